Context: an optimization exercise on an open-source flow, tuned for small area. The choices shown serve that exercise and are no tape-out recipe.
At most, simulation tests tie the RTL to the original design; equivalence was not proved.
Runs are listed by start time; runs that overlapped did not see each other's results, and the first one shown may already differ from the original design.
Not every run is shown, and edits may drop behaviour that the tests do not exercise.
Function not checked in runs 2 and 7: the RTL went through the layout flow alone.
In runs 2 to 6, 8 and 9 the design's own scripts or RTL, not TritonCTS, make the clock network.
No driver is modelled on the clock port, so clock power and skew are understated where the tree is cut down; a real chip needs a root buffer or a tree.
No activity file was given, so power comes from the tool's default toggle rates.

$ cat design/flow/design.v
`timescale 1ns / 1ps
module main(
    input clk,
    input rst,
    input [1:0] state_input,
    input secset,
    input minset,
    input hourset,
    input [5:0] timenum,
    output [7:0] seg,
    output [7:0] an
    );
localparam [16:0] D1_RST  = 17'b01100000010110101;
localparam [16:0] D1_TICK = 17'b10110011100011101;
localparam [16:0] D1_MASK = 17'b10111111111110111;
reg [16:0] d1;
wire tick_s = (d1 & D1_MASK) == (D1_TICK & D1_MASK);
always @(posedge clk)
    if (rst) d1 <= D1_RST;
    else     d1 <= {d1[15:0], d1[16] ^ d1[13] ^ tick_s};
localparam [6:0] D2_RST  = 7'b0110100;
localparam [6:0] D2_TICK = 7'b0010100;
localparam [6:0] D2_MASK = 7'b0111111;
reg [6:0] d2;
wire step = (d2 & D2_MASK) == (D2_TICK & D2_MASK);
always @(posedge clk)
    if (rst) d2 <= D2_RST;
    else     d2 <= {d2[5:0], d2[6] ^ d2[5] ^ step};
wire run  = state_input == 2'b00;
wire setm = state_input[0] ^ state_input[1];
wire ldm  = state_input == 2'b11;
reg [5:0] sec, sec_reg;
reg sec60sig;
always @(posedge clk)
    if (rst) begin
        sec <= 0; sec_reg <= 0; sec60sig <= 0;
    end else if (tick_s) begin
        if (run) begin
            sec <= (sec == 59) ? 6'd0 : sec + 6'd1;
            sec60sig <= (sec == 59);
        end
    end else begin
        if (setm && secset) sec_reg <= timenum;
        else if (ldm && secset) sec <= sec_reg;
    end
reg s_now, s_before;
always @(posedge clk) begin
    s_now <= sec60sig;
    s_before <= s_now;
end
wire tick_m = s_now & ~s_before;
reg [5:0] min, min_reg;
reg min60sig;
always @(posedge clk)
    if (rst) begin
        min <= 0; min_reg <= 0; min60sig <= 0;
    end else if (tick_m) begin
        if (run) begin
            min <= (min == 59) ? 6'd0 : min + 6'd1;
            min60sig <= (min == 59);
        end
    end else begin
        if (setm && minset) min_reg <= timenum;
        else if (ldm && minset) min <= min_reg;
    end
reg m_now, m_before;
always @(posedge clk) begin
    m_now <= min60sig;
    m_before <= m_now;
end
wire tick_h = m_now & ~m_before;
reg [5:0] hour, hour_reg;
always @(posedge clk)
    if (rst) begin
        hour <= 0; hour_reg <= 0;
    end else if (tick_h) begin
        if (run)
            hour <= (hour == 23) ? 6'd0 : hour + 6'd1;
    end else begin
        if (setm && hourset) hour_reg <= timenum;
        else if (ldm && hourset) hour <= hour_reg;
    end
reg [2:0] sc;
reg [3:0] Q;
wire [2:0] k = (sc == 3'd6) ? 3'd0 : sc;       
wire [5:0] v = (k[2:1] == 2'd0) ? sec : (k[2:1] == 2'd1) ? min : hour;
wire [2:0] H = (v > 49) ? 3'd5 : (v > 39) ? 3'd4 : (v > 29) ? 3'd3 :
               (v > 19) ? 3'd2 : (v > 9) ? 3'd1 : 3'd0;
wire [5:0] Lw = v - H * 4'd10;
wire [3:0] dig = k[0] ? {1'b0, H} : Lw[3:0];
always @(posedge clk, posedge rst)
    if (rst) begin
        sc <= 3'd0;
        Q <= 4'hF;
    end else if (step) begin
        sc <= k + 3'd1;
        Q <= dig;
    end
assign an[7:6] = 2'b11;
genvar i;
generate for (i = 0; i < 6; i = i + 1) begin : g_an
    assign an[i] = sc != (i + 1);
end endgenerate
reg [6:0] sg;
always @* begin
    case (Q)
        4'd0: sg = 7'h40;
        4'd1: sg = 7'h79;
        4'd2: sg = 7'h24;
        4'd3: sg = 7'h30;
        4'd4: sg = 7'h19;
        4'd5: sg = 7'h12;
        4'd6: sg = 7'h02;
        4'd7: sg = 7'h78;
        4'd8: sg = 7'h00;
        4'd9: sg = 7'h10;
        default: sg = 7'h7F;
    endcase
end
assign seg = {1'b1, sg};
endmodule
$ cat design/flow/run.sh
#!/bin/bash
# synth_recipe.tcl (not shown) runs the flow's synth.tcl, then flattens the netlist and writes it again
# the make line also repeats each setting of config.mk as NAME=value (left out here)
make -C /OpenROAD-flow-scripts/flow DESIGN_CONFIG=/design/flow/config.mk WORK_HOME=/design/flow/orfs CLKGATE_MAP_FILE= SYNTH_SCRIPT=/design/flow/synth_recipe.tcl finish
$ cat design/flow/config.mk
export PLATFORM = sky130hd
export DESIGN_NAME = main
export DESIGN_NICKNAME = main
export VERILOG_FILES = /design/flow/design.v
export SDC_FILE = /design/flow/constraint.sdc
export NUM_CORES = 4
export LEC_CHECK = 0
export CAP_MARGIN = 20
export CORE_MARGIN = 2
export CORE_UTILIZATION = 40
export SLEW_MARGIN = 20
$ cat design/flow/constraint.sdc
create_clock -name core_clock -period 10.0 [get_ports {clk}]
set_input_delay 2.0000 -clock core_clock [delete_from_list [all_inputs] [get_ports {clk}]]
set_output_delay 2.0000 -clock core_clock [all_outputs]
set_load 0.01 [all_outputs]
==> results of run 1 <==
-- area by class of cell --
type,count,area share
clock inverters,7,0.0184
flip-flops and latches,73,0.368
inverters,12,0.0110
clock buffers,9,0.0303
multi-input cells,308,0.480
well taps,108,0.0331
repair buffers,25,0.0600
-- logic make-up after synthesis --
logic type,share of synthesized area
AO/OA/AOI/OAI,0.143
multiplexers,0.0913
flip-flops,0.412
AND/OR/NAND/NOR,0.237
buffers and inverters,0.0522
other,0.00103
XOR/XNOR,0.0168
adder cells (fa/ha/maj),0.0467
-- layer usage --
layer	GRT usage	vias to the layer above
met5	0	-
met4	0.0485	0
met3	0.0344	6
met2	0.261	38
met1	0.222	1340
li1	-	1455
-- final timing paths --
check                      cells past startpoint                 to                  start
max                                            6             seg[3]       Q[1]$_DFFE_PP1N_
min                                            0      s_now$_DFF_P_  sec60sig$_SDFFE_PP0P_
max in group asynchronous                      2   Q[0]$_DFFE_PP1N_                    rst
min in group asynchronous                      2  sc[2]$_DFFE_PP0N_                    rst
min reg2reg                                    0      s_now$_DFF_P_  sec60sig$_SDFFE_PP0P_
max reg2reg                                   12   Q[3]$_DFFE_PP1N_      sc[1]$_DFFE_PP0N_
-- cells in the final DEF, fill, tap and decap left out, drive strengths merged, types with 3 or more instances in the layout --
cell type	count
nand3	12
conb	3
dfrtp	3
o21ai	16
a21oi	31
a31oi	3
xnor2	4
dfstp	4
ha	12
nor2b	24
nand3b	3
or2	14
dfxtp	66
o31ai	3
or3	3
nor3	3
nand2	27
mux2i	31
inv	14
and3	5
clkdlybuf4s50	24
o211ai	5
a22oi	5
a211oi	7
nor2	57
nand2b	9
clkinv	4
clkbuf	9
a21o	3
xor2	3
-- where the power goes --
group	switching, mW	total [mW]	internal [mW]
Clock	0.115	0.233	0.117
Sequential	0.0363	0.352	0.316
Combinational	0.110	0.224	0.114
-- stage by stage --
step	area [um^2]	setup WS (ns)	std cells	power, mW	util
2_1_floorplan	3650	6.67	420	0.514	-
3_3_place_gp	3890	5.93	526	0.581	0.443
3_5_place_dp	3890	5.78	526	0.584	0.443
4_1_cts	4090	5.79	542	0.818	0.466
5_1_grt	4090	5.73	542	0.863	0.466
6_report	4090	5.82	542	0.809	0.466
-- cells in the mapped netlist, drive strengths merged (7+ instances only) --
cell type	number	area share
or2	14	0.024
nand2b	9	0.018
a211oi	7	0.014
clkbuf	19	0.020
mux2i	31	0.085
dfxtp	66	0.36
o21ai	16	0.022
inv	11	0.011
ha	12	0.041
buf	7	0.018
nand2	27	0.028
nand3	12	0.016
nor2	57	0.059
nor2b	24	0.041
a21oi	31	0.045
==> flow_summary.json, run 1 <==
{
  "ys_seq_area_frac": 0.412,
  "cts_hold_buf": 0,
  "clock_latency_ns": 0.35,
  "clock_sinks": 73,
  "ir_drop_mv": 0.107,
  "top_layer": "met4",
  "cts_resized": 0,
  "crit_arrival_ns": 2.18,
  "portBuffers": 25,
  "max_slew_margin": 0.306,
  "outcome": "complete, no violations",
  "drive_above_1_share": 0.0991,
  "htree_num_levels": 3,
  "met1_length_um": 3660,
  "min_path_type": "reg -> reg",
  "async_flop_share": 0.0959,
  "clock_path_buffers": 2,
  "cts_made_buffers": 9,
  "cts-root-buf": "clkbuf_8",
  "met3_length_um": 314,
  "total_leakage_power_nw": 1.64,
  "regMostFlops": "d1",
  "fp.dieW_um": 99.4,
  "crit_fanout": 6,
  "setup_violations": 0,
  "worst_pin_slew_ns": 1.04,
  "grt_setup_unrepaired": "no",
  "max_stage_delay_ns": 0.59,
  "crit_chain": "inv_1 > ha_1 > or2_2 > a21oi_1 > nor2_1 > clkdlybuf4s50_1",
  "grt_start_max_net_pins": 62,
  "final_hold_viol_count": 0,
  "cap_violations": 0,
  "whs_ns": 0.353,
  "core_area_um2": 8760,
  "cp_num_buf_inv": 2,
  "critPathCaptureType": "primary output",
  "required_ns": 8.00,
  "yosysWarnings": 1,
  "crit_family": "flip-flops",
  "die_area_um2": 9890,
  "crit_type": "reg -> out",
  "syn_to_final_growth_pct": 12.1,
  "r2r_setup_slack_ns": 6.38,
  "via_count": 2839,
  "cts.clk_slew.worst_paths_ns": 0.09,
  "grt_pass1_vias": 2743,
  "place_congestion": 0.887,
  "initial_core_util": 0.416,
  "n_antenna_cell": 0,
  "nNetsFinal": 455,
  "dp_hpwl_um": 5360,
  "fill_cells": 864,
  "ios": 29,
  "powerDensity_nw_per_um2": 198,
  "cts_tree": "done",
  "syn_area_per_cell_um2": 8.72,
  "largest_register_ffs": 17,
  "synth-edff-count": 0,
  "drt_pre_antenna_iters": 4,
  "period_share": 0.418,
  "synth.distinct_cells": 57,
  "clock-skew-final_ns": 0.0106,
  "via_per_inst": 5.24,
  "postCtsSetupBuffers": 0,
  "crit_path_start_kind": "flop",
  "slowest_stage": "dfstp_2",
  "ant_nets": 0,
  "drv_slew": 0,
  "drc": 0,
  "wl_per_cell_um": 13.9,
  "grt-ovfl-total": 0,
  "synthCells": 418,
  "wl_met2_um": 3520,
  "die_h_um": 99.4,
  "track_usage": 0.163,
  "drtIter0Drc": 133,
  "routed_wl_um": 7560,
  "rows": 34,
  "synth_seq_cells": 73,
  "ff_latch_area_um2": 1500,
  "multi_input_area_um2": 1960,
  "synth-main-ff-cell": "dfxtp_1",
  "antenna_found_initial": 0,
  "fin_tns_setup_ns": 0,
  "period_minus_slack_ns": 4.18,
  "fmax_ghz": 0.239,
  "netlist_area_um2": 3640,
  "grt_pass1_wl_um": 13000
}
==> inputs of run 2 (changes only) <==
--- a/design/flow/design.v
+++ b/design/flow/design.v
@@ -12,18 +12,26 @@
     );
-localparam [16:0] D1_RST  = 17'b01100000010110101;
-localparam [16:0] D1_TICK = 17'b10110011100011101;
-localparam [16:0] D1_MASK = 17'b10111111111110111;
-reg [16:0] d1;
-wire tick_s = (d1 & D1_MASK) == (D1_TICK & D1_MASK);
+localparam [16:0] d1_P = 17'b00110010010100100;
+localparam [16:0] d1_R = 17'b00111100010100011;    
+localparam [16:0] d1_X = 17'b00111111111010110;    
+localparam [16:0] d1_M = 17'b11111111011111011;    
+reg [16:0] d1_q;
+wire [16:0] d1 = d1_q ^ d1_P;
+wire tick_s = (d1 & d1_M) == (d1_X & d1_M);
+wire [16:0] d1_n = {d1[15:0], d1[16] ^ d1[2]} ^ (tick_s ? 17'd8 : 17'd0);
+localparam [16:0] d1_F = 17'b01010110111101101;    
 always @(posedge clk)
-    if (rst) d1 <= D1_RST;
-    else     d1 <= {d1[15:0], d1[16] ^ d1[13] ^ tick_s};
-localparam [6:0] D2_RST  = 7'b0110100;
-localparam [6:0] D2_TICK = 7'b0010100;
-localparam [6:0] D2_MASK = 7'b0111111;
-reg [6:0] d2;
-wire step = (d2 & D2_MASK) == (D2_TICK & D2_MASK);
+    d1_q <= rst ? (((d1_R ^ d1_P) & d1_F) | ({d1_q[15:0], 1'b0} & ~d1_F))
+               : (d1_n ^ d1_P);
+localparam [6:0] d2_P = 7'b1100100;
+localparam [6:0] d2_R = 7'b0011011;    
+localparam [6:0] d2_X = 7'b1100001;    
+localparam [6:0] d2_M = 7'b1111101;    
+reg [6:0] d2_q;
+wire [6:0] d2 = d2_q ^ d2_P;
+wire step = (d2 & d2_M) == (d2_X & d2_M);
+wire [6:0] d2_n = {d2[5:0], d2[6] ^ d2[2]} ^ (step ? 7'd8 : 7'd0);
+localparam [6:0] d2_F = 7'b0101101;    
 always @(posedge clk)
-    if (rst) d2 <= D2_RST;
-    else     d2 <= {d2[5:0], d2[6] ^ d2[5] ^ step};
+    d2_q <= rst ? (((d2_R ^ d2_P) & d2_F) | ({d2_q[5:0], 1'b0} & ~d2_F))
+               : (d2_n ^ d2_P);
 wire run  = state_input == 2'b00;
@@ -31,3 +39,6 @@
 wire ldm  = state_input == 2'b11;
+wire [5:0] num0 = timenum & {6{~rst}};
 reg [5:0] sec, sec_reg;
+always @(posedge clk)
+    if (rst || (setm && secset && !tick_s)) sec_reg <= num0;
 reg sec60sig;
@@ -35,3 +46,3 @@
     if (rst) begin
-        sec <= 0; sec_reg <= 0; sec60sig <= 0;
+        sec <= 0; sec60sig <= 0;
     end else if (tick_s) begin
@@ -42,4 +53,3 @@
     end else begin
-        if (setm && secset) sec_reg <= timenum;
-        else if (ldm && secset) sec <= sec_reg;
+        if (ldm && secset) sec <= sec_reg;
     end
@@ -52,2 +62,4 @@
 reg [5:0] min, min_reg;
+always @(posedge clk)
+    if (rst || (setm && minset && !tick_m)) min_reg <= num0;
 reg min60sig;
@@ -55,3 +67,3 @@
     if (rst) begin
-        min <= 0; min_reg <= 0; min60sig <= 0;
+        min <= 0; min60sig <= 0;
     end else if (tick_m) begin
@@ -62,4 +74,3 @@
     end else begin
-        if (setm && minset) min_reg <= timenum;
-        else if (ldm && minset) min <= min_reg;
+        if (ldm && minset) min <= min_reg;
     end
@@ -73,4 +84,6 @@
 always @(posedge clk)
+    if (rst || (setm && hourset && !tick_h)) hour_reg <= num0;
+always @(posedge clk)
     if (rst) begin
-        hour <= 0; hour_reg <= 0;
+        hour <= 0;
     end else if (tick_h) begin
@@ -79,4 +92,3 @@
     end else begin
-        if (setm && hourset) hour_reg <= timenum;
-        else if (ldm && hourset) hour <= hour_reg;
+        if (ldm && hourset) hour <= hour_reg;
     end
==> design/flow/flow/run.sh (new file) <==
#!/bin/bash
# The standard layout (standard.sh) with three changes:
#  - synthesis is synth_recipe.tcl unchanged except that ABC maps the logic
#    with flow/area.abc (an area-only script) instead of ORFS's script
#    (my_synth.tcl); registers are mapped before ABC, so they are the same;
#  - port buffers use the smallest buffer (buf_1);
#  - the clock tree is one level of buffers fed by the clock port (cts_hook.tcl).
# Every tool's output goes to standard.log (and ORFS's own logs under orfs/logs).
set -euo pipefail
WORK="$(cd "$(dirname "$0")/.." && pwd)"
cd "$WORK"
export FLOW_SYNTH_TCL="$WORK/synth_recipe.tcl"
export MY_ABC_SCRIPT="$WORK/flow/area.abc"
export BUFFER_PORTS_ARGS="-buffer_cell sky130_fd_sc_hd__buf_1"
export PRE_CTS_TCL="$WORK/flow/cts_hook.tcl"
export CTS_LEAVES=4
export CTS_LEAF_BUF=sky130_fd_sc_hd__clkbuf_8
sed "s#SYNTH_SCRIPT=[^ ]*#SYNTH_SCRIPT=$WORK/flow/my_synth.tcl#" standard.sh > my_standard.sh
grep -q "SYNTH_SCRIPT=$WORK/flow/my_synth.tcl" my_standard.sh
bash my_standard.sh > standard.log 2>&1
==> design/flow/flow/area.abc (new file) <==
strash
dc2
dch -f
amap
topo
==> design/flow/flow/cts_hook.tcl (new file) <==
# Replaces clock tree synthesis with one level of clock buffers: the register
# clock pins are split into CTS_LEAVES groups of nearby registers (recursive
# halving along the longer side), each group gets one buffer at its centre,
# and the clock port drives those buffers directly. Every register is one
# buffer away from the clock port.
proc split_groups {pins k} {
  if {$k <= 1 || [llength $pins] < 2} { return [list $pins] }
  set xs {}; set ys {}
  foreach p $pins { lappend xs [lindex $p 1]; lappend ys [lindex $p 2] }
  set dx [expr {[tcl::mathfunc::max {*}$xs] - [tcl::mathfunc::min {*}$xs]}]
  set dy [expr {[tcl::mathfunc::max {*}$ys] - [tcl::mathfunc::min {*}$ys]}]
  set idx [expr {$dx >= $dy ? 1 : 2}]
  set sorted [lsort -real -index $idx $pins]
  set k1 [expr {$k / 2}]
  set n1 [expr {int(round([llength $pins] * double($k1) / $k))}]
  return [concat [split_groups [lrange $sorted 0 [expr {$n1 - 1}]] $k1] \
                 [split_groups [lrange $sorted $n1 end] [expr {$k - $k1}]]]
}
proc clock_tree_synthesis {args} {
  set block [ord::get_db_block]
  set dbu [$block getDbUnitsPerMicron]
  set clk_net [$block findNet clk]
  set pins {}
  foreach pin [get_pins -of_objects [get_nets clk]] {
    if {[get_property $pin direction] != "input"} { continue }
    set inst [[sta::sta_to_db_pin $pin] getInst]
    set bb [$inst getBBox]
    set x [expr {([$bb xMin] + [$bb xMax]) / 2.0 / $dbu}]
    set y [expr {([$bb yMin] + [$bb yMax]) / 2.0 / $dbu}]
    lappend pins [list $pin $x $y]
  }
  set k $::env(CTS_LEAVES)
  set g 0
  foreach grp [split_groups $pins $k] {
    set sx 0; set sy 0; set names {}
    foreach p $grp {
      lappend names [lindex $p 0]
      set sx [expr {$sx + [lindex $p 1]}]
      set sy [expr {$sy + [lindex $p 2]}]
    }
    set n [llength $grp]
    set x [expr {$sx / $n}]
    set y [expr {$sy / $n}]
    puts "cts_hook: group $g: $n clock pins, buffer at ($x, $y)"
    insert_buffer -buffer_cell $::env(CTS_LEAF_BUF) -net clk \
      -load_pins $names -location [list $x $y] \
      -buffer_name clkbuf_leaf_$g -net_name clknet_leaf_$g
    incr g
  }
  foreach inst [$block getInsts] {
    if {[[$inst getMaster] getName] == $::env(CTS_LEAF_BUF)} {
      foreach it [$inst getITerms] {
        set net [$it getNet]
        if {$net != "NULL" && [$it isOutputSignal]} { $net setSigType CLOCK }
      }
    }
  }
  $clk_net setSigType CLOCK
}
==> design/flow/flow/my_synth.tcl (new file) <==
# The standard synthesis (synth_recipe.tcl, unchanged) with one change: the
# ABC technology mapping uses the script in $::env(MY_ABC_SCRIPT) instead of
# ORFS's abc_area.script. Registers are mapped before ABC runs, so their
# count, names and cell types are those of the standard synthesis.
proc abc {args} {
  set i [lsearch -exact $args -script]
  if {$i >= 0} { lset args [expr {$i + 1}] $::env(MY_ABC_SCRIPT) }
  puts "my_synth: abc $args"
  yosys abc {*}$args
}
source $::env(FLOW_SYNTH_TCL)
==> design/flow/standard.sh (new file) <==
#!/bin/bash
# synth_recipe.tcl (not shown) runs the flow's synth.tcl, then flattens the netlist and writes it again
# the make line also repeats each setting of config.mk as NAME=value (left out here)
make -C /OpenROAD-flow-scripts/flow DESIGN_CONFIG=/design/flow/config.mk WORK_HOME=/design/flow/orfs CLKGATE_MAP_FILE= SYNTH_SCRIPT=/design/flow/synth_recipe.tcl "${@:-finish}"
--- a/design/flow/config.mk
+++ b/design/flow/config.mk
@@ -7,2 +7,3 @@
 export LEC_CHECK = 0
+export ABC_AREA = 1
 export CAP_MARGIN = 20
removed: design/flow/run.sh
==> flow_summary.json, run 2 <==
{
  "ys_seq_area_frac": 0.524,
  "whs_ns": 0.335,
  "grt_start_max_net_pins": 30,
  "syn_area_per_cell_um2": 8.94,
  "dp_hpwl_um": 4980,
  "n_antenna_cell": 0,
  "drive_above_1_share": 0.0232,
  "cp_num_buf_inv": 3,
  "required_ns": 10.10,
  "grt_setup_unrepaired": "no",
  "crit_path_start_kind": "flop",
  "crit_type": "reg -> reg",
  "drt_pre_antenna_iters": 4,
  "crit_fanout": 9,
  "synth_seq_cells": 73,
  "ir_drop_mv": 0.0944,
  "antenna_found_initial": 0,
  "clock_latency_ns": 0.17,
  "yosysWarnings": 1,
  "crit_arrival_ns": 3.96,
  "final_cell_area_um2": 3480,
  "min_path_type": "reg -> reg",
  "setup_violations": 0,
  "total_leakage_power_nw": 1.27,
  "core_area_um2": 7770,
  "grt_pass1_wl_um": 10900,
  "grt_pass1_vias": 2261,
  "critPathCaptureType": "flop",
  "via_count": 2551,
  "routed_wl_um": 6490,
  "place_congestion": 0.842,
  "max_slew_margin": 0.426,
  "die_h_um": 93.6,
  "track_usage": 0.150,
  "powerDensity_nw_per_um2": 163,
  "synth.distinct_cells": 39,
  "largest_register_ffs": 17,
  "stdcell_count": 490,
  "drc": 0,
  "crit_family": "compound AO/OA/AOI/OAI gates",
  "cts_hold_buf": 0,
  "initial_core_util": 0.413,
  "max_stage_delay_ns": 0.51,
  "regMostFlops": "d1_q",
  "syn_to_final_growth_pct": 8.38,
  "synth_top_area_frac": 0.299,
  "pre_cts_ws_ns": 5.89,
  "rows": 32,
  "netlist_area_um2": 3210,
  "fmax_ghz": 0.259,
  "synth_most_common_cell": "dfxtp_1",
  "drtIter0Drc": 169,
  "synth_top_area_cell": "dfxtp_1",
  "postCtsSetupBuffers": 0,
  "outcome": "complete, no violations",
  "mostFrequentLayoutCell": "dfxtp_1",
  "ys_top_cells_by_count": "dfxtp_1 (48), nor2_1 (47), clkinv_1 (42)",
  "via_per_inst": 5.21,
  "period_share": 0.387,
  "cts_resized": 0,
  "dp.cells": 486,
  "grt-ovfl-total": 0,
  "nNetsFinal": 415,
  "cts.clk_slew.worst_paths_ns": 0.12,
  "wl_per_cell_um": 13.3,
  "ant_nets": 0,
  "cap_violations": 0,
  "clock-skew-final_ns": 0.0175,
  "synthCells": 359,
  "ios": 29,
  "mostFrequentLayoutCells": "dfxtp_1 (48), nor2_1 (47), clkinv_1 (42)",
  "die_area_um2": 8760,
  "synth_area_leaders": "dfxtp_1 (30%), edfxtp_1 (17%), nor2_1 (5.5%), o21ai_0 (5.1%), clkinv_1 (4.9%)",
  "fin_util": 0.448,
  "fp.dieW_um": 93.6,
  "total_power_mw": 0.568,
  "crit_chain": "clkinv_1 > nor2_1 > clkinv_1 > a22oi_1 > nor2_1 > a21oi_1 > a21oi_1 > a21oi_1 > nor2_1 > o21ai_0 > ha_1 > clkinv_1 > fa_1 > a21oi_1 > nor2_1 > a21oi_1 > o22ai_1",
  "synth-main-ff-cell": "dfxtp_1",
  "worst_pin_slew_ns": 0.852,
  "async_flop_share": 0.0959,
  "crit_top_cell": "a21oi_1",
  "setup_ws_ns": 6.13,
  "synth-edff-count": 18,
  "period_minus_slack_ns": 3.87,
  "placed_area_um2": 3420,
  "slowest_stage": "nor2_1",
  "final_hold_viol_count": 0,
  "drv_slew": 0,
  "fin_tns_setup_ns": 0,
  "portBuffers": 25
}
## run 2: kinds of logic (layout without fill, tap and decap cells)
| kind of cell | after synthesis | in the layout | share of synthesized area |
|---|---|---|---|
| and+or+nand+nor | 130 | 130 | 0.181 |
| AOI/OAI and AO/OA | 98 | 98 | 0.188 |
| DFF | 73 | 73 | 0.524 |
| buffers and inverters | 45 | 72 | 0.0561 |
| adders and majority gates | 12 | 12 | 0.0491 |
| other | 1 | 3 | 0.00117 |
## run 2: final timing paths
path,startpoint,end,slack (ns),cells after the start
max,sc[1]$_DFFE_PP0P_,Q[3]$_DFFE_PP1P_,6.13,17
min reg2reg,d1_q[8]$_SDFF_PP0_,d1_q[9]$_DFF_P_,0.33,0
min in group asynchronous,rst,sc[1]$_DFFE_PP0P_,2.09,3
min,d1_q[8]$_SDFF_PP0_,d1_q[9]$_DFF_P_,0.33,0
max reg2reg,sc[1]$_DFFE_PP0P_,Q[3]$_DFFE_PP1P_,6.13,17
max in group asynchronous,rst,Q[1]$_DFFE_PP1P_,7.54,3
## run 2: power by group
group          internal, mW  switching, mW
sequential            0.327         0.0153
combinational        0.0413         0.0760
clock                0.0373         0.0704
## run 2: metal layers
| layer | global-route usage | vias up | routed length (um) |
|---|---|---|---|
| met1 | 0.232 | 1159 | 3360 |
| met2 | 0.243 | 53 | 2800 |
| met5 | 0 | - | 0 |
| met4 | 0.0121 | 0 | 48 |
| li1 | - | 1335 | - |
| met3 | 0.00645 | 4 | 280 |
## run 2: cell type report, clock buffers not listed
class | instances | area [um^2]
flip-flops and latches | 73 | 1680
multi-input cells | 243 | 1360
repair buffers | 26 | 101
well taps | 102 | 128
fillers | 775 | 4290
inverters | 42 | 158
==> inputs of run 3 (changes only) <==
--- a/design/flow/design.v
+++ b/design/flow/design.v
@@ -40,2 +40,3 @@
 wire [5:0] num0 = timenum & {6{~rst}};
+wire tick_m, tick_h;
 reg [5:0] sec, sec_reg;
@@ -43,15 +44,54 @@
     if (rst || (setm && secset && !tick_s)) sec_reg <= num0;
+wire sec_up = tick_s & run;                        
+wire sec_ld = ~tick_s & ldm & secset & ~rst;          
+wire sec_wrap = sec == 6'd59;
+wire sec_clr = rst | sec_ld | (sec_up & sec_wrap);
+wire [5:0] sec_c;                                   
+assign sec_c[0] = sec_up;
+assign sec_c[1] = sec_c[0] & sec[0];
+assign sec_c[2] = sec_c[1] & sec[1];
+assign sec_c[3] = sec_c[2] & sec[2];
+assign sec_c[4] = sec_c[3] & sec[3];
+assign sec_c[5] = sec_c[4] & sec[4];
+always @(posedge clk)
+    sec <= (sec_reg & {6{sec_ld}}) | ({6{~sec_clr}} & (sec ^ sec_c));
 reg sec60sig;
 always @(posedge clk)
-    if (rst) begin
-        sec <= 0; sec60sig <= 0;
-    end else if (tick_s) begin
-        if (run) begin
-            sec <= (sec == 59) ? 6'd0 : sec + 6'd1;
-            sec60sig <= (sec == 59);
-        end
-    end else begin
-        if (ldm && secset) sec <= sec_reg;
-    end
-reg s_now, s_before;
+    sec60sig <= ~rst & (sec_up ? sec_wrap : sec60sig);
+reg [5:0] min, min_reg;
+always @(posedge clk)
+    if (rst || (setm && minset && !tick_m)) min_reg <= num0;
+wire min_up = tick_m & run;                        
+wire min_ld = ~tick_m & ldm & minset & ~rst;          
+wire min_wrap = min == 6'd59;
+wire min_clr = rst | min_ld | (min_up & min_wrap);
+wire [5:0] min_c;                                   
+assign min_c[0] = min_up;
+assign min_c[1] = min_c[0] & min[0];
+assign min_c[2] = min_c[1] & min[1];
+assign min_c[3] = min_c[2] & min[2];
+assign min_c[4] = min_c[3] & min[3];
+assign min_c[5] = min_c[4] & min[4];
+always @(posedge clk)
+    min <= (min_reg & {6{min_ld}}) | ({6{~min_clr}} & (min ^ min_c));
+reg min60sig;
+always @(posedge clk)
+    min60sig <= ~rst & (min_up ? min_wrap : min60sig);
+reg [5:0] hour, hour_reg;
+always @(posedge clk)
+    if (rst || (setm && hourset && !tick_h)) hour_reg <= num0;
+wire hour_up = tick_h & run;                        
+wire hour_ld = ~tick_h & ldm & hourset & ~rst;          
+wire hour_wrap = hour == 6'd23;
+wire hour_clr = rst | hour_ld | (hour_up & hour_wrap);
+wire [5:0] hour_c;                                   
+assign hour_c[0] = hour_up;
+assign hour_c[1] = hour_c[0] & hour[0];
+assign hour_c[2] = hour_c[1] & hour[1];
+assign hour_c[3] = hour_c[2] & hour[2];
+assign hour_c[4] = hour_c[3] & hour[3];
+assign hour_c[5] = hour_c[4] & hour[4];
+always @(posedge clk)
+    hour <= (hour_reg & {6{hour_ld}}) | ({6{~hour_clr}} & (hour ^ hour_c));
+reg s_now, s_before, m_now, m_before;
 always @(posedge clk) begin
@@ -59,21 +99,2 @@
     s_before <= s_now;
-end
-wire tick_m = s_now & ~s_before;
-reg [5:0] min, min_reg;
-always @(posedge clk)
-    if (rst || (setm && minset && !tick_m)) min_reg <= num0;
-reg min60sig;
-always @(posedge clk)
-    if (rst) begin
-        min <= 0; min60sig <= 0;
-    end else if (tick_m) begin
-        if (run) begin
-            min <= (min == 59) ? 6'd0 : min + 6'd1;
-            min60sig <= (min == 59);
-        end
-    end else begin
-        if (ldm && minset) min <= min_reg;
-    end
-reg m_now, m_before;
-always @(posedge clk) begin
     m_now <= min60sig;
@@ -81,15 +102,4 @@
 end
-wire tick_h = m_now & ~m_before;
-reg [5:0] hour, hour_reg;
-always @(posedge clk)
-    if (rst || (setm && hourset && !tick_h)) hour_reg <= num0;
-always @(posedge clk)
-    if (rst) begin
-        hour <= 0;
-    end else if (tick_h) begin
-        if (run)
-            hour <= (hour == 23) ? 6'd0 : hour + 6'd1;
-    end else begin
-        if (ldm && hourset) hour <= hour_reg;
-    end
+assign tick_m = s_now & ~s_before;
+assign tick_h = m_now & ~m_before;
 reg [2:0] sc;
--- a/design/flow/flow/run.sh
+++ b/design/flow/flow/run.sh
@@ -16,3 +16,3 @@
 export CTS_LEAVES=4
-export CTS_LEAF_BUF=sky130_fd_sc_hd__clkbuf_8
+export CTS_LEAF_BUF=sky130_fd_sc_hd__clkbuf_16
 sed "s#SYNTH_SCRIPT=[^ ]*#SYNTH_SCRIPT=$WORK/flow/my_synth.tcl#" standard.sh > my_standard.sh
==> flow_summary.json, run 3 <==
{
  "cap_violations": 0,
  "drt_pre_antenna_iters": 4,
  "fmax_ghz": 0.225,
  "synth_area_leaders": "dfxtp_1 (31%), edfxtp_1 (18%), ha_1 (9.4%), clkinv_1 (5.9%), nor2_1 (4.8%)",
  "ir_drop_mv": 0.136,
  "worst_pin_slew_ns": 0.925,
  "die_area_um2": 8400,
  "max_slew_margin": 0.383,
  "final_hold_viol_count": 0,
  "clock_latency_ns": 0.14,
  "period_minus_slack_ns": 4.44,
  "synthSimpleGateAreaFrac": 0.144,
  "drtIter0Drc": 60,
  "crit_path_start_kind": "input port",
  "grt_setup_unrepaired": "no",
  "n_antenna_cell": 0,
  "total_power_mw": 0.593,
  "crit_arrival_ns": 4.21,
  "synth_top_area_frac": 0.313,
  "synth_seq_cells": 73,
  "ios": 29,
  "min_path_type": "reg -> reg",
  "largest_register_ffs": 17,
  "period_share": 0.444,
  "fill_cells": 708,
  "r2r-start": "sc[2]$_DFFE_PP0P_",
  "routed_wl_um": 5660,
  "cts_resized": 0,
  "muxShareOfSynthArea": 0,
  "fin_tns_setup_ns": 0,
  "place_congestion": 0.804,
  "rows": 31,
  "ant_nets": 0,
  "mostFrequentLayoutCells": "clkinv_1 (48), dfxtp_1 (48), nor2_1 (39)",
  "required_ns": 9.77,
  "synthCells": 314,
  "syn_to_final_growth_pct": 9.85,
  "synth.distinct_cells": 35,
  "dp_hpwl_um": 4420,
  "cp-startpoint": "rst",
  "setup_violations": 0,
  "postCtsSetupBuffers": 0,
  "critPathCaptureType": "flop",
  "synth_top_family_by_area": "simple AND/OR/NAND/NOR gates",
  "yosysWarnings": 1,
  "placed_area_um2": 3280,
  "ys_seq_area_frac": 0.547,
  "final_cell_area_um2": 3380,
  "track_usage": 0.138,
  "antenna_found_initial": 0,
  "wl_per_cell_um": 12.8,
  "via_per_inst": 4.84,
  "synth_compound_area_frac": 0.139,
  "grt_pass1_vias": 2050,
  "async_flop_share": 0.0959,
  "fp.dieW_um": 91.7,
  "drv_slew": 0,
  "synth_top_area_cell": "dfxtp_1",
  "cts.clk_slew.worst_paths_ns": 0.07,
  "powerDensity_nw_per_um2": 176,
  "outcome": "complete, no violations",
  "via_count": 2133,
  "hold_depth": 0,
  "synth_fa_ha_area_frac": 0.100,
  "total_leakage_power_nw": 1.31,
  "core_area_um2": 7330,
  "synth-main-ff-cell": "dfxtp_1",
  "grt_pass1_wl_um": 9800,
  "grt-ovfl-total": 0,
  "regMostFlops": "d1_q",
  "ys_top_cells_by_count": "clkinv_1 (48), dfxtp_1 (48), nor2_1 (39)",
  "drive_above_1_share": 0.0234,
  "synthXorXnorAreaFrac": 0.00285,
  "clock-skew-final_ns": 0.0104,
  "crit_type": "in -> reg",
  "crit_fanout": 24,
  "synth-edff-count": 18,
  "holdCritStartpoint": "d1_q[8]$_SDFF_PP0_",
  "nNetsFinal": 381,
  "portBuffers": 25,
  "drc": 0,
  "die_h_um": 91.7,
  "reg2reg_depth": 15,
  "cts_hold_buf": 0,
  "netlist_area_um2": 3070,
  "grt_start_max_net_pins": 25,
  "syn_area_per_cell_um2": 9.79,
  "initial_core_util": 0.419
}
-- run 3: report_power, final --
part           switching [mW]  internal [mW]  leakage, nW
Sequential             0.0131          0.327        0.664
Combinational          0.0725         0.0392        0.592
Clock                  0.0692         0.0722       0.0493
Total                   0.155          0.438         1.31
-- run 3: worst max-delay path: stages --
cell and delay [ns]:
buf_1 0.67, clkinv_1 0.91, o21ai_0 0.61
-- run 3: kinds of logic after synthesis --
| kind of cell | count (synthesis) |
|---|---|
| buffers and inverters | 51 |
| adder cells (fa/ha/maj) | 24 |
| other | 1 |
| AO/OA/AOI/OAI | 68 |
| AND/OR/NAND/NOR | 96 |
| flip-flops | 73 |
| XOR/XNOR | 1 |
-- run 3: routing by layer --
| layer | wire length (um) | global-route usage | up-vias |
|---|---|---|---|
| met5 | 0 | 0 | - |
| met4 | 46 | 0.0126 | 0 |
| met3 | 232 | 0.00740 | 5 |
| met2 | 2450 | 0.223 | 49 |
| met1 | 2930 | 0.213 | 947 |
| li1 | - | - | 1132 |
-- run 3: path summary, 6_finish.rpt --
| check | endpoint | slack (ns) |
|---|---|---|
| max | sec_reg[0]$_DFFE_PP_ | 5.56 |
| min | d1_q[9]$_DFF_P_ | 0.33 |
| max reg2reg | Q[3]$_DFFE_PP1P_ | 6.18 |
| min reg2reg | d1_q[9]$_DFF_P_ | 0.33 |
| max in group asynchronous | Q[1]$_DFFE_PP1P_ | 7.28 |
| min in group asynchronous | sc[2]$_DFFE_PP0P_ | 2.35 |
-- run 3: stage by stage --
step                cells  utilization  worst slack [ns]  hold slack (ns)
detailed placement    437        0.447              5.39            0.318
floorplan             316            -              6.36            0.310
finish                441        0.461              5.56            0.329
global placement      437        0.447              5.45            0.311
global route          441        0.461              5.25            0.342
CTS                   441        0.461              5.38            0.318
-- run 3: layout make-up, clock buffers not listed --
cell class,count,area [um^2],area share
sequential,73,1680,0.498
multi-input combinational,192,1200,0.355
timing repair buffer,25,93.8,0.0278
inverter,48,180,0.0534
tap,99,124,0.0367
==> inputs of run 4 (changes only) <==
--- a/design/flow/flow/run.sh
+++ b/design/flow/flow/run.sh
@@ -16,3 +16,3 @@
 export CTS_LEAVES=4
-export CTS_LEAF_BUF=sky130_fd_sc_hd__clkbuf_16
+export CTS_LEAF_BUF=sky130_fd_sc_hd__clkbuf_8
 sed "s#SYNTH_SCRIPT=[^ ]*#SYNTH_SCRIPT=$WORK/flow/my_synth.tcl#" standard.sh > my_standard.sh
--- a/design/flow/config.mk
+++ b/design/flow/config.mk
@@ -10,3 +10,3 @@
 export CORE_MARGIN = 2
-export CORE_UTILIZATION = 40
+export CORE_UTILIZATION = 70
 export SLEW_MARGIN = 20
==> flow_summary.json, run 4 <==
{
  "outcome": "complete, no violations",
  "synth_area_leaders": "dfxtp_1 (31%), edfxtp_1 (18%), ha_1 (9.4%), clkinv_1 (5.9%), nor2_1 (4.8%)",
  "synth-main-ff-cell": "dfxtp_1",
  "ir_drop_mv": 0.158,
  "track_usage": 0.231,
  "regMostFlops": "d1_q",
  "globalRoute.busiestLayer": "met2",
  "synth-edff-count": 18,
  "ant_nets": 0,
  "routed_wl_um": 5450,
  "synthXorXnorAreaFrac": 0.00285,
  "async_flop_share": 0.0959,
  "drive_above_1_share": 0.0234,
  "synth_top_area_cell": "dfxtp_1",
  "final_hold_viol_count": 0,
  "rows": 24,
  "ys_seq_area_frac": 0.547,
  "synthCells": 314,
  "synth_fa_ha_area_frac": 0.100,
  "clock_latency_ns": 0.16,
  "synth_compound_area_frac": 0.139,
  "place_congestion": 0.806,
  "synth_seq_cells": 73,
  "cts_hold_buf": 0,
  "dp_hpwl_um": 4210,
  "synth_top_family_by_area": "simple AND/OR/NAND/NOR gates",
  "drt_pre_antenna_iters": 4,
  "grt-ovfl-total": 0,
  "whs_ns": 0.337,
  "cap_violations": 0,
  "crit_fanout": 24,
  "die_area_um2": 4940,
  "period_minus_slack_ns": 4.30,
  "grtUsageMet3": 0.0159,
  "min_path_type": "reg -> reg",
  "drtIter0Drc": 211,
  "total_leakage_power_nw": 1.28,
  "netlist_area_um2": 3070,
  "ys_top_cells_by_count": "clkinv_1 (48), dfxtp_1 (48), nor2_1 (39)",
  "crit_path_start_kind": "input port",
  "via_count": 2202,
  "syn_area_per_cell_um2": 9.79,
  "grt_start_max_net_pins": 25,
  "synthSimpleGateAreaFrac": 0.144,
  "period_share": 0.430,
  "grt_pass1_wl_um": 9450,
  "antenna_found_initial": 0,
  "muxShareOfSynthArea": 0,
  "worst_pin_slew_ns": 0.907,
  "setup_violations": 0,
  "yosysWarnings": 1,
  "grtUsageMet1": 0.344,
  "ios": 29,
  "clock-skew-final_ns": 0.0109,
  "critPathCaptureType": "flop",
  "grt_use_met2": 0.383,
  "drv_slew": 0,
  "drc": 0,
  "initial_core_util": 0.716,
  "portBuffers": 25,
  "fp.dieW_um": 70.3,
  "synth_top_area_frac": 0.313,
  "syn_to_final_growth_pct": 6.47,
  "cts.clk_slew.worst_paths_ns": 0.10,
  "mostFrequentLayoutCells": "clkinv_1 (48), dfxtp_1 (48), nor2_1 (39)",
  "required_ns": 9.80,
  "grt_setup_unrepaired": "no",
  "powerDensity_nw_per_um2": 170,
  "die_h_um": 70.3,
  "nNetsFinal": 381,
  "largest_register_ffs": 17,
  "max_slew_margin": 0.389,
  "synth.distinct_cells": 35,
  "via_per_inst": 5.59,
  "grt_pass1_vias": 2070,
  "crit_type": "in -> reg",
  "postCtsSetupBuffers": 0,
  "r2r_setup_slack_ns": 6.12,
  "core_area_um2": 4290,
  "fmax_ghz": 0.233,
  "cts_resized": 0,
  "wl_per_cell_um": 13.8,
  "fin_tns_setup_ns": 0,
  "crit_arrival_ns": 4.10,
  "n_antenna_cell": 0
}
run 4: through the flow:
step	instances	worst slack [ns]	cell area [um^2]	power, mW	utilization
2_1_floorplan	316	6.36	3080	0.425	-
3_3_place_gp	390	5.54	3220	0.454	0.749
3_5_place_dp	390	5.49	3220	0.456	0.749
4_1_cts	394	5.49	3270	0.538	0.762
5_1_grt	394	5.41	3270	0.588	0.762
6_report	394	5.70	3270	0.557	0.762
run 4: cell type report, clock buffers not listed:
type	count	area, um^2
inverter	48	180
tap	52	65.1
timing repair buffer	25	93.8
multi-input combinational	192	1200
sequential	73	1680
fill	322	1020
run 4: critical path: stages:
cell      delay [ns]
buf_1           0.62
clkinv_1        0.87
o21ai_0         0.59
run 4: power breakdown:
part / switching [mW] / internal [mW]
registers: 0.0135 / 0.327
clock network: 0.0682 / 0.0372
logic: 0.0721 / 0.0390
total: 0.154 / 0.403
run 4: kinds of logic (layout without fill, tap and decap cells):
logic type | after synthesis | in the layout
AOI/OAI and AO/OA | 68 | 68
xor gates and xnor gates | 1 | 1
adders and majority gates | 24 | 24
buffers and inverters | 51 | 77
DFF | 73 | 73
other | 1 | 3
and+or+nand+nor | 96 | 96
run 4: final timing paths:
kind | startpoint | end | depth (start not counted)
setup reg to reg | sc[1]$_DFFE_PP0P_ | Q[3]$_DFFE_PP1P_ | 18
hold reg to reg | d1_q[8]$_SDFF_PP0_ | d1_q[9]$_DFF_P_ | 0
max in group asynchronous | rst | Q[2]$_DFFE_PP1P_ | 2
setup / recovery | rst | sec_reg[1]$_DFFE_PP_ | 3
min in group asynchronous | rst | sc[2]$_DFFE_PP0P_ | 2
hold / removal | d1_q[8]$_SDFF_PP0_ | d1_q[9]$_DFF_P_ | 0
run 4: metal layers:
metal,share of wire,routed length [um]
met5,0,0
met3,0.048,262
met1,0.49,2650
met2,0.45,2470
met4,0.014,74
==> inputs of run 5 (changes only) <==
--- a/design/flow/flow/run.sh
+++ b/design/flow/flow/run.sh
@@ -4,3 +4,5 @@
 #    with flow/area.abc (an area-only script) instead of ORFS's script
-#    (my_synth.tcl); registers are mapped before ABC, so they are the same;
+#    (my_synth.tcl), and adders are left to ABC instead of being mapped to
+#    half/full adder cells first (ADDER_MAP_FILE empty); registers are
+#    mapped by the same dfflibmap step, so they are the same;
 #  - port buffers use the smallest buffer (buf_1);
@@ -13,2 +15,3 @@
 export MY_ABC_SCRIPT="$WORK/flow/area.abc"
+export ADDER_MAP_FILE=
 export BUFFER_PORTS_ARGS="-buffer_cell sky130_fd_sc_hd__buf_1"
==> design/flow/flow/area.abc (replaced) <==
strash
ifraig
scorr
dc2
strash
dch -f
amap
topo
==> flow_summary.json, run 5 <==
{
  "outcome": "complete, no violations",
  "synthCells": 323,
  "max_stage_delay_ns": 0.79,
  "fin_util": 0.780,
  "worst_pin_slew_ns": 0.932,
  "synth_most_common_cell": "clkinv_1",
  "synth_top_area_frac": 0.328,
  "drtIter0Drc": 103,
  "synth_seq_cells": 73,
  "mostFrequentLayoutCells": "clkinv_1 (55), nor2_1 (50), dfxtp_1 (48)",
  "track_usage": 0.247,
  "postCtsSetupBuffers": 0,
  "cts_hold_buf": 0,
  "mostFrequentLayoutCell": "clkinv_1",
  "ant_nets": 0,
  "portBuffers": 25,
  "crit_arrival_ns": 4.02,
  "clock-skew-final_ns": 0.0110,
  "routed_wl_um": 5670,
  "fin_tns_setup_ns": 0,
  "synth.distinct_cells": 37,
  "crit_chain": "buf_1 > clkinv_1 > o21ai_0",
  "ir_drop_mv": 0.170,
  "grt-ovfl-total": 0,
  "synth-main-ff-cell": "dfxtp_1",
  "n_antenna_cell": 0,
  "drc": 0,
  "fp.dieW_um": 68.6,
  "crit_type": "in -> reg",
  "drive_above_1_share": 0.0228,
  "powerDensity_nw_per_um2": 161,
  "period_share": 0.422,
  "clock_latency_ns": 0.17,
  "max_slew_margin": 0.371,
  "min_path_type": "reg -> reg",
  "syn_area_per_cell_um2": 9.06,
  "required_ns": 9.80,
  "die_h_um": 68.6,
  "grt_pass1_vias": 1984,
  "grt_pass1_wl_um": 8830,
  "grt_start_max_net_pins": 22,
  "async_flop_share": 0.0959,
  "rows": 23,
  "final_hold_viol_count": 0,
  "cts.clk_slew.worst_paths_ns": 0.10,
  "period_minus_slack_ns": 4.22,
  "netlist_area_um2": 2930,
  "largest_register_ffs": 17,
  "drt_pre_antenna_iters": 4,
  "critPathCaptureType": "flop",
  "crit_path_start_kind": "input port",
  "core_area_um2": 4000,
  "cts_resized": 0,
  "synth_top_area_cell": "dfxtp_1",
  "crit_fanout": 21,
  "synth_area_leaders": "dfxtp_1 (33%), edfxtp_1 (18%), clkinv_1 (7.1%), nor2_1 (6.4%), o21ai_0 (4.4%)",
  "fmax_ghz": 0.237,
  "drv_slew": 0,
  "slowest_stage": "clkinv_1",
  "initial_core_util": 0.731,
  "via_per_inst": 5.61,
  "regMostFlops": "d1_q",
  "setup_violations": 0,
  "ios": 29,
  "ys_seq_area_frac": 0.575,
  "syn_to_final_growth_pct": 6.71,
  "grt_setup_unrepaired": "no",
  "via_count": 2248,
  "die_area_um2": 4710,
  "nNetsFinal": 366,
  "wl_per_cell_um": 14.1,
  "place_congestion": 0.864,
  "dp_hpwl_um": 4370,
  "yosysWarnings": 1,
  "antenna_found_initial": 0,
  "synth-edff-count": 18,
  "total_leakage_power_nw": 1.09,
  "cap_violations": 0,
  "ys_top_cells_by_count": "clkinv_1 (55), nor2_1 (50), dfxtp_1 (48)"
}
## run 5: changes by cell type in the layout (fill, tap and decap cells not counted), sizes merged, moves of 3 or more
cell	before	now
nand3	11	7
o32ai	0	8
o22ai	18	15
nor2	39	50
a32o	5	1
clkinv	48	55
ha	23	0
o21ai	19	26
## run 5: final cells by class, clock buffers not listed
| class | instances | area, um^2 |
|---|---|---|
| multi-input combinational | 194 | 1020 |
| fill | 292 | 878 |
| sequential | 73 | 1680 |
| tap | 50 | 62.6 |
| timing repair buffer | 25 | 93.8 |
| inverter | 55 | 206 |
## run 5: routing by layer
metal,routed length [um],up-vias,global-route usage,part of all wire
met1,2590,1008,0.350,0.46
met5,0,-,0,0
met2,2650,65,0.417,0.47
met4,82,0,0.0375,0.014
li1,-,1165,-,-
met3,341,10,0.0325,0.060
## run 5: through the flow
step / worst slack, ns / hold WS (ns) / std cells / power [mW] / cell area, um^2
finish: 5.78 / 0.340 / 401 / 0.504 / 3120
global route: 5.43 / 0.352 / 401 / 0.524 / 3120
CTS: 5.58 / 0.322 / 401 / 0.486 / 3120
detailed placement: 5.57 / 0.324 / 397 / 0.404 / 3070
global placement: 5.66 / 0.314 / 397 / 0.402 / 3070
floorplan: 6.32 / 0.310 / 325 / 0.383 / 2930
## run 5: final timing paths
path / endpoint / cells past startpoint / from / slack (ns)
min in group asynchronous: sc[0]$_DFFE_PP0P_ / 2 / rst / 2.24
setup reg to reg: Q[3]$_DFFE_PP1P_ / 15 / sc[1]$_DFFE_PP0P_ / 6.36
hold reg to reg: d1_q[9]$_DFF_P_ / 0 / d1_q[8]$_SDFF_PP0_ / 0.34
setup / recovery: sec_reg[1]$_DFFE_PP_ / 3 / rst / 5.78
max in group asynchronous: Q[2]$_DFFE_PP1P_ / 2 / rst / 7.42
hold / removal: d1_q[9]$_DFF_P_ / 0 / d1_q[8]$_SDFF_PP0_ / 0.34
## run 5: cells by family (layout without fill, tap and decap cells)
kind of cell,after synthesis,in the layout,share of synthesized area
AOI/OAI and AO/OA,82,82,0.178
DFF,73,73,0.575
and+or+nand+nor,109,109,0.168
other,1,3,0.00128
buffers and inverters,58,84,0.0783
## run 5: power by group
part           internal (mW)  switching [mW]
Sequential             0.322          0.0109
Combinational         0.0221          0.0433
Clock                 0.0372          0.0684
## run 5: worst max-delay path: cells and delay by family
| kind | cells | cell delay, ns |
|---|---|---|
| buffers and inverters | 2 | 1.40 |
| AO/OA/AOI/OAI | 1 | 0.60 |
==> inputs of run 6 (changes only) <==
--- a/design/flow/design.v
+++ b/design/flow/design.v
@@ -39,7 +39,7 @@
 wire ldm  = state_input == 2'b11;
-wire [5:0] num0 = timenum & {6{~rst}};
+wire [5:0] num0_n = ~timenum | {6{rst}};    
 wire tick_m, tick_h;
-reg [5:0] sec, sec_reg;
+reg [5:0] sec, sec_reg_n;                
 always @(posedge clk)
-    if (rst || (setm && secset && !tick_s)) sec_reg <= num0;
+    if (rst || (setm && secset && !tick_s)) sec_reg_n <= num0_n;
 wire sec_up = tick_s & run;                        
@@ -56,3 +56,3 @@
 always @(posedge clk)
-    sec <= (sec_reg & {6{sec_ld}}) | ({6{~sec_clr}} & (sec ^ sec_c));
+    sec <= (~sec_reg_n & {6{sec_ld}}) | ({6{~sec_clr}} & (sec ^ sec_c));
 reg sec60sig;
@@ -60,5 +60,5 @@
     sec60sig <= ~rst & (sec_up ? sec_wrap : sec60sig);
-reg [5:0] min, min_reg;
+reg [5:0] min, min_reg_n;                
 always @(posedge clk)
-    if (rst || (setm && minset && !tick_m)) min_reg <= num0;
+    if (rst || (setm && minset && !tick_m)) min_reg_n <= num0_n;
 wire min_up = tick_m & run;                        
@@ -75,3 +75,3 @@
 always @(posedge clk)
-    min <= (min_reg & {6{min_ld}}) | ({6{~min_clr}} & (min ^ min_c));
+    min <= (~min_reg_n & {6{min_ld}}) | ({6{~min_clr}} & (min ^ min_c));
 reg min60sig;
@@ -79,5 +79,5 @@
     min60sig <= ~rst & (min_up ? min_wrap : min60sig);
-reg [5:0] hour, hour_reg;
+reg [5:0] hour, hour_reg_n;                
 always @(posedge clk)
-    if (rst || (setm && hourset && !tick_h)) hour_reg <= num0;
+    if (rst || (setm && hourset && !tick_h)) hour_reg_n <= num0_n;
 wire hour_up = tick_h & run;                        
@@ -94,3 +94,3 @@
 always @(posedge clk)
-    hour <= (hour_reg & {6{hour_ld}}) | ({6{~hour_clr}} & (hour ^ hour_c));
+    hour <= (~hour_reg_n & {6{hour_ld}}) | ({6{~hour_clr}} & (hour ^ hour_c));
 reg s_now, s_before, m_now, m_before;
==> design/flow/flow/area.abc (replaced) <==
strash
ifraig
scorr
dc2
strash
dch -f
amap -F 100 -A 100
topo
==> flow_summary.json, run 6 <==
{
  "nNetsFinal": 349,
  "crit_arrival_ns": 3.97,
  "cap_violations": 0,
  "drtIter0Drc": 173,
  "setup_ws_ns": 5.83,
  "drv_slew": 0,
  "syn_area_per_cell_um2": 9.25,
  "portBuffers": 25,
  "synth_most_common_cell": "dfxtp_1",
  "antenna_found_initial": 0,
  "largest_register_ffs": 17,
  "dp.cells": 380,
  "final_hold_viol_count": 0,
  "mostFrequentLayoutCell": "dfxtp_1",
  "drive_above_1_share": 0.0240,
  "cts.clk_slew.worst_paths_ns": 0.10,
  "total_leakage_power_nw": 1.05,
  "ant_nets": 0,
  "routed_wl_um": 5490,
  "synth_seq_cells": 73,
  "drc": 0,
  "regMostFlops": "d1_q",
  "synth_area_leaders": "dfxtp_1 (34%), edfxtp_1 (19%), clkinv_1 (5.8%), nand2_1 (5.2%), nor2_1 (4.9%)",
  "mostFrequentLayoutCells": "dfxtp_1 (48), clkinv_1 (44), nand2_1 (39)",
  "worst_pin_slew_ns": 0.820,
  "period_share": 0.417,
  "grt_start_max_net_pins": 27,
  "core_area_um2": 3940,
  "postCtsSetupBuffers": 0,
  "cts_resized": 0,
  "final_cell_area_um2": 3030,
  "wl_per_cell_um": 14.3,
  "grt_setup_unrepaired": "no",
  "placed_area_um2": 2970,
  "stdcell_count": 384,
  "fin_util": 0.768,
  "synth_top_area_cell": "dfxtp_1",
  "crit_type": "in -> reg",
  "period_minus_slack_ns": 4.17,
  "ys_seq_area_frac": 0.594,
  "max_stage_delay_ns": 0.83,
  "critPathCaptureType": "flop",
  "via_count": 2178,
  "clock-skew-final_ns": 0.0150,
  "syn_to_final_growth_pct": 6.94,
  "rows": 23,
  "crit_path_start_kind": "input port",
  "n_antenna_cell": 0,
  "slowest_stage": "clkinv_1",
  "powerDensity_nw_per_um2": 165,
  "via_per_inst": 5.67,
  "crit_chain": "buf_1 > clkinv_1 > o21ai_0",
  "required_ns": 9.80,
  "synth-main-ff-cell": "dfxtp_1",
  "grt_pass1_vias": 1918,
  "fmax_ghz": 0.240,
  "min_path_type": "reg -> reg",
  "ios": 29,
  "dp_hpwl_um": 4210,
  "ys_top_cells_by_count": "dfxtp_1 (48), clkinv_1 (44), nand2_1 (39)",
  "fin_tns_setup_ns": 0,
  "cts_hold_buf": 0,
  "synth-edff-count": 18,
  "die_area_um2": 4570,
  "pre_cts_ws_ns": 5.59,
  "synth.distinct_cells": 31,
  "die_h_um": 67.6,
  "outcome": "complete, no violations",
  "clock_latency_ns": 0.17,
  "fp.dieW_um": 67.6,
  "max_slew_margin": 0.448,
  "place_congestion": 0.851,
  "netlist_area_um2": 2830,
  "drt_pre_antenna_iters": 5,
  "crit_fanout": 26,
  "ir_drop_mv": 0.149,
  "grt_pass1_wl_um": 8800,
  "synthCells": 306,
  "yosysWarnings": 1,
  "reg_top3": "d1_q: 17 flops, d2_q: 7 flops",
  "initial_core_util": 0.718,
  "synth_top_area_frac": 0.339,
  "async_flop_share": 0.0959,
  "grt-ovfl-total": 0,
  "track_usage": 0.254,
  "setup_violations": 0
}
## run 6: cell types whose count changed after synthesis, moves of 2 or more
cell / change
and3_1: -2
nor3_1: +3
a21oi_1: -3
clkinv_1: -11
o32ai_1: -5
nand2b_1: +2
nand3_1: +2
a222oi_1: +2
o221ai_1: +2
nor2b_1: -9
nor2_1: -13
nand2_1: +13
o22ai_1: +7
## run 6: through the flow
step / hold WS [ns] / power, mW
floorplan: 0.310 / 0.381
global placement: 0.312 / 0.398
detailed placement: 0.315 / 0.400
CTS: 0.315 / 0.481
global route: 0.344 / 0.521
finish: 0.337 / 0.500
## run 6: logic make-up after synthesis
kind of cell / synth area share
compound gates: 0.183
other cells: 0.00132
simple gates: 0.156
buf+inv: 0.0663
flops: 0.594
## run 6: critical path: cells and delay by family
family	cells	cell delay, ns
AOI/OAI and AO/OA	1	0.64
buffers and inverters	2	1.32
## run 6: per-layer routing
| metal | vias to the layer above | wire length, um | GRT usage |
|---|---|---|---|
| met5 | - | 0 | 0 |
| met2 | 56 | 2480 | 0.408 |
| met4 | 0 | 81 | 0.0485 |
| met1 | 979 | 2640 | 0.378 |
| met3 | 7 | 291 | 0.0250 |
| li1 | 1136 | - | - |
## run 6: path summary, 6_finish.rpt
| check | startpoint | endpoint | slack (ns) | depth (start not counted) |
|---|---|---|---|---|
| max in group asynchronous | rst | Q[1]$_DFFE_PP1P_ | 7.44 | 2 |
| worst min register to register | d1_q[8]$_SDFF_PP0_ | d1_q[9]$_DFF_P_ | 0.34 | 0 |
| worst max register to register | sc[1]$_DFFE_PP0P_ | Q[2]$_DFFE_PP1P_ | 6.33 | 17 |
| min in group asynchronous | rst | sc[1]$_DFFE_PP0P_ | 2.19 | 2 |
| worst max-delay path | rst | min_reg_n[1]$_DFFE_PP_ | 5.83 | 3 |
| worst min-delay path | d1_q[8]$_SDFF_PP0_ | d1_q[9]$_DFF_P_ | 0.34 | 0 |
## run 6: where the power goes
part           internal, mW  switching (mW)
clock                0.0373          0.0692
combinational        0.0212          0.0397
sequential            0.322          0.0111
## run 6: layout make-up, clock buffers not listed
cell class | count | area (um^2)
Fill cell | 287 | 915
Inverter | 44 | 165
Multi-Input combinational cell | 188 | 970
Sequential cell | 73 | 1680
Tap cell | 50 | 62.6
Timing Repair Buffer | 25 | 93.8
==> inputs of run 7 (changes only) <==
--- a/design/flow/design.v
+++ b/design/flow/design.v
@@ -105,4 +105,18 @@
 reg [2:0] sc;
-reg [3:0] Q;
-wire [2:0] k = (sc == 3'd6) ? 3'd0 : sc;       
+reg [3:0] Q_n;                  
+wire [3:0] Q = ~Q_n;
+reg [2:0] k;                                   
+reg [2:0] sc_n;
+always @* begin
+    case (sc)
+    3'd0: begin k = 3'd0; sc_n = 3'd1; end
+    3'd1: begin k = 3'd1; sc_n = 3'd2; end
+    3'd2: begin k = 3'd2; sc_n = 3'd3; end
+    3'd3: begin k = 3'd3; sc_n = 3'd6; end
+    3'd6: begin k = 3'd4; sc_n = 3'd7; end
+    3'd7: begin k = 3'd5; sc_n = 3'd4; end
+    3'd4: begin k = 3'd0; sc_n = 3'd1; end
+    default: begin k = 3'd0; sc_n = 3'd0; end
+    endcase
+end
 wire [5:0] v = (k[2:1] == 2'd0) ? sec : (k[2:1] == 2'd1) ? min : hour;
@@ -115,11 +129,12 @@
         sc <= 3'd0;
-        Q <= 4'hF;
+        Q_n <= 4'h0;
     end else if (step) begin
-        sc <= k + 3'd1;
-        Q <= dig;
+        sc <= sc_n;
+        Q_n <= ~dig;
     end
 assign an[7:6] = 2'b11;
+localparam [17:0] AN_CODE = {3'd4, 3'd7, 3'd6, 3'd3, 3'd2, 3'd1};
 genvar i;
 generate for (i = 0; i < 6; i = i + 1) begin : g_an
-    assign an[i] = sc != (i + 1);
+    assign an[i] = sc != AN_CODE[3*i +: 3];
 end endgenerate
--- a/design/flow/flow/run.sh
+++ b/design/flow/flow/run.sh
@@ -19,3 +19,3 @@
 export CTS_LEAVES=4
-export CTS_LEAF_BUF=sky130_fd_sc_hd__clkbuf_8
+export CTS_LEAF_BUF=sky130_fd_sc_hd__clkbuf_4
 sed "s#SYNTH_SCRIPT=[^ ]*#SYNTH_SCRIPT=$WORK/flow/my_synth.tcl#" standard.sh > my_standard.sh
--- a/design/flow/config.mk
+++ b/design/flow/config.mk
@@ -10,3 +10,3 @@
 export CORE_MARGIN = 2
-export CORE_UTILIZATION = 70
+export CORE_UTILIZATION = 85
 export SLEW_MARGIN = 20
==> flow_summary.json, run 7 <==
{
  "outcome": "stopped before the end",
  "lastStage": "global placement without I/O",
  "tool.error": "[ERROR GPL-0301] Utilization 100.756 % exceeds 100%.",
  "synth_seq_cells": 73,
  "rows": 20,
  "initial_core_util": 0.904,
  "synthCells": 296,
  "synth-edff-count": 18,
  "synth-main-ff-cell": "dfxtp_1",
  "ys_seq_area_frac": 0.597,
  "syn_area_per_cell_um2": 9.48,
  "fp.dieW_um": 61.5,
  "synth_top_area_cell": "dfxtp_1",
  "synth_most_common_cell": "dfxtp_1",
  "async_flop_share": 0.0959,
  "ys_top_cells_by_count": "dfxtp_1 (48), nand2_1 (37), o21ai_0 (35)",
  "yosysWarnings": 1,
  "synth.distinct_cells": 31,
  "synth_area_leaders": "dfxtp_1 (34%), edfxtp_1 (19%), dfrtp_1 (6.2%), o21ai_0 (6.2%), nand2_1 (4.9%)",
  "netlist_area_um2": 2810,
  "die_h_um": 61.5,
  "synth_top_area_frac": 0.342
}
run 7: changes by cell type after synthesis, sizes merged, moves of 4 or more:
| cell | before | now |
|---|---|---|
| dfstp | 4 | 0 |
| dfrtp | 3 | 7 |
| clkinv | 44 | 33 |
| o221ai | 3 | 7 |
| o21ai | 27 | 35 |
| nor2 | 37 | 31 |
run 7: cell families after synthesis:
family                 after synthesis  share of synthesized area
AOI/OAI and AO/OA                   88                      0.193
other                                1                    0.00134
buffers and inverters               36                     0.0522
and+or+nand+nor                     98                      0.156
DFF                                 73                      0.597
==> inputs of run 8 (changes only) <==
--- a/design/flow/design.v
+++ b/design/flow/design.v
@@ -107,16 +107,3 @@
 wire [3:0] Q = ~Q_n;
-reg [2:0] k;                                   
-reg [2:0] sc_n;
-always @* begin
-    case (sc)
-    3'd0: begin k = 3'd0; sc_n = 3'd1; end
-    3'd1: begin k = 3'd1; sc_n = 3'd2; end
-    3'd2: begin k = 3'd2; sc_n = 3'd3; end
-    3'd3: begin k = 3'd3; sc_n = 3'd6; end
-    3'd6: begin k = 3'd4; sc_n = 3'd7; end
-    3'd7: begin k = 3'd5; sc_n = 3'd4; end
-    3'd4: begin k = 3'd0; sc_n = 3'd1; end
-    default: begin k = 3'd0; sc_n = 3'd0; end
-    endcase
-end
+wire [2:0] k = (sc == 3'd6) ? 3'd0 : sc;       
 wire [5:0] v = (k[2:1] == 2'd0) ? sec : (k[2:1] == 2'd1) ? min : hour;
@@ -131,3 +118,3 @@
     end else if (step) begin
-        sc <= sc_n;
+        sc <= k + 3'd1;
         Q_n <= ~dig;
@@ -135,6 +122,5 @@
 assign an[7:6] = 2'b11;
-localparam [17:0] AN_CODE = {3'd4, 3'd7, 3'd6, 3'd3, 3'd2, 3'd1};
 genvar i;
 generate for (i = 0; i < 6; i = i + 1) begin : g_an
-    assign an[i] = sc != AN_CODE[3*i +: 3];
+    assign an[i] = sc != (i + 1);
 end endgenerate
--- a/design/flow/flow/run.sh
+++ b/design/flow/flow/run.sh
@@ -1,3 +1,3 @@
 #!/bin/bash
-# The standard layout (standard.sh) with three changes:
+# The standard layout (standard.sh) with these changes:
 #  - synthesis is synth_recipe.tcl unchanged except that ABC maps the logic
@@ -7,3 +7,4 @@
 #    mapped by the same dfflibmap step, so they are the same;
-#  - port buffers use the smallest buffer (buf_1);
+#  - port buffers use the smallest buffer (buf_1), and the constant outputs
+#    share one tie cell (SKIP_REPAIR_TIE_FANOUT);
 #  - the clock tree is one level of buffers fed by the clock port (cts_hook.tcl).
@@ -16,2 +17,3 @@
 export ADDER_MAP_FILE=
+export SKIP_REPAIR_TIE_FANOUT=1
 export BUFFER_PORTS_ARGS="-buffer_cell sky130_fd_sc_hd__buf_1"
@@ -19,3 +21,3 @@
 export CTS_LEAVES=4
-export CTS_LEAF_BUF=sky130_fd_sc_hd__clkbuf_4
+export CTS_LEAF_BUF=sky130_fd_sc_hd__clkbuf_8
 sed "s#SYNTH_SCRIPT=[^ ]*#SYNTH_SCRIPT=$WORK/flow/my_synth.tcl#" standard.sh > my_standard.sh
--- a/design/flow/config.mk
+++ b/design/flow/config.mk
@@ -10,3 +10,3 @@
 export CORE_MARGIN = 2
-export CORE_UTILIZATION = 85
+export CORE_UTILIZATION = 70
 export SLEW_MARGIN = 20
==> flow_summary.json, run 8 <==
{
  "grt_start_max_net_pins": 27,
  "crit_arrival_ns": 4.00,
  "syn_to_final_growth_pct": 6.70,
  "clock_latency_ns": 0.16,
  "synthCells": 300,
  "setup_violations": 0,
  "min_path_type": "reg -> reg",
  "synth_top_area_cell": "dfxtp_1",
  "fill_cells": 293,
  "outcome": "complete, no violations",
  "ys_seq_area_frac": 0.594,
  "synth.distinct_cells": 33,
  "fmax_ghz": 0.238,
  "p_switching_mw": 0.132,
  "r2r-start": "sc[1]$_DFFE_PP0P_",
  "regMostFlops": "d1_q",
  "cts_resized": 0,
  "clock-skew-final_ns": 0.0138,
  "netlist_area_um2": 2820,
  "crit_type": "in -> reg",
  "crit_path_start_kind": "input port",
  "postCtsSetupBuffers": 0,
  "async_flop_share": 0.0959,
  "synth_most_common_cell": "dfxtp_1",
  "reg_top3": "d1_q: 17 flops, d2_q: 7 flops",
  "drt_pre_antenna_iters": 4,
  "cts.clk_slew.worst_paths_ns": 0.10,
  "reg2reg_depth": 16,
  "wl_per_cell_um": 14.2,
  "total_leakage_power_nw": 1.01,
  "drv_slew": 0,
  "cap_violations": 0,
  "ir_drop_mv": 0.158,
  "initial_core_util": 0.716,
  "required_ns": 9.79,
  "via_per_inst": 5.72,
  "hold_depth": 0,
  "rows": 23,
  "grt_pass1_wl_um": 8590,
  "die_area_um2": 4550,
  "die_h_um": 67.5,
  "synth_seq_cells": 73,
  "worst_pin_slew_ns": 0.924,
  "place_congestion": 0.799,
  "holdCritStartpoint": "d1_q[8]$_SDFF_PP0_",
  "via_count": 2151,
  "max_slew_margin": 0.378,
  "routed_wl_um": 5350,
  "whs_ns": 0.344,
  "mostFrequentLayoutCell": "dfxtp_1",
  "drc": 0,
  "grt_setup_unrepaired": "no",
  "fin_tns_setup_ns": 0,
  "grt_pass1_vias": 1907,
  "synth_area_leaders": "dfxtp_1 (34%), edfxtp_1 (19%), dfrtp_1 (6.2%), o21ai_0 (5.9%), clkinv_1 (4.8%)",
  "mostFrequentLayoutCells": "dfxtp_1 (48), clkinv_1 (36), nor2_1 (35), nand2_1 (35), o21ai_0 (33)",
  "period_share": 0.421,
  "sw_frac_of_total": 0.255,
  "cp-startpoint": "rst",
  "intPower_mw": 0.386,
  "pwr-share-seq": 0.649,
  "period_minus_slack_ns": 4.21,
  "ys_top_cells_by_count": "dfxtp_1 (48), clkinv_1 (36), nand2_1 (35), nor2_1 (35), o21ai_0 (33)",
  "cts_hold_buf": 0,
  "nNetsFinal": 341,
  "ant_nets": 0,
  "antenna_found_initial": 0,
  "powerDensity_nw_per_um2": 172,
  "track_usage": 0.248,
  "critPathCaptureType": "flop",
  "power_frac_clock": 0.199,
  "portBuffers": 25,
  "fp.dieW_um": 67.5,
  "core_area_um2": 3940,
  "r2r_setup_slack_ns": 6.14,
  "yosysWarnings": 1,
  "n_antenna_cell": 0,
  "drtIter0Drc": 111,
  "power_frac_comb": 0.152,
  "syn_area_per_cell_um2": 9.40,
  "synth_top_area_frac": 0.341,
  "drive_above_1_share": 0.0123,
  "largest_register_ffs": 17,
  "ios": 29,
  "dp_hpwl_um": 4030,
  "synth-edff-count": 18,
  "hold_end": "d1_q[9]$_DFF_P_",
  "crit_fanout": 26,
  "final_hold_viol_count": 0,
  "r2r-end": "Q_n[3]$_DFFE_PP0P_",
  "synth-main-ff-cell": "dfxtp_1",
  "grt-ovfl-total": 0
}
-- run 8: changes by cell type after synthesis, sizes merged, moves of 2 or more --
cell    before  now
nand2       37   35
nand3       12    8
a22oi        2    6
clkinv      33   36
o221ai       7    1
o21ai       35   33
nor2b        2    0
o21a         3    1
nor2        31   35
o22ai       19   21
a21oi        9   12
-- run 8: metrics by stage --
stage	util	std cells	total power, mW	area, um^2	setup slack (ns)
after global placement	0.750	372	0.419	2960	5.75
after CTS	0.764	376	0.502	3010	5.60
final	0.764	376	0.518	3010	5.79
after floorplan	-	300	0.396	2820	6.57
after detailed placement	0.750	372	0.421	2960	5.60
after global routing	0.764	376	0.544	3010	5.53
-- run 8: how the worst max path moves through the flow --
stage	endpoint	slack, ns	cells past startpoint
2_1_floorplan	sec[5]$_DFF_P_	6.57	9
3_3_place_gp	min_reg_n[2]$_DFFE_PP_	5.75	3
3_5_place_dp	hour_reg_n[0]$_DFFE_PP_	5.60	3
4_1_cts	hour_reg_n[0]$_DFFE_PP_	5.60	3
5_1_grt	min_reg_n[1]$_DFFE_PP_	5.53	3
6_report	hour_reg_n[3]$_DFFE_PP_	5.79	3
-- run 8: routing by layer --
layer | GRT usage | share of wire
met1 | 0.381 | 0.48
met2 | 0.396 | 0.47
met4 | 0.0434 | 0.010
met5 | 0 | 0
met3 | 0.0150 | 0.048
-- run 8: cell type report, clock buffers not listed --
type / instances / area, um^2 / share of cell area
sequential: 73 / 1680 / 0.557
multi-input combinational: 188 / 987 / 0.328
inverter: 36 / 135 / 0.0449
timing repair buffer: 25 / 93.8 / 0.0312
tap: 50 / 62.6 / 0.0208
-- run 8: cells by family after synthesis --
group / Yosys count / synth area share
buf+inv: 39 / 0.0559
xor+xnor: 1 / 0.00310
compound gates: 92 / 0.200
flops: 73 / 0.594
simple gates: 94 / 0.145
other cells: 1 / 0.00133
-- run 8: power groups by stage --
stage / clock, mW / sequential, mW / combinational [mW]
2_1_floorplan: 0 / 0.338 / 0.0580
3_3_place_gp: 0 / 0.342 / 0.0768
3_5_place_dp: 0 / 0.343 / 0.0782
4_1_cts: 0.0807 / 0.343 / 0.0789
5_1_grt: 0.114 / 0.339 / 0.0915
6_report: 0.103 / 0.336 / 0.0787
-- run 8: worst max-delay path, cell delays in order --
cell and delay [ns]:
buf_1 0.49, clkinv_1 0.83, o21ai_0 0.67
==> inputs of run 9 (changes only) <==
--- a/design/flow/flow/run.sh
+++ b/design/flow/flow/run.sh
@@ -20,4 +20,4 @@
 export PRE_CTS_TCL="$WORK/flow/cts_hook.tcl"
-export CTS_LEAVES=4
-export CTS_LEAF_BUF=sky130_fd_sc_hd__clkbuf_8
+export CTS_LEAVES=2
+export CTS_LEAF_BUF=sky130_fd_sc_hd__clkbuf_16
 sed "s#SYNTH_SCRIPT=[^ ]*#SYNTH_SCRIPT=$WORK/flow/my_synth.tcl#" standard.sh > my_standard.sh
==> flow_summary.json, run 9 <==
{
  "outcome": "complete, no violations",
  "final_cell_area_um2": 3010,
  "regMostFlops": "d1_q",
  "hold_depth": 0,
  "synth-edff-count": 18,
  "pwr-share-seq": 0.646,
  "max_slew_margin": 0.398,
  "final_hold_viol_count": 0,
  "setup_ws_ns": 5.82,
  "ios": 29,
  "drc": 0,
  "ir_drop_mv": 0.130,
  "synthSimpleGateAreaFrac": 0.145,
  "power_frac_clock": 0.203,
  "sw_frac_of_total": 0.259,
  "total_power_mw": 0.521,
  "drtIter0Drc": 162,
  "routed_wl_um": 5430,
  "fin_tns_setup_ns": 0,
  "power_frac_comb": 0.151,
  "period_share": 0.418,
  "antenna_found_initial": 0,
  "ff_latch_area_um2": 1680,
  "cp_num_buf_inv": 2,
  "via_count": 2158,
  "total_leakage_power_nw": 1.00,
  "grt-ovfl-total": 0,
  "wl_per_cell_um": 14.5,
  "cap_violations": 0,
  "die_area_um2": 4550,
  "drv_slew": 0,
  "reg2reg_depth": 16,
  "crit_path_start_kind": "input port",
  "synth_seq_cells": 73,
  "intPower_mw": 0.386,
  "cts.clk_slew.worst_paths_ns": 0.12,
  "syn_area_per_cell_um2": 9.40,
  "n_antenna_cell": 0,
  "required_ns": 9.83,
  "via_per_inst": 5.77,
  "setup_violations": 0,
  "nNetsFinal": 339,
  "dp_hpwl_um": 4030,
  "stdcell_count": 374,
  "crit_fanout": 26,
  "place_congestion": 0.799,
  "slowest_stage": "clkinv_1",
  "max_stage_delay_ns": 0.83,
  "mostFrequentLayoutCells": "dfxtp_1 (48), clkinv_1 (36), nor2_1 (35), nand2_1 (35), o21ai_0 (33)",
  "drive_above_1_share": 0.00617,
  "period_minus_slack_ns": 4.18,
  "critPathCaptureType": "flop",
  "clock-skew-final_ns": 0.0104,
  "cts_hold_buf": 0,
  "synth_top_area_cell": "dfxtp_1",
  "ys_seq_area_frac": 0.594,
  "dp.cells": 372,
  "pre_cts_ws_ns": 5.60,
  "clock_latency_ns": 0.18,
  "crit_arrival_ns": 4.00,
  "synth_compound_area_frac": 0.200,
  "synthCells": 300,
  "grt_pass1_vias": 1874,
  "crit_family": "buffers and inverters",
  "cts_resized": 0,
  "die_h_um": 67.5,
  "synth.distinct_cells": 33,
  "multi_input_area_um2": 987,
  "core_area_um2": 3940,
  "synth_top_area_frac": 0.341,
  "portBuffers": 25,
  "reg_top3": "d1_q: 17 flops, d2_q: 7 flops",
  "placed_area_um2": 2960,
  "min_path_type": "reg -> reg",
  "worst-path-stages": 3,
  "p_switching_mw": 0.135,
  "synth_area_leaders": "dfxtp_1 (34%), edfxtp_1 (19%), dfrtp_1 (6.2%), o21ai_0 (5.9%), clkinv_1 (4.8%)",
  "synth_top_family_by_area": "compound AO/OA/AOI/OAI gates",
  "synth-main-ff-cell": "dfxtp_1",
  "track_usage": 0.249,
  "largest_register_ffs": 17,
  "rows": 23,
  "syn_to_final_growth_pct": 6.52,
  "ys_top_cells_by_count": "dfxtp_1 (48), clkinv_1 (36), nand2_1 (35), nor2_1 (35), o21ai_0 (33)",
  "synthXorXnorAreaFrac": 0.00310,
  "powerDensity_nw_per_um2": 173,
  "grt_start_max_net_pins": 38,
  "fill_cells": 291,
  "crit_type": "in -> reg",
  "whs_ns": 0.353,
  "initial_core_util": 0.716,
  "async_flop_share": 0.0959,
  "grt_setup_unrepaired": "no",
  "synth_most_common_cell": "dfxtp_1",
  "crit_chain": "buf_1 > clkinv_1 > o21ai_0",
  "drt_pre_antenna_iters": 4,
  "grt_pass1_wl_um": 8600,
  "fp.dieW_um": 67.5,
  "fin_util": 0.762,
  "postCtsSetupBuffers": 0,
  "worst_pin_slew_ns": 0.893,
  "netlist_area_um2": 2820,
  "mostFrequentLayoutCell": "dfxtp_1",
  "ant_nets": 0,
  "yosysWarnings": 1,
  "muxShareOfSynthArea": 0,
  "fmax_ghz": 0.239,
  "synth_fa_ha_area_frac": 0
}
-- run 9: cell type report, clock buffers not listed --
class / instances / share of cell area
inverters: 36 / 0.0450
flip-flops and latches: 73 / 0.558
repair buffers: 25 / 0.0312
well taps: 50 / 0.0208
multi-input cells: 188 / 0.328
-- run 9: cell families (layout without fill, tap and decap cells) --
logic type | after synthesis | after routing
buffers and inverters | 39 | 63
other | 1 | 1
AO/OA/AOI/OAI | 92 | 92
XOR/XNOR | 1 | 1
flip-flops | 73 | 73
AND/OR/NAND/NOR | 94 | 94
-- run 9: power by group through the flow --
stage | sequential (mW) | combinational [mW] | clock [mW]
after floorplan | 0.338 | 0.0580 | 0
after global placement | 0.342 | 0.0768 | 0
after detailed placement | 0.343 | 0.0782 | 0
after CTS | 0.343 | 0.0788 | 0.0807
after global routing | 0.339 | 0.0913 | 0.113
final | 0.337 | 0.0786 | 0.106
-- run 9: path summary, 6_finish.rpt --
kind	endpoint	from	slack, ns
setup reg to reg	Q_n[3]$_DFFE_PP0P_	sc[1]$_DFFE_PP0P_	6.17
hold / removal	d1_q[9]$_DFF_P_	d1_q[8]$_SDFF_PP0_	0.35
setup / recovery	hour_reg_n[0]$_DFFE_PP_	rst	5.82
hold reg to reg	d1_q[9]$_DFF_P_	d1_q[8]$_SDFF_PP0_	0.35
max in group asynchronous	sc[2]$_DFFE_PP0P_	rst	7.47
min in group asynchronous	sc[0]$_DFFE_PP0P_	rst	2.17
-- run 9: layer usage --
layer,track usage,vias up,share of wire
met3,0.00833,4,0.049
met5,0,-,0
met4,0.0434,0,0.011
met2,0.397,63,0.46
li1,-,1114,-
met1,0.388,977,0.48

==> separate check: timing with driven ports <==
How much do the figures lean on ideal ports? The routed layouts below were timed once more, with nothing changed but the port constraints. Step 1 sets driving cells, clkbuf_16 on the clock port and buf_2 on the other inputs (assumed; they add their load-dependent delay and slew). Step 2, shift: input delay + t, output delay - t, t = (earliest + latest rising clock arrival at the registers) / 2. This alone moves slack from input paths to output paths. a / b / c = ideal ports / drivers / drivers and shift; a / b = the first two.
run	shift t [ns]	slack for setup (ns)	hold slack, ns	worst slew at a driven data input, ns
run 1	0.371	5.823 / 5.794 / 5.818	0.353 / 0.353 / 0.353	0.03
run 2	0.217	6.133 / 6.133 / 5.962	0.335 / 0.335 / 0.335	0.03
run 3	0.209	5.563 / 5.608 / 5.398	0.329 / 0.329 / 0.329	0.03
run 4	0.211	5.704 / 5.731 / 5.519	0.337 / 0.337 / 0.337	0.03
run 5	0.214	5.779 / 5.808 / 5.593	0.340 / 0.340 / 0.340	0.03
run 6	0.216	5.832 / 5.861 / 5.645	0.337 / 0.337 / 0.337	0.03
run 8	0.212	5.791 / 5.822 / 5.610	0.344 / 0.343 / 0.343	0.03
run 9	0.224	5.824 / 5.842 / 5.618	0.353 / 0.353 / 0.353	0.03
After both steps setup and hold are still met in every run listed. The setup slack of run 9, which loses most, moves by +0.018 ns with the drivers and by -0.206 ns with both steps.
